This is an optimization exercise on Yosys and OpenROAD, whose aim is small area and a short achievable clock period, not a production implementation.
In this exercise RTL edits were held to simulation tests only and were not proved equivalent to the original.
Runs are listed by start time; runs that overlapped did not see each other's results, and the first one shown may already differ from the original design.
Some runs may be left out. An edit can pass the tests and still lose a function that they never use.
No activity file was given, so power comes from the tool's default toggle rates.

===== flow/run.sh =====
#!/bin/bash
# synth_recipe.tcl (not shown) runs the flow's synth.tcl, then flattens the netlist and writes it again
# the make line also repeats each setting of config.mk as NAME=value (left out here)
make -C /OpenROAD-flow-scripts/flow DESIGN_CONFIG=/design/flow/config.mk WORK_HOME=/design/flow/orfs CLKGATE_MAP_FILE= SYNTH_SCRIPT=/design/flow/synth_recipe.tcl finish

===== flow/config.mk =====
export PLATFORM = sky130hd
export DESIGN_NAME = pipelined_mips
export DESIGN_NICKNAME = pipelined_mips
export VERILOG_FILES = /design/flow/design.v
export SDC_FILE = /design/flow/constraint.sdc
export NUM_CORES = 4
export LEC_CHECK = 0
export CAP_MARGIN = 20
export CORE_MARGIN = 2
export CORE_UTILIZATION = 40
export SLEW_MARGIN = 20

===== flow/constraint.sdc =====
create_clock -name core_clock -period 9.0 [get_ports {clk}]
set_input_delay 1.8000 -clock core_clock [delete_from_list [all_inputs] [get_ports {clk}]]
set_output_delay 1.8000 -clock core_clock [all_outputs]
set_load 0.01 [all_outputs]

===== flow/design.v =====
`timescale 1ns/1ps
module alu (
    input [32 - 1:0] opA,
    input [32 - 1:0] opB,
    input [3:0] alusel,
    output alu_zero,
    output reg [32 - 1:0] alu_res
);
    wire sign_opA;
    wire sign_opB;
    wire [32 - 1:0] mag_opA;
    wire [32 - 1:0] mag_opB;
    assign sign_opA = opA[31];
    assign sign_opB = opB[31];
    assign mag_opA = sign_opA ? (~opA + 1) : opA;
    assign mag_opB = sign_opB ? (~opB + 1) : opB;
    always @ (*) begin
        case (alusel)
            4'b0111: alu_res <= opA & opB;
            4'b1111:  alu_res <= opA | opB;
            4'b0001: alu_res <= opA + opB;
            4'b0011: alu_res <= opA - opB;
            4'b1110: begin
                case ({sign_opA, sign_opB})
                    2'b01: alu_res <= 32'd0;
                    2'b10: alu_res <= 32'd1;
                    2'b00: alu_res <= mag_opA < mag_opB ? 32'd1 : 32'd0;
                    2'b11: alu_res <= mag_opA > mag_opB ? 32'd1 : 32'd0;
                endcase
            end
            4'b1100: alu_res <= opB << opA;      
            4'b1000: alu_res <= opB >> opA;      
            default:     alu_res <= 0;
        endcase
    end
    assign alu_zero = alu_res ? 1'b0 : 1'b1;
endmodule
`timescale 1ns/1ps
module rf(
    input clk,
    input nrst,
    input [5 - 1:0] rd_addrA,
    input [5 - 1:0] rd_addrB,
    input [5 - 1:0] wr_addr,
    input wr_en,
    input [32 - 1:0] wr_data,
    output [32 - 1:0] rd_dataA,
    output [32 - 1:0] rd_dataB
);
    reg [32 - 1:0] regf [0:32 - 1];
    wire [32 - 1:0] reg0 ;
    wire [32 - 1:0] reg1 ;
    wire [32 - 1:0] reg2 ;
    wire [32 - 1:0] reg3 ;
    wire [32 - 1:0] reg4 ;
    wire [32 - 1:0] reg5 ;
    wire [32 - 1:0] reg6 ;
    wire [32 - 1:0] reg7 ;
    wire [32 - 1:0] reg8 ;
    wire [32 - 1:0] reg9 ;
    wire [32 - 1:0] reg10 ;
    wire [32 - 1:0] reg11 ;
    wire [32 - 1:0] reg12 ;
    wire [32 - 1:0] reg13 ;
    wire [32 - 1:0] reg14 ;
    wire [32 - 1:0] reg15 ;
    wire [32 - 1:0] reg16 ;
    wire [32 - 1:0] reg17 ;
    wire [32 - 1:0] reg18 ;
    wire [32 - 1:0] reg19 ;
    wire [32 - 1:0] reg20 ;
    wire [32 - 1:0] reg21 ;
    wire [32 - 1:0] reg22 ;
    wire [32 - 1:0] reg23 ;
    wire [32 - 1:0] reg24 ;
    wire [32 - 1:0] reg25 ;
    wire [32 - 1:0] reg26 ;
    wire [32 - 1:0] reg27 ;
    wire [32 - 1:0] reg28 ;
    wire [32 - 1:0] reg29 ;
    wire [32 - 1:0] reg30 ;
    wire [32 - 1:0] reg31 ;
    assign reg0 = regf[0];
    assign reg1 = regf[1];
    assign reg2 = regf[2];
    assign reg3 = regf[3];
    assign reg4 = regf[4];
    assign reg5 = regf[5];
    assign reg6 = regf[6];
    assign reg7 = regf[7];
    assign reg8 = regf[8];
    assign reg9 = regf[9];
    assign reg10 = regf[10];
    assign reg11 = regf[11];
    assign reg12 = regf[12];
    assign reg13 = regf[13];
    assign reg14 = regf[14];
    assign reg15 = regf[15];
    assign reg16 = regf[16];
    assign reg17 = regf[17];
    assign reg18 = regf[18];
    assign reg19 = regf[19];
    assign reg20 = regf[20];
    assign reg21 = regf[21];
    assign reg22 = regf[22];
    assign reg23 = regf[23];
    assign reg24 = regf[24];
    assign reg25 = regf[25];
    assign reg26 = regf[26];
    assign reg27 = regf[27];
    assign reg28 = regf[28];
    assign reg29 = regf[29];
    assign reg30 = regf[30];
    assign reg31 = regf[31];
    always @ (posedge clk or negedge nrst) begin
        if (!nrst) begin
            regf[0] <= 32'd0;
            regf[1] <= 32'd0;
            regf[2] <= 32'd0;
            regf[3] <= 32'd0;
            regf[4] <= 32'd0;
            regf[5] <= 32'd0;
            regf[6] <= 32'd0;
            regf[7] <= 32'd0;
            regf[8] <= 32'd0;
            regf[9] <= 32'd0;
            regf[10] <= 32'd0;
            regf[11] <= 32'd0;
            regf[12] <= 32'd0;
            regf[13] <= 32'd0;
            regf[14] <= 32'd0;
            regf[15] <= 32'd0;
            regf[16] <= 32'd0;
            regf[17] <= 32'd0;
            regf[18] <= 32'd0;
            regf[19] <= 32'd0;
            regf[20] <= 32'd0;
            regf[21] <= 32'd0;
            regf[22] <= 32'd0;
            regf[23] <= 32'd0;
            regf[24] <= 32'd0;
            regf[25] <= 32'd0;
            regf[26] <= 32'd0;
            regf[27] <= 32'd0;
            regf[28] <= 32'd0;
            regf[29] <= 32'd0;
            regf[30] <= 32'd0;
            regf[31] <= 32'd0;
        end
        else begin
            if (wr_en && wr_addr)
               regf[wr_addr] <= wr_data;
        end
    end
    assign rd_dataA = regf[rd_addrA];
    assign rd_dataB = regf[rd_addrB];
endmodule
`timescale 1ns/1ps
module controller (
    input clk,
    input nrst,
    input [32 - 1:0] IF_ID_inst,      
    input alu_zero,                      
    input ID_EXE_control_beq,
    input ID_EXE_control_bne,
    output reg reg_write,
    output reg reg_dst,
    output reg data_wr,
    output reg alu_src,
    output reg mem_to_reg,
    output reg pc_src,
    output reg jump,
    output reg jal,
    output reg jr,
    output reg sll,
    output reg srl,
    output reg bne,
    output reg beq,
    output reg [3:0] alusel
);
    wire [5:0] IF_ID_inst_opcode;
    wire [4:0] IF_ID_inst_rs;
    wire [4:0] IF_ID_inst_rt;
    wire [4:0] IF_ID_inst_rd;
    wire [4:0] IF_ID_inst_shamt;
    wire [5:0] IF_ID_inst_funct;
    wire [15:0] IF_ID_inst_imm;
    assign IF_ID_inst_opcode = IF_ID_inst[31:26];
    assign IF_ID_inst_rs = IF_ID_inst[25:21];
    assign IF_ID_inst_rt = IF_ID_inst[20:16];
    assign IF_ID_inst_rd = IF_ID_inst[15:11];
    assign IF_ID_inst_shamt = IF_ID_inst[10:6];
    assign IF_ID_inst_funct = IF_ID_inst[5:0];
    assign IF_ID_inst_imm = IF_ID_inst[15:0];
    always @ (*) begin
        case (IF_ID_inst_opcode)
            6'h23,
            6'h2B,
            6'h08:
                alusel <= 4'b0001;
            6'h04,
            6'h05:
                alusel <= 4'b0011;  
            6'h00:
                case (IF_ID_inst_funct)
                    6'h20: alusel <= 4'b0001;
                    6'h22: alusel <= 4'b0011;
                    6'h24: alusel <= 4'b0111;
                    6'h25:  alusel <= 4'b1111;
                    6'h2A: alusel <= 4'b1110;
                    6'h00: alusel <= 4'b1100;
                    6'h02: alusel <= 4'b1000;
                    default: alusel <= 4'h0;
                endcase
            6'h0A: alusel <= 4'b1110;
            6'h0C: alusel <= 4'b0111;
            6'h0D:  alusel <= 4'b1111;
            default:           alusel <= 4'h0;
        endcase
    end
    always @ (*) begin
        case (IF_ID_inst_opcode)
            6'h23,
            6'h2B,
            6'h08,
            6'h0C,
            6'h0A,
            6'h0D:
                alu_src <= 1'b1;
            default:
                alu_src <= 1'b0;
        endcase
    end
    always @ (*) begin
        case (IF_ID_inst_opcode)
            6'h00:  reg_dst <= 1'b1;
            default:             reg_dst <= 1'b0;
        endcase
    end
    always @ (*) begin
        case (IF_ID_inst_opcode)
            6'h00,
            6'h08,
            6'h0C,
            6'h0A,
            6'h0D,
            6'h23,
            6'h03:
                reg_write <= 1'b1;
            default:
                reg_write <= 1'b0;
        endcase
    end
    always @ (*) begin
        case (IF_ID_inst_opcode)
            6'h23: {data_wr, mem_to_reg} <= 2'b01;
            6'h2B: {data_wr, mem_to_reg} <= 2'b10;
            default:         {data_wr, mem_to_reg} <= 2'b00;
        endcase
    end
    always @ (*) begin
        case (IF_ID_inst_opcode)
            6'h04: {beq, bne} <= 2'b10;
            6'h05: {beq, bne} <= 2'b01;
            default: {beq, bne} <= 2'b00;
        endcase
    end
    always @ (*) begin
        case ({ID_EXE_control_beq, ID_EXE_control_bne})
            2'b10: pc_src <= alu_zero ? 1'b1 : 1'b0;
            2'b01: pc_src <= !alu_zero ? 1'b1 : 1'b0;
            default: pc_src <= 0;
        endcase
    end
    always @ (*) begin
        case (IF_ID_inst_opcode)
            6'h02,
            6'h03:
                jump <= 1'b1;
            default:
                jump <= 1'b0;
        endcase
    end
    always @ (*) begin
        case (IF_ID_inst_opcode)
            6'h03: 
                {jal, jr} <= 2'b10;
            6'h00:
                case (IF_ID_inst_funct)
                    6'h08:   {jal, jr} <= 2'b01;
                    default:                {jal, jr} <= 2'b00;
                endcase
            default:
                {jal, jr} <= 2'b00;
        endcase
    end
    always @ (*) begin
        case (IF_ID_inst_opcode)
            6'h00:
                case (IF_ID_inst_funct)
                    6'h00: {sll, srl} <= 2'b10;
                    6'h02: {sll, srl} <= 2'b01;
                    default:               {sll, srl} <= 2'b00;
                endcase
            default: {sll, srl} <= 2'b0;
        endcase
    end
endmodule
`timescale 1ns/1ps
module IF_ID_pipeline_reg(
    input clk,
    input nrst,
    input [32 - 1:0] pc_IF,
    input [32 - 1:0] inst_addr_plus_4,
    input [32 - 1:0] inst,
    input pc_src,
    input jump,
    input jal,
    input jr,
    output reg [32 - 1:0] pc_ID,
    output reg [32 - 1:0] IF_ID_inst_addr_plus_4,
    output reg [32 - 1:0] IF_ID_inst,
    output reg IF_ID_control_flush
);
    wire flush;
    assign flush = pc_src || jump || jal || jr;
    always @ (posedge clk, negedge nrst) begin
        if (!nrst) begin
            IF_ID_inst <= 0;
        end
        else begin
            IF_ID_inst <= inst;
        end
    end
    always @ (posedge clk, negedge nrst) begin
        if (!nrst) begin
            pc_ID <= 0;
            IF_ID_inst_addr_plus_4 <= 0;
            IF_ID_control_flush <= 0;
        end
        else begin
            pc_ID <= pc_IF;
            IF_ID_inst_addr_plus_4 <= inst_addr_plus_4;
            IF_ID_control_flush <= flush;
        end
    end
endmodule
`timescale 1ns/1ps
module ID_EXE_pipeline_reg(
    input clk,
    input nrst,
    input [32 - 1:0] pc_ID,
    input [32 - 1:0] rd_dataB,
    input [32 - 1:0] alu_opA,
    input [32 - 1:0] alu_opB,
    input [4:0] wr_addr,
    input [3:0] alusel,
    input mem_to_reg,
    input reg_write,
    input data_wr,
    input [32 - 1:0] IF_ID_inst_addr_plus_4,
    input [32 - 1:0] branch_target_address,
    input flush,
    input beq,
    input bne,
    input jal,
    output reg [32 - 1:0] pc_EXE,
    output reg [32 - 1:0] ID_EXE_data_rd_dataB,
    output reg [32 - 1:0] ID_EXE_data_alu_opA,
    output reg [32 - 1:0] ID_EXE_data_alu_opB,
    output reg [4:0] ID_EXE_data_wr_addr,
    output reg [3:0] ID_EXE_control_alusel, 
    output reg ID_EXE_control_mem_to_reg,
    output reg ID_EXE_control_reg_write,
    output reg ID_EXE_control_data_wr,
    output reg [32 - 1:0] ID_EXE_data_inst_addr_plus_4,
    output reg [32 - 1:0] ID_EXE_data_branch_target_address,
    output reg ID_EXE_control_beq,
    output reg ID_EXE_control_bne,
    output reg ID_EXE_control_jal
);
    always @ (posedge clk, negedge nrst) begin
        if (!nrst) begin
            pc_EXE <= 0;
            ID_EXE_data_rd_dataB <= 0;
            ID_EXE_data_alu_opA <= 0;
            ID_EXE_data_alu_opB <= 0;
            ID_EXE_data_wr_addr <= 0;
            ID_EXE_control_alusel <= 0;
            ID_EXE_control_mem_to_reg <= 0;
            ID_EXE_control_reg_write <= 0;
            ID_EXE_control_data_wr <= 0;
            ID_EXE_data_inst_addr_plus_4 <= 0;
            ID_EXE_data_branch_target_address <= 0;
            ID_EXE_control_beq <= 0;
            ID_EXE_control_bne <= 0;
            ID_EXE_control_jal <= 0;
        end
        else begin
            pc_EXE <= pc_ID;
            ID_EXE_data_rd_dataB <= rd_dataB;
            ID_EXE_data_alu_opA <= alu_opA;
            ID_EXE_data_alu_opB <= alu_opB;
            ID_EXE_data_wr_addr <= wr_addr;
            ID_EXE_data_branch_target_address <= branch_target_address;
            ID_EXE_data_inst_addr_plus_4 <= IF_ID_inst_addr_plus_4;
            ID_EXE_control_beq <= beq;
            ID_EXE_control_bne <= bne;
            ID_EXE_control_jal <= jal;
            if (flush) begin
                ID_EXE_control_alusel <= 0;
                ID_EXE_control_mem_to_reg <= 0;
                ID_EXE_control_reg_write <= 0;
                ID_EXE_control_data_wr <= 0;
            end
            else begin
                ID_EXE_control_alusel <= alusel;
                ID_EXE_control_mem_to_reg <= mem_to_reg;
                ID_EXE_control_reg_write <= reg_write;
                ID_EXE_control_data_wr <= data_wr;
            end
        end
    end
endmodule
`timescale 1ns/1ps
module EXE_MEM_pipeline_reg(
    input clk,
    input nrst,
    input [32 - 1:0] pc_EXE,
    input [32 - 1:0] alu_res,
    input [32 - 1:0] ID_EXE_data_rd_dataB,
    input [4:0] ID_EXE_data_wr_addr,
    input ID_EXE_control_mem_to_reg,
    input ID_EXE_control_reg_write,
    input ID_EXE_control_data_wr,
    input ID_EXE_control_jal,
    input [32 - 1:0] ID_EXE_data_inst_addr_plus_4,
    output reg [32 - 1:0] pc_MEM,
    output reg [32 - 1:0] EXE_MEM_data_alu_res,
    output reg [32 - 1:0] EXE_MEM_data_rd_dataB,
    output reg [4:0] EXE_MEM_data_wr_addr,
    output reg EXE_MEM_control_mem_to_reg,
    output reg EXE_MEM_control_reg_write,
    output reg EXE_MEM_control_data_wr,
    output reg EXE_MEM_control_jal,
    output reg [32 - 1:0] EXE_MEM_data_inst_addr_plus_4
);
    always @ (posedge clk, negedge nrst) begin
        if (!nrst) begin
            pc_MEM <= 0;
            EXE_MEM_data_alu_res <= 0;
            EXE_MEM_data_rd_dataB <= 0;
            EXE_MEM_data_wr_addr <= 0;
            EXE_MEM_control_mem_to_reg <= 0;
            EXE_MEM_control_reg_write <= 0;
            EXE_MEM_control_data_wr <= 0;
            EXE_MEM_control_jal <= 0;
            EXE_MEM_data_inst_addr_plus_4 <= 0;
        end
        else begin
            pc_MEM <= pc_EXE;
            EXE_MEM_data_alu_res <= alu_res;
            EXE_MEM_data_rd_dataB <= ID_EXE_data_rd_dataB;
            EXE_MEM_data_wr_addr <= ID_EXE_data_wr_addr;
            EXE_MEM_control_mem_to_reg <= ID_EXE_control_mem_to_reg;
            EXE_MEM_control_reg_write <= ID_EXE_control_reg_write;
            EXE_MEM_control_data_wr <= ID_EXE_control_data_wr;
            EXE_MEM_control_jal <= ID_EXE_control_jal;
            EXE_MEM_data_inst_addr_plus_4 <= ID_EXE_data_inst_addr_plus_4;
        end
    end
endmodule
`timescale 1ns/1ps
module MEM_WB_pipeline_reg(
    input clk,
    input nrst,
    input [32 - 1:0] pc_MEM,
    input [32 - 1:0] mem_data_in,
    input [32 - 1:0] EXE_MEM_data_alu_res,
    input [4:0] EXE_MEM_data_wr_addr,
    input EXE_MEM_control_mem_to_reg,
    input EXE_MEM_control_reg_write,
    input EXE_MEM_control_jal,
    input [32 - 1:0] EXE_MEM_data_inst_addr_plus_4,
    output reg [32 - 1:0] pc_WB,
    output reg [32 - 1:0] MEM_WB_data_mem_data_in,
    output reg [32 - 1:0] MEM_WB_data_alu_res,
    output reg [4:0] MEM_WB_data_wr_addr,
    output reg MEM_WB_control_mem_to_reg,
    output reg MEM_WB_control_reg_write,
    output reg MEM_WB_control_jal,
    output reg [32 - 1:0] MEM_WB_data_inst_addr_plus_4
);
    always @ (posedge clk, negedge nrst) begin
        if (!nrst) begin
            MEM_WB_data_mem_data_in <= 0;
        end
        else begin
            MEM_WB_data_mem_data_in <= mem_data_in;
        end
    end
    always @ (posedge clk, negedge nrst) begin
        if (!nrst) begin
            pc_WB <= 0;
            MEM_WB_data_alu_res <= 0;
            MEM_WB_data_wr_addr <= 0;
            MEM_WB_control_mem_to_reg <= 0;
            MEM_WB_control_reg_write <= 0;
            MEM_WB_control_jal <= 0;
            MEM_WB_data_inst_addr_plus_4 <= 0;
        end
        else begin
            pc_WB <= pc_MEM;
            MEM_WB_data_alu_res <= EXE_MEM_data_alu_res;
            MEM_WB_data_wr_addr <= EXE_MEM_data_wr_addr;
            MEM_WB_control_mem_to_reg <= EXE_MEM_control_mem_to_reg;
            MEM_WB_control_reg_write <= EXE_MEM_control_reg_write;
            MEM_WB_control_jal <= EXE_MEM_control_jal;
            MEM_WB_data_inst_addr_plus_4 <= EXE_MEM_data_inst_addr_plus_4;
        end
    end
endmodule
`timescale 1ns/1ps
module datapath (
    input clk,
    input nrst,
    input reg_write,
    input reg_dst,
    input data_wr,
    input alu_src,
    input mem_to_reg,
    input pc_src,
    input jump,
    input jal,
    input jr,
    input sll,
    input srl,
    input bne,
    input beq,
    input [3:0] alusel,
    input [32 - 1:0] inst,                  
    input [32 - 1:0] mem_data_in,           
    output alu_zero,                                 
    output reg [32 - 1:0] inst_addr,    
    output [32 - 1:0] data_addr,        
    output [32 - 1:0] mem_data_out,         
    output [32 - 1:0] IF_ID_inst,
    output ID_EXE_control_bne,
    output ID_EXE_control_beq,
    output EXE_MEM_control_data_wr,
    output [32 - 1:0] pc_IF,
    output [32 - 1:0] pc_ID,
    output [32 - 1:0] pc_EXE,
    output [32 - 1:0] pc_MEM,
    output [32 - 1:0] pc_WB
);
    wire [4:0] inst_rs;
    wire [4:0] inst_rt;
    wire [4:0] inst_rd;
    wire [4:0] inst_shamt;
    wire [15:0] inst_imm;
    wire [32 - 1:0] inst_imm_sign_extended;
    wire [15:0] inst_jump_target_addr;
    wire [4:0] rd_addrA;
    wire [4:0] rd_addrB;
    reg [4:0] wr_addr;
    reg [32 - 1:0] wr_data;
    wire [32 - 1:0] rd_dataA;
    wire [32 - 1:0] rd_dataB;
    wire [32 - 1:0] IF_ID_inst_addr_plus_4;
    wire IF_ID_control_flush;
    wire [32 - 1:0] ID_EXE_data_rd_dataB;
    wire [32 - 1:0] ID_EXE_data_alu_opA;
    wire [32 - 1:0] ID_EXE_data_alu_opB;
    wire [4:0] ID_EXE_data_wr_addr;
    wire [3:0] ID_EXE_control_alusel; 
    wire ID_EXE_control_mem_to_reg;
    wire ID_EXE_control_reg_write;
    wire ID_EXE_control_data_wr;
    wire [32 - 1:0] ID_EXE_data_inst_addr_plus_4;
    wire [32 - 1:0] ID_EXE_data_branch_target_address;
    wire ID_EXE_control_jal;
    wire [32 - 1:0] EXE_MEM_data_alu_res;
    wire [32 - 1:0] EXE_MEM_data_rd_dataB;
    wire [4:0] EXE_MEM_data_wr_addr;
    wire EXE_MEM_control_mem_to_reg;
    wire EXE_MEM_control_reg_write;
    wire EXE_MEM_control_jal;
    wire [32 - 1:0] EXE_MEM_data_inst_addr_plus_4;
    wire [32 - 1:0] MEM_WB_data_mem_data_in;
    wire [32 - 1:0] MEM_WB_data_alu_res;
    wire [4:0] MEM_WB_data_wr_addr;
    wire MEM_WB_control_mem_to_reg;
    wire MEM_WB_control_reg_write;
    wire MEM_WB_control_jal;
    wire [32 - 1:0] MEM_WB_data_inst_addr_plus_4;
    reg [32 - 1:0] next_inst_addr;
    wire [32 - 1:0] inst_addr_plus_4;
    always @ (posedge clk or negedge nrst) begin
        if (!nrst) 
            inst_addr <= 0;
        else 
            inst_addr <= next_inst_addr;
    end
    assign pc_IF = inst_addr;
    assign inst_addr_plus_4 = inst_addr + 4;
    always @ (*) begin
        case ({pc_src, jump, jr})
            3'b100: next_inst_addr <= ID_EXE_data_branch_target_address + ID_EXE_data_inst_addr_plus_4;     
            3'b010: next_inst_addr <= {IF_ID_inst_addr_plus_4[31:28], inst_jump_target_addr, 2'b00};
            3'b001: next_inst_addr <= rd_dataA;
            default: next_inst_addr <= inst_addr_plus_4;
        endcase
    end
    IF_ID_pipeline_reg P1 (.clk(clk),
        .nrst(nrst),
        .pc_IF(pc_IF),
        .inst_addr_plus_4(inst_addr_plus_4),
        .inst(inst),
        .pc_src(pc_src),
        .jump(jump),
        .jal(jal),
        .jr(jr),
        .IF_ID_inst_addr_plus_4(IF_ID_inst_addr_plus_4),
        .IF_ID_inst(IF_ID_inst),
        .pc_ID(pc_ID),
        .IF_ID_control_flush(IF_ID_control_flush)
    );
    wire [32 - 1:0] branch_target_address;
    assign inst_rs = IF_ID_inst[25:21];
    assign inst_rt = IF_ID_inst[20:16];
    assign inst_rd = IF_ID_inst[15:11];
    assign inst_shamt = IF_ID_inst[10:6];
    assign inst_imm = IF_ID_inst[15:0];
    assign inst_imm_sign_extended = {{16{IF_ID_inst[15]}}, IF_ID_inst[15:0]};
    assign inst_jump_target_addr = IF_ID_inst[25:0];
    wire [32 - 1:0] opA;
    wire [32 - 1:0] opB;
    wire [32 - 1:0] alu_res;
    assign rd_addrA = inst_rs;
    assign rd_addrB = inst_rt;
    always @ (*) begin
        case (jal)
            1'b1: wr_addr <= 32'd31;                         
            1'b0: wr_addr <= reg_dst ? inst_rd : inst_rt;    
        endcase
    end
    always @ (*) begin
        case (MEM_WB_control_jal)
            1'b1: wr_data <= MEM_WB_data_inst_addr_plus_4;
            1'b0: wr_data <= MEM_WB_control_mem_to_reg ? MEM_WB_data_mem_data_in : MEM_WB_data_alu_res;
        endcase
    end
    rf U1 (.clk(clk),
        .nrst(nrst),
        .rd_addrA(rd_addrA),
        .rd_addrB(rd_addrB),
        .wr_addr(MEM_WB_data_wr_addr),
        .wr_en(MEM_WB_control_reg_write),
        .wr_data(wr_data),
        .rd_dataA(rd_dataA),
        .rd_dataB(rd_dataB)
    );
    assign opA = (sll || srl) ? { {27{1'b0}}, inst_shamt } : rd_dataA;
    assign opB = alu_src ? inst_imm_sign_extended : rd_dataB;
    assign branch_target_address = inst_imm_sign_extended << 2;
    wire flush;
    assign flush = pc_src || IF_ID_control_flush;
    ID_EXE_pipeline_reg P2 (.clk(clk),
        .nrst(nrst),
        .pc_ID(pc_ID),
        .rd_dataB(rd_dataB),
        .alu_opA(opA),
        .alu_opB(opB),
        .wr_addr(wr_addr),
        .alusel(alusel),
        .mem_to_reg(mem_to_reg),
        .reg_write(reg_write),
        .data_wr(data_wr),
        .IF_ID_inst_addr_plus_4(IF_ID_inst_addr_plus_4),
        .branch_target_address(branch_target_address),
        .flush(flush),
        .beq(beq),
        .bne(bne),
        .jal(jal),
        .pc_EXE(pc_EXE),
        .ID_EXE_data_rd_dataB(ID_EXE_data_rd_dataB),
        .ID_EXE_data_alu_opA(ID_EXE_data_alu_opA),
        .ID_EXE_data_alu_opB(ID_EXE_data_alu_opB),
        .ID_EXE_data_wr_addr(ID_EXE_data_wr_addr),
        .ID_EXE_control_alusel(ID_EXE_control_alusel),
        .ID_EXE_control_mem_to_reg(ID_EXE_control_mem_to_reg),
        .ID_EXE_control_reg_write(ID_EXE_control_reg_write),
        .ID_EXE_control_data_wr(ID_EXE_control_data_wr),
        .ID_EXE_data_inst_addr_plus_4(ID_EXE_data_inst_addr_plus_4),
        .ID_EXE_data_branch_target_address(ID_EXE_data_branch_target_address),
        .ID_EXE_control_beq(ID_EXE_control_beq),
        .ID_EXE_control_bne(ID_EXE_control_bne),
        .ID_EXE_control_jal(ID_EXE_control_jal)
    );
    alu U2 (.opA(ID_EXE_data_alu_opA), 
        .opB(ID_EXE_data_alu_opB),
        .alusel(ID_EXE_control_alusel),
        .alu_res(alu_res),
        .alu_zero(alu_zero)
    );
    EXE_MEM_pipeline_reg P3 (.clk(clk),
        .nrst(nrst),
        .pc_EXE(pc_EXE),
        .alu_res(alu_res),
        .ID_EXE_data_rd_dataB(ID_EXE_data_rd_dataB),
        .ID_EXE_data_wr_addr(ID_EXE_data_wr_addr),
        .ID_EXE_control_mem_to_reg(ID_EXE_control_mem_to_reg),
        .ID_EXE_control_reg_write(ID_EXE_control_reg_write),
        .ID_EXE_control_data_wr(ID_EXE_control_data_wr),
        .ID_EXE_control_jal(ID_EXE_control_jal),
        .ID_EXE_data_inst_addr_plus_4(ID_EXE_data_inst_addr_plus_4),
        .pc_MEM(pc_MEM),
        .EXE_MEM_data_alu_res(EXE_MEM_data_alu_res),
        .EXE_MEM_data_rd_dataB(EXE_MEM_data_rd_dataB),
        .EXE_MEM_data_wr_addr(EXE_MEM_data_wr_addr),
        .EXE_MEM_control_mem_to_reg(EXE_MEM_control_mem_to_reg),
        .EXE_MEM_control_reg_write(EXE_MEM_control_reg_write),
        .EXE_MEM_control_data_wr(EXE_MEM_control_data_wr),
        .EXE_MEM_control_jal(EXE_MEM_control_jal),
        .EXE_MEM_data_inst_addr_plus_4(EXE_MEM_data_inst_addr_plus_4)
    );
    assign data_addr = EXE_MEM_data_alu_res;
    assign mem_data_out = EXE_MEM_data_rd_dataB;
    MEM_WB_pipeline_reg P4 (.clk(clk),
        .nrst(nrst),
        .pc_MEM(pc_MEM),
        .mem_data_in(mem_data_in),
        .EXE_MEM_data_alu_res(EXE_MEM_data_alu_res),
        .EXE_MEM_data_wr_addr(EXE_MEM_data_wr_addr),
        .EXE_MEM_control_mem_to_reg(EXE_MEM_control_mem_to_reg),
        .EXE_MEM_control_reg_write(EXE_MEM_control_reg_write),
        .EXE_MEM_control_jal(EXE_MEM_control_jal),
        .EXE_MEM_data_inst_addr_plus_4(EXE_MEM_data_inst_addr_plus_4),
        .pc_WB(pc_WB),
        .MEM_WB_data_mem_data_in(MEM_WB_data_mem_data_in),
        .MEM_WB_data_alu_res(MEM_WB_data_alu_res),
        .MEM_WB_data_wr_addr(MEM_WB_data_wr_addr),
        .MEM_WB_control_mem_to_reg(MEM_WB_control_mem_to_reg),
        .MEM_WB_control_reg_write(MEM_WB_control_reg_write),
        .MEM_WB_control_jal(MEM_WB_control_jal),
        .MEM_WB_data_inst_addr_plus_4(MEM_WB_data_inst_addr_plus_4)
    );
endmodule
`timescale 1ns/1ps
module pipelined_mips(
    input clk,
    input nrst,
    input [32 - 1:0] inst,              
    input [32 - 1:0] data_in,           
    output [32 - 1:0] data_out,         
    output data_wr,                            
    output [32 - 1:0] inst_addr,    
    output [32 - 1:0] data_addr,     
    output [32 - 1:0] pc_IF,
    output [32 - 1:0] pc_ID,
    output [32 - 1:0] pc_EXE,    
    output [32 - 1:0] pc_MEM,
    output [32 - 1:0] pc_WB
);
    wire reg_write;
    wire reg_dst;
    wire alu_src;
    wire mem_to_reg;
    wire pc_src;
    wire jump;
    wire jal;
    wire jr;
    wire sll;
    wire srl;
    wire [3:0] alusel;
    wire alu_zero;
    wire ID_data_wr;
    wire ID_EXE_control_bne;
    wire ID_EXE_control_beq;
    wire bne;
    wire beq;
    wire [32 - 1:0] IF_ID_inst;
    datapath U1 (.clk(clk),
        .nrst(nrst),
        .reg_write(reg_write),
        .reg_dst(reg_dst),
        .data_wr(ID_data_wr),
        .alu_src(alu_src),
        .mem_to_reg(mem_to_reg),
        .pc_src(pc_src),
        .jump(jump),
        .jal(jal),
        .jr(jr),
        .sll(sll),
        .srl(srl),
        .bne(bne),
        .beq(beq),
        .alusel(alusel),
        .inst(inst),
        .mem_data_in(data_in),
        .alu_zero(alu_zero),
        .inst_addr(inst_addr),
        .data_addr(data_addr),
        .mem_data_out(data_out),
        .IF_ID_inst(IF_ID_inst),
        .ID_EXE_control_bne(ID_EXE_control_bne),
        .ID_EXE_control_beq(ID_EXE_control_beq),
        .EXE_MEM_control_data_wr(data_wr),
        .pc_IF(pc_IF),
        .pc_ID(pc_ID),
        .pc_EXE(pc_EXE),
        .pc_MEM(pc_MEM),
        .pc_WB(pc_WB)
    );
    controller U2 (.clk(clk),
        .nrst(nrst),
        .IF_ID_inst(IF_ID_inst),
        .alu_zero(alu_zero),
        .ID_EXE_control_beq(ID_EXE_control_beq),
        .ID_EXE_control_bne(ID_EXE_control_bne),
        .reg_write(reg_write),
        .reg_dst(reg_dst),
        .data_wr(ID_data_wr),
        .alu_src(alu_src),
        .mem_to_reg(mem_to_reg),
        .pc_src(pc_src),
        .jump(jump),
        .jal(jal),
        .jr(jr),
        .sll(sll),
        .srl(srl),
        .bne(bne),
        .beq(beq),
        .alusel(alusel)
    );
endmodule

==> results of run 1 <==
synth_stat cells, types with 23 or more instances:
master,number
dfrtp_1,1609
clkbuf_1,624
a31oi_1,29
maj3_1,27
a221oi_1,331
buf_4,46
nand4_1,146
a22oi_1,362
and3_1,32
xor2_1,85
a22o_1,327
mux2i_1,114
a21oi_1,207
nor2_1,233
o31ai_1,23
o21ai_0,1075
nor2b_1,23
buf_2,27
inv_1,41
ha_1,97
buf_1,40
xnor2_1,73
or3_1,46
o32a_1,64
nand2_1,1229
nand3_1,138
mux2_2,47
a211oi_1,25
and2_1,45
a21o_1,40
nor3_1,45
mux4_2,58
final cells by class:
cell class / count / share of cell area
multi-input cells: 5181 / 0.381
flip-flops and latches: 1609 / 0.456
well taps: 2511 / 0.0355
diodes: 25 / 0.000708
clock inverters: 70 / 0.0111
inverters: 45 / 0.00191
clock buffers: 244 / 0.0557
repair buffers: 548 / 0.0579
critical path, cell delays in order, from the launching register on:
cell	delay, ps
dfrtp_1	400
or3_1	370
or3_1	340
or3_1	340
or3_4	370
or3_1	370
or3_4	360
or3_4	360
or3_1	380
or3_4	390
o31ai_2	210
xor2_1	190
ha_1	290
a21oi_2	190
nor2b_1	70
or2_2	310
or3_1	400
a211o_1	290
or4_1	550
or4_1	470
or4_1	460
or4_1	430
buf_6	190
mux2_4	370
buf_12	150
mux2i_1	110
a211o_1	270
cells by family (layout without fill, tap and decap cells):
| kind of cell | after synthesis | in the layout |
|---|---|---|
| xor+xnor | 158 | 158 |
| flops | 1609 | 1609 |
| mux | 223 | 224 |
| fa+ha+maj | 126 | 126 |
| other cells | 0 | 25 |
| buf+inv | 786 | 907 |
| simple gates | 2031 | 2031 |
| compound gates | 2642 | 2642 |
per-stage QoR:
step                      total power, mW  setup WS [ps]  instance area, µm²
final                                18.9            221               88400
after global routing                 19.4           17.0               88300
after CTS                            18.8           31.1               88100
after detailed placement             11.4           50.2               82200
after global placement               11.4            129               82200
after floorplan                      9.69            493               76100
timing repair:
item | 4_1_cts | 5_1_grt
setup buffers | 0 | 1
resized for setup | 0 | 24
endpoints found under the hold margin | 0 | 0
endpoints found under the setup margin | 0 | 39
hold buffers | 0 | 0
worst max path at each step:
stage                                                 from                     endpoint  slack (ps)  cells past startpoint
floorplan           U1.P2.ID_EXE_data_alu_opB[1]$_DFF_PN0_  U1.inst_addr[0]$_DFFE_PN0P_         490                     32
global placement    U1.P2.ID_EXE_data_alu_opB[1]$_DFF_PN0_  U1.inst_addr[1]$_DFFE_PN0P_         130                     26
detailed placement  U1.P2.ID_EXE_data_alu_opB[1]$_DFF_PN0_  U1.inst_addr[1]$_DFFE_PN0P_          50                     26
CTS                 U1.P2.ID_EXE_data_alu_opB[1]$_DFF_PN0_  U1.inst_addr[1]$_DFFE_PN0P_          30                     26
global route        U1.P2.ID_EXE_data_alu_opB[1]$_DFF_PN0_   U1.inst_addr[19]$_DFF_PN0_          20                     26
finish              U1.P2.ID_EXE_data_alu_opB[1]$_DFF_PN0_  U1.inst_addr[1]$_DFFE_PN0P_         220                     26
layer usage:
metal | routed length [µm] | GRT usage | up-vias
met5 | 381 | 0.00918 | -
met4 | 27200 | 0.227 | 24
met3 | 53600 | 0.138 | 1621
met2 | 151000 | 0.520 | 5942
met1 | 140000 | 0.501 | 34399
li1 | - | - | 27850
report_power, final:
part           total (mW)  switching, mW  internal (mW)
combinational        2.91           1.65           1.27
sequential           8.45          0.598           7.86
clock                7.49           3.19           4.30
==> results.sh, run 1 <==
export IMPL_outcome="no timing/DRC/antenna violations"
export IMPL_timing_critical_path_from_type="register"
export IMPL_grt_usage=0.377
export IMPL_largest_register="U1.U1.regf"
export IMPL_worst_setup_path_end_kind="register"
export IMPL_hp_start="U1.P1.IF_ID_inst_addr_plus_4[2]$_DFF_PN0_"
export IMPL_post_route_drc_count=0
export IMPL_timing_hold_worst_class="register to register"
export IMPL_tightestPinTransition_ps=1310
export IMPL_fill_cells=17494
export IMPL_slew_violations=0
export IMPL_critical_path_required_ps=9730
export IMPL_total_congestion_overflow=0
export IMPL_regArea_mm2=0.0403
export IMPL_area_of_the_multi_input_gates_mm2=0.0337
export IMPL_synth_simple_gate_area_share=0.117
export IMPL_number_of_global_route_vias_before_repair=65939
export IMPL_mappedNetlistArea_mm2=0.0761
export IMPL_post_synth_edffs=0
export IMPL_design_core_area_mm2=0.190
export IMPL_placedCellCount=9891
export IMPL_ant_nets=0
export IMPL_initial_core_utilization=0.401
export IMPL_initial_antenna_violation_count=37
export IMPL_synth_top_area_frac=0.529
export IMPL_r2r_slack_ps=220
export IMPL_syn_inst=7575
export IMPL_clkSinkCount=1609
export IMPL_vias=69836
export IMPL_synth_xor_xnor_area_share=0.0182
export IMPL_period_utilisation_layout=0.975
export IMPL_setup_viol_count_final=0
export IMPL_power_density_cell_area_mw_per_mm2=213
export IMPL_most_used_cells_in_the_layout_excluding_fill_and_tap_cells="1603 x dfrtp_1, 1216 x nand2_1, 1072 x o21ai_0"
export IMPL_port_buffers=322
export IMPL_mostFrequentLayoutCell="dfrtp_1"
export IMPL_die_area_mm2=0.194
export IMPL_yosys_mux_area_fraction=0.0398
export IMPL_power_ir_vdd_worst_uv=176
export IMPL_crit_path_class="register to register"
export IMPL_synth_avg_cell_area_um2=10.0
export IMPL_adder_cell_area_share_of_the_yosys_netlist=0.0200
export IMPL_synthArstFlopShare=1.00
export IMPL_ctsLongestPathBuffers=3
export IMPL_power_leakage_nw=37.5
export IMPL_htree_levels=4
export IMPL_worst_hold_slack_ps=343
export IMPL_wire_per_inst_um=36.4
export IMPL_syn_to_final_growth_pct=16.2
export IMPL_ctsRootBufferMaster="clkbuf_16"
export IMPL_critical_path_reg2reg_endpoint="U1.inst_addr[1]$_DFFE_PN0P_"
export IMPL_final_core_utilization=0.466
export IMPL_die_height_um=440
export IMPL_largest_register_ff_count=1024
export IMPL_cts_buffer_count=172
export IMPL_tritoncts="done"
export IMPL_route_detailed_vias_per_inst=6.82
export IMPL_synth_area_leader_cell="dfrtp_1"
export IMPL_place_hpwl_um=218000
export IMPL_rsz0062_at_grt="no"
export IMPL_finalClockSkew_ps=47.1
export IMPL_design_final_nets=7722
export IMPL_hold_violations=0
export IMPL_holdPathStages=0
export IMPL_synthDistinctLibCells=87
export IMPL_post_route_cells_drive_above_1_share=0.104
export IMPL_grt_start_max_net_pins=163
export IMPL_synth_top_cells_by_area="dfrtp_1 53%, o21ai_0 7.1%, nand2_1 6.1%, a221oi_1 3.8%, a22o_1 3.8%"
export IMPL_synth_net_count=7740
export IMPL_routed_wirelength_um=372000
export IMPL_synthesized_area_fraction_occupied_by_ao_oa_aoi_and_oai_cells=0.234
export IMPL_maxClockFrequency_mhz=114
export IMPL_drt_pre_antenna_iters=7
export IMPL_r2r_startpoint="U1.P2.ID_EXE_data_alu_opB[1]$_DFF_PN0_"
export IMPL_ys_dominant_reg_cell="dfrtp_1"
export IMPL_clk_insertion_delay_late_ps=860
export IMPL_place_congestion=1.01
export IMPL_grt_pass1_wl_um=517000
export IMPL_timing_hold_worst_endpoint="U1.P2.ID_EXE_data_inst_addr_plus_4[2]$_DFF_PN0_"
export IMPL_drt_first_iter_violations=11590
export IMPL_maxCapViolations=0
export IMPL_io_pins=323
export IMPL_path_clk_slew_ps=60
export IMPL_crit_path_dat_ps=9510
export IMPL_die_w_um=440
export IMPL_timing_slew_headroom=0.127
export IMPL_seq_area_frac_synth=0.529
export IMPL_finish_cell_count_without_fillers=10233
export IMPL_dominant_combinational_cell_family_by_area_after_synthesis="compound AO/OA/AOI/OAI gates"
export IMPL_worst_reg_to_reg_cells=26
export IMPL_timing_critical_path_fanout_max=8
export IMPL_yosysWarnings=9
export IMPL_finalCriticalPeriod_ps=8780
export IMPL_fin_setup_tns_ps=0
export IMPL_ys_ff_latch=1609
export IMPL_rows=160
==> inputs of run 2 (changes only) <==
==> flow/design.v (replaced) <==
`timescale 1ns/1ps
module pipelined_mips(
    input clk,
    input nrst,
    input [31:0] inst,
    input [31:0] data_in,
    output [31:0] data_out,
    output data_wr,
    output [31:0] inst_addr,
    output [31:0] data_addr,
    output [31:0] pc_IF,
    output [31:0] pc_ID,
    output [31:0] pc_EXE,
    output [31:0] pc_MEM,
    output [31:0] pc_WB
);
    integer i;
    reg [31:0] pc_f;
    reg [31:0] ir_d, pc_d;
    reg        sq_d;             
    reg [31:0] pc_e, b_e;
    reg [31:0] a_e;              
    reg [15:0] imm_e;            
    reg [4:0]  wa_e;             
    reg        srcimm_e;
    reg        ar_e, m_e, and_e, or_e, slt_e, sll_e, srl_e;
    reg        lw_e, sw_e, rw_e, jal_e;
    reg        tka_e, tkeq_e, tkne_e;
    reg [31:0] pc_m, alu_m, b_m;
    reg [4:0]  wa_m;             
    reg        sw_m, rw_m, lw_m, jal_m;
    reg [31:0] pc_w;
    reg [31:0] wd_w;             
    reg [4:0]  wa_w;             
    reg        we_w;
    reg [31:0] rf [1:31];
    reg [31:1] vld;
    always @(posedge clk) begin
        for (i = 1; i < 32; i = i + 1)
            if (we_w && wa_w == i)
                rf[i] <= wd_w;
    end
    always @(posedge clk or negedge nrst) begin
        if (!nrst)
            vld <= 31'd0;
        else
            for (i = 1; i < 32; i = i + 1)
                if (we_w && wa_w == i)
                    vld[i] <= 1'b1;
    end
    wire [4:0] rs = ir_d[25:21];
    wire [4:0] rt = ir_d[20:16];
    wire [4:0] rd = ir_d[15:11];
    reg [31:0] rdA, rdB;
    always @(*) begin
        rdA = 32'd0;
        rdB = 32'd0;
        for (i = 1; i < 32; i = i + 1) begin
            rdA = rdA | ({32{vld[i] && rs == i}} & rf[i]);
            rdB = rdB | ({32{vld[i] && rt == i}} & rf[i]);
        end
    end
    wire [5:0] opc = ir_d[31:26];
    wire [5:0] fn  = ir_d[5:0];
    wire rtype  = opc == 6'h00;
    wire f_add  = rtype && fn == 6'h20;
    wire f_sub  = rtype && fn == 6'h22;
    wire f_and  = rtype && fn == 6'h24;
    wire f_or   = rtype && fn == 6'h25;
    wire f_slt  = rtype && fn == 6'h2A;
    wire f_sll  = rtype && fn == 6'h00;
    wire f_srl  = rtype && fn == 6'h02;
    wire f_jr   = rtype && fn == 6'h08;
    wire o_lw   = opc == 6'h23;
    wire o_sw   = opc == 6'h2B;
    wire o_addi = opc == 6'h08;
    wire o_andi = opc == 6'h0C;
    wire o_ori  = opc == 6'h0D;
    wire o_slti = opc == 6'h0A;
    wire o_beq  = opc == 6'h04;
    wire o_bne  = opc == 6'h05;
    wire o_j    = opc == 6'h02;
    wire o_jal  = opc == 6'h03;
    wire d_add  = o_lw | o_sw | o_addi | f_add;
    wire d_sub  = o_beq | o_bne | f_sub;
    wire d_and  = o_andi | f_and;
    wire d_or   = o_ori | f_or;
    wire d_slt  = o_slti | f_slt;
    wire d_src  = o_lw | o_sw | o_addi | o_andi | o_ori | o_slti;
    wire d_rw   = rtype | o_addi | o_andi | o_slti | o_ori | o_lw | o_jal;
    wire jump   = o_j | o_jal;
    wire [4:0] wa_d = o_jal ? 5'd31 : (rtype ? rd : rt);
    wire [31:0] opB = srcimm_e ? {{16{imm_e[15]}}, imm_e} : b_e;
    wire [31:0] sum = a_e + (opB ^ {32{m_e}}) + {31'd0, m_e};
    wire lt = (a_e[31] ^ opB[31]) ? a_e[31] : sum[31];
    wire [4:0] sh = imm_e[10:6];
    reg  [31:0] shin;
    always @(*)
        for (i = 0; i < 32; i = i + 1)
            shin[i] = sll_e ? opB[31 - i] : opB[i];
    wire [31:0] shr = shin >> sh;
    reg  [31:0] shl;
    always @(*)
        for (i = 0; i < 32; i = i + 1)
            shl[i] = shr[31 - i];
    wire [31:0] alu_res = ({32{ar_e}}  & sum)
                        | ({32{and_e}} & (a_e & opB))
                        | ({32{or_e}}  & (a_e | opB))
                        | {31'd0, slt_e & lt}
                        | ({32{sll_e}} & shl)
                        | ({32{srl_e}} & shr);
    wire eq = a_e == b_e;
    wire pc_src = tka_e | (tkeq_e & eq) | (tkne_e & ~eq);
    wire [31:0] btarget = {pc_e[31:2] + {{14{imm_e[15]}}, imm_e} + 30'd1, pc_e[1:0]};
    wire [31:0] pc4_f = {pc_f[31:2] + 30'd1, pc_f[1:0]};
    wire [3:0]  pc4_d_hi = pc_d[31:28] + {3'd0, &pc_d[27:2]};
    wire [31:0] jtarget = {10'd0, pc4_d_hi, ir_d[15:0], 2'b00};
    reg [31:0] npc;
    always @(*) begin
        case ({pc_src, jump, f_jr})
            3'b100:  npc = btarget;
            3'b010:  npc = jtarget;
            3'b001:  npc = rdA;
            default: npc = pc4_f;
        endcase
    end
    wire flush = pc_src | sq_d;
    wire [31:0] pc4_m = {pc_m[31:2] + 30'd1, pc_m[1:0]};
    wire [31:0] wd_m = jal_m ? pc4_m : (lw_m ? data_in : alu_m);
    always @(posedge clk or negedge nrst) begin
        if (!nrst) begin
            pc_f <= 32'd0;
            ir_d <= 32'd0; pc_d <= 32'd0; sq_d <= 1'b0;
            pc_e <= 32'd0; b_e <= 32'd0; srcimm_e <= 1'b0;
            ar_e <= 1'b0; m_e <= 1'b0; and_e <= 1'b0; or_e <= 1'b0;
            slt_e <= 1'b0; sll_e <= 1'b0; srl_e <= 1'b0;
            lw_e <= 1'b0; sw_e <= 1'b0; rw_e <= 1'b0; jal_e <= 1'b0;
            tka_e <= 1'b0; tkeq_e <= 1'b0; tkne_e <= 1'b0;
            pc_m <= 32'd0; alu_m <= 32'd0; b_m <= 32'd0;
            sw_m <= 1'b0; rw_m <= 1'b0; lw_m <= 1'b0; jal_m <= 1'b0;
            pc_w <= 32'd0; we_w <= 1'b0;
        end else begin
            pc_f <= npc;
            ir_d <= inst;
            pc_d <= pc_f;
            sq_d <= pc_src | jump | f_jr;
            pc_e <= pc_d;
            b_e <= rdB;
            srcimm_e <= d_src;
            ar_e  <= ~flush & (d_add | d_sub);
            m_e   <= ~flush & (d_sub | d_slt);
            and_e <= ~flush & d_and;
            or_e  <= ~flush & d_or;
            slt_e <= ~flush & d_slt;
            sll_e <= ~flush & f_sll;
            srl_e <= ~flush & f_srl;
            lw_e  <= ~flush & o_lw;
            sw_e  <= ~flush & o_sw;
            rw_e  <= ~flush & d_rw & (wa_d != 5'd0);
            jal_e <= o_jal;
            tka_e  <= o_beq & flush;
            tkeq_e <= o_beq & ~flush;
            tkne_e <= o_bne & ~flush;
            pc_m <= pc_e;
            alu_m <= alu_res;
            b_m <= b_e;
            sw_m <= sw_e; rw_m <= rw_e; lw_m <= lw_e; jal_m <= jal_e;
            pc_w <= pc_m;
            we_w <= rw_m;
        end
    end
    always @(posedge clk) begin
        a_e <= rdA;
        imm_e <= ir_d[15:0];
        wa_e <= wa_d;
        wa_m <= wa_e;
        wa_w <= wa_m;
        wd_w <= wd_m;
    end
    assign inst_addr = pc_f;
    assign pc_IF = pc_f;
    assign pc_ID = pc_d;
    assign pc_EXE = pc_e;
    assign pc_MEM = pc_m;
    assign pc_WB = pc_w;
    assign data_addr = alu_m;
    assign data_out = b_m;
    assign data_wr = sw_m;
endmodule
==> results.sh, run 2 <==
export IMPL_mappedNetlistArea_mm2=0.0623
export IMPL_timing_final_ws_setup_ps=4400
export IMPL_die_height_um=399
export IMPL_most_used_cells_in_the_layout_excluding_fill_and_tap_cells="992 x edfxtp_1, 594 x a22oi_1, 335 x dfrtp_1"
export IMPL_synth_top_area_frac=0.478
export IMPL_power_density_cell_area_mw_per_mm2=236
export IMPL_setup_viol_count_final=0
export IMPL_grt_usage=0.363
export IMPL_drt_pre_antenna_iters=11
export IMPL_timing_slew_headroom=0.0803
export IMPL_fin_setup_tns_ps=0
export IMPL_rsz0062_at_grt="no"
export IMPL_syn_inst=4592
export IMPL_yosysWarnings=2
export IMPL_placedCellCount=6699
export IMPL_drt_first_iter_violations=11280
export IMPL_route_detailed_vias_per_inst=7.30
export IMPL_ctsLongestPathBuffers=3
export IMPL_die_area_mm2=0.159
export IMPL_ys_ff_latch=1427
export IMPL_post_route_drc_count=0
export IMPL_number_of_global_route_vias_before_repair=47896
export IMPL_timing_hold_worst_class="register to register"
export IMPL_ys_dominant_reg_cell="edfxtp_1"
export IMPL_rows=144
export IMPL_dpl_worst_slack_ps=4500
export IMPL_largest_register="rf"
export IMPL_finish_instance_area_mm2=0.0730
export IMPL_critical_path_required_ps=9740
export IMPL_vias=51123
export IMPL_power_ir_vdd_worst_uv=163
export IMPL_routed_wirelength_um=297000
export IMPL_synth_top_cells_by_area="edfxtp_1 48%, dfrtp_1 14%, a22oi_1 7.2%, dfxtp_1 3.1%, a221oi_1 2.3%"
export IMPL_worst_setup_path_end_kind="register"
export IMPL_synthMostInstantiatedCell="edfxtp_1"
export IMPL_hold_buffers=0
export IMPL_outcome="no timing/DRC/antenna violations"
export IMPL_crit_path_class="register to register"
export IMPL_path_clk_slew_ps=70
export IMPL_clk_insertion_delay_late_ps=830
export IMPL_syn_to_final_growth_pct=17.2
export IMPL_maxClockFrequency_mhz=217
export IMPL_postCtsResizedCells=0
export IMPL_synth_net_count=4725
export IMPL_place_hpwl_um=173000
export IMPL_ctsRootBufferMaster="clkbuf_16"
export IMPL_worst_hold_slack_ps=328
export IMPL_crit_path_dat_ps=5340
export IMPL_power_leakage_nw=26.7
export IMPL_grt_pass1_wl_um=397000
export IMPL_post_cts_buffers=0
export IMPL_grt_start_max_net_pins=115
export IMPL_largest_register_ff_count=992
export IMPL_ant_nets=0
export IMPL_synth_avg_cell_area_um2=13.6
export IMPL_post_synth_edffs=992
export IMPL_clkSinkCount=1427
export IMPL_yosys_top_cells_count="992 x edfxtp_1, 594 x a22oi_1, 340 x dfrtp_1, 263 x nand3_1, 249 x clkbuf_1"
export IMPL_seq_area_frac_synth=0.645
export IMPL_timing_critical_path_fanout_max=56
export IMPL_maxCapViolations=0
export IMPL_finalClockSkew_ps=30.4
export IMPL_timing_critical_path_from_type="register"
export IMPL_slew_violations=0
export IMPL_finalCriticalPeriod_ps=4600
export IMPL_design_core_area_mm2=0.154
export IMPL_post_route_cells_drive_above_1_share=0.116
export IMPL_initial_antenna_violation_count=20
export IMPL_synthDistinctLibCells=76
export IMPL_dpl_instance_area_mm2=0.0677
export IMPL_htree_levels=4
export IMPL_synth_area_leader_cell="edfxtp_1"
export IMPL_cts_buffer_count=150
export IMPL_total_congestion_overflow=0
export IMPL_place_congestion=0.968
export IMPL_mostFrequentLayoutCell="edfxtp_1"
export IMPL_tightestPinTransition_ps=1370
export IMPL_finish_cell_count_without_fillers=7007
export IMPL_hold_violations=0
export IMPL_wire_per_inst_um=42.4
export IMPL_port_buffers=322
export IMPL_period_utilisation_layout=0.511
export IMPL_tritoncts="done"
export IMPL_die_w_um=399
export IMPL_io_pins=323
export IMPL_initial_core_utilization=0.403
export IMPL_design_final_nets=4940
export IMPL_synthArstFlopShare=0.238
==> run 2: cell count changes after synthesis, moves of 107 or more <==
cell	delta
dfrtp_1	-1269
nand2_1	-1066
edfxtp_1	+992
o21ai_0	-968
clkbuf_1	-375
a22oi_1	+232
a22o_1	-171
a221oi_1	-169
nand3_1	+125
a21oi_1	-119
nor2_1	-107
==> run 2: area by class of cell <==
type	instances	area (µm²)
Sequential cell	1427	40200
Tap cell	2044	2560
Fill cell	13487	81400
Clock inverter	98	1130
Timing Repair Buffer	420	3980
Antenna cell	26	65.1
Multi-Input combinational cell	2766	20800
Clock buffer	184	4100
Inverter	42	158
==> run 2: metrics by stage <==
step	power, mW	util
after global routing	17.6	0.473
after floorplan	9.16	-
final	17.2	0.473
after detailed placement	10.7	0.439
after global placement	10.7	0.439
after CTS	17.2	0.473
==> run 2: report_power, final <==
group          leakage (nW)  switching, mW  total [mW]  internal, mW
clock                  2.54           2.83        6.63          3.80
sequential             14.4          0.633        8.05          7.42
combinational          9.69           1.33        2.55          1.22
total                  26.7           4.79        17.2          12.4
==> run 2: worst paths after layout <==
kind,startpoint,depth (start not counted),slack (ps),end
max in group asynchronous,nrst,2,6430,vld[16]$_DFFE_PN0P_
min in group asynchronous,nrst,1,1030,pc_m[18]$_DFF_PN0_
max reg2reg,srcimm_e$_DFF_PN0_,14,4400,alu_m[24]$_DFF_PN0_
min,wa_m[4]$_DFF_P_,0,330,wa_w[4]$_DFF_P_
min reg2reg,wa_m[4]$_DFF_P_,0,330,wa_w[4]$_DFF_P_
max,srcimm_e$_DFF_PN0_,14,4400,alu_m[24]$_DFF_PN0_
==> run 2: worst max-delay path, cell delays in order (launching register included) <==
cell and delay, ps:
dfrtp_2 340, buf_4 640, mux2i_1 460, mux2_2 420, inv_1 80, fa_1 220
nor2b_1 70, o31a_1 310, nor4_1 220, o21ai_1 270, o31a_1 440, o21a_1 290
or4b_1 480, a21o_1 170, nand4_1 70
==> run 2: cell families after synthesis <==
| logic type | Yosys count | synth area share |
|---|---|---|
| AOI/OAI and AO/OA | 1373 | 0.169 |
| xor gates and xnor gates | 169 | 0.0238 |
| adders and majority gates | 67 | 0.0137 |
| buffers and inverters | 399 | 0.0272 |
| DFF | 1427 | 0.645 |
| muxes | 187 | 0.0384 |
| and+or+nand+nor | 970 | 0.0828 |
==> run 2: per-layer routing <==
layer | wire (µm) | part of all wire | vias up | GRT usage
met5 | 158 | 0.00053 | - | 0
met4 | 26100 | 0.088 | 10 | 0.260
met3 | 45900 | 0.15 | 1491 | 0.146
met2 | 126000 | 0.42 | 5515 | 0.533
met1 | 99300 | 0.33 | 25035 | 0.433
li1 | - | - | 19072 | -
==> inputs of run 3 (changes only) <==
--- a/flow/design.v
+++ b/flow/design.v
@@ -93,3 +93,23 @@
     wire [31:0] opB = srcimm_e ? {{16{imm_e[15]}}, imm_e} : b_e;
-    wire [31:0] sum = a_e + (opB ^ {32{m_e}}) + {31'd0, m_e};
+    wire [31:0] bx = opB ^ {32{m_e}};
+    reg  [31:0] pg [0:5];
+    reg  [31:0] pp [0:5];
+    reg  [31:0] sum;
+    integer l, j;
+    always @(*) begin
+        pg[0] = a_e & bx;
+        pp[0] = a_e ^ bx;
+        pg[0][0] = pg[0][0] | (pp[0][0] & m_e);
+        for (l = 0; l < 5; l = l + 1) begin
+            pg[l+1] = pg[l];
+            pp[l+1] = pp[l];
+            for (i = 0; i < 32; i = i + 1)
+                if ((i >> l) & 1) begin
+                    j = ((i >> (l + 1)) << (l + 1)) + (1 << l) - 1;
+                    pg[l+1][i] = pg[l][i] | (pp[l][i] & pg[l][j]);
+                    pp[l+1][i] = pp[l][i] & pp[l][j];
+                end
+        end
+        sum = pp[0] ^ {pg[5][30:0], m_e};
+    end
     wire lt = (a_e[31] ^ opB[31]) ? a_e[31] : sum[31];
--- a/flow/config.mk
+++ b/flow/config.mk
@@ -10,2 +10,3 @@
 export CORE_UTILIZATION = 40
+export SETUP_SLACK_MARGIN = 5
 export SLEW_MARGIN = 20
==> results.sh, run 3 <==
export IMPL_timing_critical_path_fanout_max=17
export IMPL_initial_core_utilization=0.402
export IMPL_syn_inst=4526
export IMPL_most_used_cells_in_the_layout_excluding_fill_and_tap_cells="992 x edfxtp_1, 624 x a22oi_1, 334 x dfrtp_1"
export IMPL_crit_path_dat_ps=4830
export IMPL_synth_area_leader_cell="edfxtp_1"
export IMPL_wire_per_inst_um=42.0
export IMPL_number_of_global_route_vias_before_repair=46777
export IMPL_cts_buffer_count=145
export IMPL_place_congestion=1.00
export IMPL_routed_wirelength_um=291000
export IMPL_hold_buffers=0
export IMPL_route_detailed_vias_per_inst=7.21
export IMPL_hold_violations=0
export IMPL_synth_top_cells_by_area="edfxtp_1 48%, dfrtp_1 14%, a22oi_1 7.6%, dfxtp_1 3.1%, a22o_1 2.2%"
export IMPL_mappedNetlistArea_mm2=0.0618
export IMPL_yosys_top_cells_count="992 x edfxtp_1, 624 x a22oi_1, 340 x dfrtp_1, 259 x nand3_1, 244 x clkbuf_1"
export IMPL_htree_levels=4
export IMPL_setup_viol_count_final=0
export IMPL_clkSinkCount=1427
export IMPL_fin_setup_tns_ps=0
export IMPL_yosysWarnings=4
export IMPL_grt_usage=0.358
export IMPL_vias=50003
export IMPL_slew_violations=0
export IMPL_die_w_um=397
export IMPL_total_congestion_overflow=0
export IMPL_synthMostInstantiatedCell="edfxtp_1"
export IMPL_worst_setup_path_end_kind="register"
export IMPL_path_clk_slew_ps=60
export IMPL_port_buffers=322
export IMPL_ys_dominant_reg_cell="edfxtp_1"
export IMPL_ctsLongestPathBuffers=3
export IMPL_synth_top_area_frac=0.482
export IMPL_initial_antenna_violation_count=34
export IMPL_synthArstFlopShare=0.238
export IMPL_synth_avg_cell_area_um2=13.7
export IMPL_finish_instance_area_mm2=0.0726
export IMPL_design_final_nets=4876
export IMPL_grt_pass1_wl_um=389000
export IMPL_timing_hold_worst_class="register to register"
export IMPL_fill_cells=13284
export IMPL_post_route_cells_drive_above_1_share=0.123
export IMPL_synthDistinctLibCells=83
export IMPL_busiest_layer="met2"
export IMPL_dpl_instance_area_mm2=0.0672
export IMPL_grt_start_max_net_pins=122
export IMPL_rows=144
export IMPL_tritoncts="done"
export IMPL_die_height_um=397
export IMPL_seq_area_frac_synth=0.650
export IMPL_clk_insertion_delay_late_ps=800
export IMPL_period_utilisation_layout=0.458
export IMPL_outcome="no timing/DRC/antenna violations"
export IMPL_synth_net_count=4662
export IMPL_gr_usage_met1=0.420
export IMPL_post_route_drc_count=0
export IMPL_design_core_area_mm2=0.154
export IMPL_syn_to_final_growth_pct=17.5
export IMPL_drt_pre_antenna_iters=13
export IMPL_ant_nets=0
export IMPL_power_ir_vdd_worst_uv=157
export IMPL_crit_path_class="register to register"
export IMPL_timing_critical_path_from_type="register"
export IMPL_power_density_cell_area_mw_per_mm2=237
export IMPL_place_hpwl_um=164000
export IMPL_ys_ff_latch=1427
export IMPL_finalCriticalPeriod_ps=4120
export IMPL_mostFrequentLayoutCell="edfxtp_1"
export IMPL_post_synth_edffs=992
export IMPL_largest_register_ff_count=992
export IMPL_drt_first_iter_violations=11817
export IMPL_power_leakage_nw=26.4
export IMPL_tightestPinTransition_ps=1230
export IMPL_rsz0062_at_grt="no"
export IMPL_largest_register="rf"
export IMPL_maxClockFrequency_mhz=242
export IMPL_globalRouteMet2Util=0.537
export IMPL_finalClockSkew_ps=29.0
export IMPL_ctsRootBufferMaster="clkbuf_16"
export IMPL_die_area_mm2=0.158
export IMPL_io_pins=323
export IMPL_timing_slew_headroom=0.183
export IMPL_critical_path_required_ps=9700
export IMPL_maxCapViolations=0
export IMPL_grt_met3_usage=0.145
-- run 3: area by class of cell --
cell class | count | area (µm²) | area share
Antenna cell | 34 | 85.1 | 0.00117
Tap cell | 2044 | 2560 | 0.0352
Sequential cell | 1427 | 40200 | 0.554
Multi-Input combinational cell | 2687 | 20300 | 0.279
Clock inverter | 67 | 1010 | 0.0138
Timing Repair Buffer | 434 | 4130 | 0.0569
Clock buffer | 201 | 4210 | 0.0580
Inverter | 45 | 169 | 0.00233
-- run 3: final timing paths --
kind / from / end / slack, ps / depth (start not counted)
max in group asynchronous: nrst / ir_d[25]$_DFF_PN0_ / 6720 / 2
min in group asynchronous: nrst / pc_w[27]$_DFF_PN0_ / 1030 / 1
worst max register to register: ir_d[24]$_DFF_PN0_ / pc_f[20]$_DFF_PN0_ / 4880 / 11
worst max-delay path: ir_d[24]$_DFF_PN0_ / pc_f[20]$_DFF_PN0_ / 4880 / 11
worst min-delay path: wa_e[4]$_DFF_P_ / wa_m[4]$_DFF_P_ / 320 / 0
worst min register to register: wa_e[4]$_DFF_P_ / wa_m[4]$_DFF_P_ / 320 / 0
-- run 3: kinds of logic (layout without fill, tap and decap cells) --
logic type	count (synthesis)	after routing	synth area share
AO/OA/AOI/OAI	1353	1353	0.168
multiplexers	173	173	0.0347
buffers and inverters	412	747	0.0293
flip-flops	1427	1427	0.650
AND/OR/NAND/NOR	923	923	0.0790
XOR/XNOR	168	168	0.0238
adder cells (fa/ha/maj)	70	70	0.0149
other	0	34	0
-- run 3: layer usage --
metal / vias to the layer above / wire length (µm) / share of wire
li1: 18729 / - / -
met1: 24410 / 94500 / 0.32
met2: 5412 / 126000 / 0.43
met3: 1430 / 46400 / 0.16
met4: 22 / 24300 / 0.083
met5: - / 172 / 0.00059
-- run 3: per-stage QoR --
step	utilization	setup WS [ps]	hold slack (ps)	power, mW	instances
2_1_floorplan	-	5080	310	9.13	4526
3_3_place_gp	0.437	3780	311	10.6	6632
3_5_place_dp	0.437	3830	314	10.7	6632
4_1_cts	0.472	5010	327	17.2	6904
5_1_grt	0.472	5000	331	17.7	6920
6_report	0.473	4880	323	17.2	6939
-- run 3: critical path: stages, from the launching register on --
cell	delay, ps
dfrtp_1	620
nor3b_1	450
and3_2	530
buf_4	440
buf_4	580
a22o_1	240
a221oi_1	50
nand3_1	120
or4_1	330
a22oi_1	180
mux2_2	300
a32oi_1	150
-- run 3: repair_timing --
item | CTS | global route
setup endpoints to repair | 30 | 18
resized for setup | 8 | 15
cloned | 1 | 0
pin swaps | 2 | 1
buffers inserted | 3 | 1
-- run 3: where the power goes --
part / leakage, nW / switching [mW] / internal, mW / total, mW
clock network: 2.53 / 2.71 / 3.91 / 6.62
logic: 9.39 / 1.28 / 1.21 / 2.49
registers: 14.4 / 0.701 / 7.41 / 8.11
total: 26.4 / 4.69 / 12.5 / 17.2
==> inputs of run 4 (changes only) <==
--- a/flow/design.v
+++ b/flow/design.v
@@ -22,5 +22,5 @@
     reg [31:0] a_e;              
+    reg [31:0] bx_e;             
     reg [15:0] imm_e;            
     reg [4:0]  wa_e;             
-    reg        srcimm_e;
     reg        ar_e, m_e, and_e, or_e, slt_e, sll_e, srl_e;
@@ -92,4 +92,8 @@
     wire [4:0] wa_d = o_jal ? 5'd31 : (rtype ? rd : rt);
-    wire [31:0] opB = srcimm_e ? {{16{imm_e[15]}}, imm_e} : b_e;
-    wire [31:0] bx = opB ^ {32{m_e}};
+    wire [31:0] opB_d = d_src ? {{16{ir_d[15]}}, ir_d[15:0]} : rdB;
+    reg  [31:0] bx_d;
+    always @(*)
+        for (i = 0; i < 32; i = i + 1)
+            bx_d[i] = f_sll ? rdB[31 - i] : (opB_d[i] ^ (d_sub | d_slt));
+    wire [31:0] bx = bx_e;
     reg  [31:0] pg [0:5];
@@ -114,9 +118,5 @@
     end
-    wire lt = (a_e[31] ^ opB[31]) ? a_e[31] : sum[31];
+    wire lt = (a_e[31] ~^ bx[31]) ? a_e[31] : sum[31];
     wire [4:0] sh = imm_e[10:6];
-    reg  [31:0] shin;
-    always @(*)
-        for (i = 0; i < 32; i = i + 1)
-            shin[i] = sll_e ? opB[31 - i] : opB[i];
-    wire [31:0] shr = shin >> sh;
+    wire [31:0] shr = bx >> sh;
     reg  [31:0] shl;
@@ -126,4 +126,4 @@
     wire [31:0] alu_res = ({32{ar_e}}  & sum)
-                        | ({32{and_e}} & (a_e & opB))
-                        | ({32{or_e}}  & (a_e | opB))
+                        | ({32{and_e}} & (a_e & bx))
+                        | ({32{or_e}}  & (a_e | bx))
                         | {31'd0, slt_e & lt}
@@ -153,3 +153,3 @@
             ir_d <= 32'd0; pc_d <= 32'd0; sq_d <= 1'b0;
-            pc_e <= 32'd0; b_e <= 32'd0; srcimm_e <= 1'b0;
+            pc_e <= 32'd0; b_e <= 32'd0;
             ar_e <= 1'b0; m_e <= 1'b0; and_e <= 1'b0; or_e <= 1'b0;
@@ -168,3 +168,2 @@
             b_e <= rdB;
-            srcimm_e <= d_src;
             ar_e  <= ~flush & (d_add | d_sub);
@@ -193,2 +192,3 @@
         a_e <= rdA;
+        bx_e <= bx_d;
         imm_e <= ir_d[15:0];
==> flow/flow/run.sh (new file) <==
#!/bin/bash
# Layout with the standard flow (standard.sh), changing only how it optimises:
#  - no full/half-adder cell extraction in synthesis (ADDER_MAP_FILE empty), so the
#    parallel-prefix adder in the RTL is mapped by ABC as plain gates;
#  - port buffers are buf_4 instead of the default delay-buffer pick.
# The clock period, SDC and everything else are the standard flow's. Make's output goes to
# flow_standard.log here; each ORFS step logs under orfs/logs/.
set -euo pipefail
bash standard.sh ADDER_MAP_FILE= SETUP_SLACK_MARGIN=5.8 \
    "BUFFER_PORTS_ARGS=-buffer_cell sky130_fd_sc_hd__buf_4" finish > flow_standard.log 2>&1
==> flow/standard.sh (new file) <==
#!/bin/bash
# synth_recipe.tcl (not shown) runs the flow's synth.tcl, then flattens the netlist and writes it again
# the make line also repeats each setting of config.mk as NAME=value (left out here)
make -C /OpenROAD-flow-scripts/flow DESIGN_CONFIG=/design/flow/config.mk WORK_HOME=/design/flow/orfs CLKGATE_MAP_FILE= SYNTH_SCRIPT=/design/flow/synth_recipe.tcl "${@:-finish}"
--- a/flow/config.mk
+++ b/flow/config.mk
@@ -10,3 +10,4 @@
 export CORE_UTILIZATION = 40
-export SETUP_SLACK_MARGIN = 5
+export CTS_CLUSTER_DIAMETER = 70
+export CTS_CLUSTER_SIZE = 30
 export SLEW_MARGIN = 20
removed: flow/run.sh
==> results.sh, run 4 <==
export IMPL_dpl_worst_slack_ps=4710
export IMPL_maxCapViolations=0
export IMPL_routed_wirelength_um=302000
export IMPL_worst_reg_to_reg_cells=11
export IMPL_power_leakage_nw=26.6
export IMPL_drt_pre_antenna_iters=14
export IMPL_hold_violations=0
export IMPL_critical_path_required_ps=9660
export IMPL_htree_levels=3
export IMPL_synth_avg_cell_area_um2=13.4
export IMPL_crit_path_class="register to register"
export IMPL_fill_cells=13296
export IMPL_grt_usage=0.358
export IMPL_ant_nets=0
export IMPL_seq_area_frac_synth=0.657
export IMPL_synthMostInstantiatedCell="edfxtp_1"
export IMPL_port_buffers=322
export IMPL_die_w_um=398
export IMPL_timing_critical_path_from_type="register"
export IMPL_clkSinkCount=1458
export IMPL_ys_dominant_reg_cell="edfxtp_1"
export IMPL_synthArstFlopShare=0.233
export IMPL_post_route_cells_drive_above_1_share=0.264
export IMPL_worst_setup_path_end_kind="register"
export IMPL_drt_first_iter_violations=12310
export IMPL_ctsLongestPathBuffers=3
export IMPL_rsz0062_at_grt="yes"
export IMPL_initial_antenna_violation_count=18
export IMPL_r2r_startpoint="ir_d[25]$_DFF_PN0_"
export IMPL_post_route_drc_count=0
export IMPL_die_height_um=398
export IMPL_total_congestion_overflow=0
export IMPL_timing_critical_path_fanout_max=16
export IMPL_outcome="no timing/DRC/antenna violations"
export IMPL_die_area_mm2=0.158
export IMPL_place_hpwl_um=169000
export IMPL_most_used_cells_in_the_layout_excluding_fill_and_tap_cells="992 x edfxtp_1, 617 x a22oi_1, 518 x buf_4"
export IMPL_mappedNetlistArea_mm2=0.0621
export IMPL_number_of_global_route_vias_before_repair=47143
export IMPL_power_density_cell_area_mw_per_mm2=214
export IMPL_cp_slowest_stage_delay_ps=870
export IMPL_tightestPinTransition_ps=1440
export IMPL_post_synth_edffs=992
export IMPL_wire_per_inst_um=42.7
export IMPL_area_of_the_multi_input_gates_mm2=0.0209
export IMPL_largest_register="rf"
export IMPL_setup_viol_count_final=0
export IMPL_rows=144
export IMPL_timing_slew_headroom=0.0371
export IMPL_synth_top_area_frac=0.480
export IMPL_mostFrequentLayoutCell="edfxtp_1"
export IMPL_finish_instance_area_mm2=0.0736
export IMPL_vias=51912
export IMPL_final_core_utilization=0.478
export IMPL_timing_final_ws_setup_ps=5410
export IMPL_crit_buf_inv=1
export IMPL_crit_path_dat_ps=4250
export IMPL_dominant_combinational_cell_family_by_area_after_synthesis="compound AO/OA/AOI/OAI gates"
export IMPL_grt_pass1_wl_um=392000
export IMPL_yosys_top_cells_count="992 x edfxtp_1, 622 x a22oi_1, 339 x dfrtp_1, 303 x clkbuf_1, 259 x nand3_1"
export IMPL_holdPathStages=0
export IMPL_critPathSlowestCell="nor3_2"
export IMPL_synth_simple_gate_area_share=0.0792
export IMPL_path_clk_slew_ps=110
export IMPL_hold_buffers=0
export IMPL_synth_area_leader_cell="edfxtp_1"
export IMPL_yosys_mux_area_fraction=0.0241
export IMPL_critical_path_top_delay_family="simple AND/OR/NAND/NOR gates"
export IMPL_tritoncts="done"
export IMPL_synthesized_area_fraction_occupied_by_ao_oa_aoi_and_oai_cells=0.173
export IMPL_largest_register_ff_count=992
export IMPL_design_core_area_mm2=0.154
export IMPL_power_ir_vdd_worst_uv=176
export IMPL_finalClockSkew_ps=57.6
export IMPL_cts_buffer_count=87
export IMPL_regArea_mm2=0.0410
export IMPL_ctsRootBufferMaster="clkbuf_16"
export IMPL_syn_to_final_growth_pct=18.6
export IMPL_ys_ff_latch=1458
export IMPL_critical_path_cell_chain="buf_4 > nor3_2 > and3_4 > a22o_1 > a221oi_1 > nand3_1 > or4_4 > a22oi_2 > o21ai_0 > nor2_1 > a21oi_1"
export IMPL_synth_top_cells_by_area="edfxtp_1 48%, dfrtp_1 14%, a22oi_1 7.5%, dfxtp_1 4.1%, a221oi_1 2.4%"
export IMPL_io_pins=323
export IMPL_synthDistinctLibCells=95
export IMPL_initial_core_utilization=0.403
export IMPL_adder_cell_area_share_of_the_yosys_netlist=0.00373
export IMPL_synth_net_count=4684
export IMPL_timing_hold_worst_class="register to register"
export IMPL_slew_violations=0
export IMPL_r2r_slack_ps=5410
export IMPL_hp_start="wa_m[0]$_DFF_P_"
export IMPL_grt_start_max_net_pins=190
export IMPL_dpl_instance_area_mm2=0.0666
export IMPL_syn_inst=4618
export IMPL_clk_insertion_delay_late_ps=790
export IMPL_synth_xor_xnor_area_share=0.0316
export IMPL_place_congestion=0.995
export IMPL_design_final_nets=5010
export IMPL_finalCriticalPeriod_ps=3590
export IMPL_timing_hold_worst_endpoint="wa_w[0]$_DFF_P_"
export IMPL_period_utilisation_layout=0.399
export IMPL_critical_path_reg2reg_endpoint="pc_f[17]$_DFF_PN0_"
export IMPL_fin_setup_tns_ps=0
export IMPL_yosysWarnings=4
export IMPL_route_detailed_vias_per_inst=7.32
export IMPL_maxClockFrequency_mhz=279
## run 4: where the power goes
| group | switching (mW) | internal (mW) | total, mW |
|---|---|---|---|
| Sequential | 0.590 | 7.57 | 8.16 |
| Combinational | 1.47 | 1.24 | 2.71 |
| Clock | 2.78 | 2.13 | 4.92 |
| Total | 4.84 | 10.9 | 15.8 |
## run 4: per-stage QoR
step,hold WS [ps],power [mW],instances
finish,336,15.8,7089
global route,342,16.2,7065
CTS,339,15.5,6946
detailed placement,314,10.3,6688
global placement,312,10.3,6687
floorplan,310,9.13,4618
## run 4: cell families (layout without fill, tap and decap cells)
| group | after synthesis | count (layout) |
|---|---|---|
| other | 0 | 28 |
| AOI/OAI and AO/OA | 1425 | 1425 |
| DFF | 1458 | 1458 |
| xor gates and xnor gates | 222 | 222 |
| buffers and inverters | 441 | 826 |
| adders and majority gates | 22 | 22 |
| and+or+nand+nor | 932 | 946 |
| muxes | 118 | 118 |
## run 4: routing by layer
layer / track usage / wire (µm) / part of all wire / up-vias
li1: - / - / - / 19135
met1: 0.423 / 96800 / 0.32 / 24873
met2: 0.520 / 123000 / 0.41 / 5937
met3: 0.159 / 49800 / 0.16 / 1955
met4: 0.251 / 32400 / 0.11 / 12
met5: 0.000605 / 170 / 0.00056 / -
## run 4: worst reg2reg max path: stages (launching register included)
cell      delay (ps)
dfrtp_2          490
buf_4            160
nor3_2           870
and3_4           780
a22o_1           260
a221oi_1          50
nand3_1          120
or4_4            300
a22oi_2          150
o21ai_0          100
nor2_1            50
a21oi_1          120
## run 4: cell type report
cell class,count,area share
diodes,28,0.000952
clock buffers,91,0.0301
clock inverters,71,0.0163
inverters,28,0.00143
multi-input cells,2733,0.284
flip-flops and latches,1458,0.557
well taps,2044,0.0347
repair buffers,636,0.0750
## run 4: worst max path at each step
stage	from	end	slack [ps]	depth (start not counted)
after floorplan	pc_e[3]$_DFF_PN0_	pc_f[28]$_DFF_PN0_	5970	11
after global placement	a_e[9]$_DFF_P_	pc_f[29]$_DFF_PN0_	4750	9
after detailed placement	ir_d[26]$_DFF_PN0_	pc_f[29]$_DFF_PN0_	4710	10
after CTS	ir_d[26]$_DFF_PN0_	pc_f[8]$_DFF_PN0_	5730	10
after global routing	ir_d[25]$_DFF_PN0_	pc_f[17]$_DFF_PN0_	5490	11
final	ir_d[25]$_DFF_PN0_	pc_f[17]$_DFF_PN0_	5410	11
## run 4: repair_timing
action                                  4_1_cts  5_1_grt
pin swaps                                    24       92
endpoints found under the setup margin      232      116
gates cloned                                  2       13
gates resized for setup                     341      230
setup buffers                                94      101
==> inputs of run 5 (changes only) <==
--- a/flow/flow/run.sh
+++ b/flow/flow/run.sh
@@ -4,3 +4,3 @@
 #    parallel-prefix adder in the RTL is mapped by ABC as plain gates;
-#  - port buffers are buf_4 instead of the default delay-buffer pick.
+#  - port buffers are buf_2 instead of the default delay-buffer pick.
 # The clock period, SDC and everything else are the standard flow's. Make's output goes to
@@ -9,2 +9,2 @@
 bash standard.sh ADDER_MAP_FILE= SETUP_SLACK_MARGIN=5.8 \
-    "BUFFER_PORTS_ARGS=-buffer_cell sky130_fd_sc_hd__buf_4" finish > flow_standard.log 2>&1
+    "BUFFER_PORTS_ARGS=-buffer_cell sky130_fd_sc_hd__buf_2" finish > flow_standard.log 2>&1
==> results.sh, run 5 <==
export IMPL_die_area_mm2=0.158
export IMPL_synthArstFlopShare=0.233
export IMPL_timing_final_ws_setup_ps=5640
export IMPL_place_hpwl_um=167000
export IMPL_die_w_um=398
export IMPL_worst_hold_slack_ps=334
export IMPL_largest_register_ff_count=992
export IMPL_cts_buffer_count=87
export IMPL_power_ir_vdd_worst_uv=157
export IMPL_regArea_mm2=0.0410
export IMPL_ys_dominant_reg_cell="edfxtp_1"
export IMPL_cp_slowest_stage_delay_ps=620
export IMPL_syn_inst=4618
export IMPL_place_congestion=0.953
export IMPL_fin_setup_tns_ps=0
export IMPL_post_synth_edffs=992
export IMPL_seq_area_frac_synth=0.657
export IMPL_route_detailed_vias_per_inst=7.43
export IMPL_tritoncts="done"
export IMPL_path_clk_slew_ps=110
export IMPL_largest_register="rf"
export IMPL_ant_nets=0
export IMPL_drt_pre_antenna_iters=15
export IMPL_yosys_mux_area_fraction=0.0241
export IMPL_synth_top_cells_by_area="edfxtp_1 48%, dfrtp_1 14%, a22oi_1 7.5%, dfxtp_1 4.1%, a221oi_1 2.4%"
export IMPL_grt_usage=0.372
export IMPL_wire_per_inst_um=43.9
export IMPL_power_leakage_nw=26.2
export IMPL_mostFrequentLayoutCell="edfxtp_1"
export IMPL_initial_antenna_violation_count=42
export IMPL_vias=52442
export IMPL_area_of_the_multi_input_gates_mm2=0.0211
export IMPL_timing_hold_worst_class="register to register"
export IMPL_synth_top_area_frac=0.480
export IMPL_htree_levels=3
export IMPL_post_route_drc_count=0
export IMPL_dpl_worst_slack_ps=4690
export IMPL_hold_violations=0
export IMPL_initial_core_utilization=0.403
export IMPL_yosys_top_cells_count="992 x edfxtp_1, 622 x a22oi_1, 339 x dfrtp_1, 303 x clkbuf_1, 259 x nand3_1"
export IMPL_synth_net_count=4684
export IMPL_port_buffers=322
export IMPL_finalClockSkew_ps=64.5
export IMPL_clk_insertion_delay_late_ps=770
export IMPL_most_used_cells_in_the_layout_excluding_fill_and_tap_cells="992 x edfxtp_1, 617 x a22oi_1, 293 x buf_2"
export IMPL_die_height_um=398
export IMPL_adder_cell_area_share_of_the_yosys_netlist=0.00373
export IMPL_yosysWarnings=4
export IMPL_io_pins=323
export IMPL_synthMostInstantiatedCell="edfxtp_1"
export IMPL_slew_violations=0
export IMPL_number_of_global_route_vias_before_repair=47620
export IMPL_grt_pass1_wl_um=404000
export IMPL_rows=144
export IMPL_crit_path_class="register to register"
export IMPL_synth_xor_xnor_area_share=0.0316
export IMPL_maxClockFrequency_mhz=298
export IMPL_ys_ff_latch=1458
export IMPL_period_utilisation_layout=0.373
export IMPL_mappedNetlistArea_mm2=0.0621
export IMPL_worst_setup_path_end_kind="register"
export IMPL_syn_to_final_growth_pct=16.6
export IMPL_power_density_cell_area_mw_per_mm2=215
export IMPL_timing_slew_headroom=0.155
export IMPL_grt_start_max_net_pins=79
export IMPL_design_core_area_mm2=0.154
export IMPL_critical_path_required_ps=9670
export IMPL_post_route_cells_drive_above_1_share=0.255
export IMPL_crit_path_dat_ps=4030
export IMPL_rsz0062_at_grt="yes"
export IMPL_synth_simple_gate_area_share=0.0792
export IMPL_setup_viol_count_final=0
export IMPL_outcome="no timing/DRC/antenna violations"
export IMPL_ctsLongestPathBuffers=3
export IMPL_drt_first_iter_violations=12974
export IMPL_synthDistinctLibCells=95
export IMPL_synth_area_leader_cell="edfxtp_1"
export IMPL_critPathSlowestCell="buf_4"
export IMPL_synth_avg_cell_area_um2=13.4
export IMPL_clkSinkCount=1458
export IMPL_timing_critical_path_fanout_max=24
export IMPL_fill_cells=13295
export IMPL_routed_wirelength_um=310000
export IMPL_dominant_combinational_cell_family_by_area_after_synthesis="compound AO/OA/AOI/OAI gates"
export IMPL_timing_critical_path_from_type="register"
export IMPL_critical_path_cell_chain="nor2_2 > and3_4 > buf_4 > a22oi_1 > nand3_1 > or4_4 > o21ai_1 > xor2_1 > o21ai_0"
export IMPL_tightestPinTransition_ps=1250
export IMPL_finalCriticalPeriod_ps=3360
export IMPL_synthesized_area_fraction_occupied_by_ao_oa_aoi_and_oai_cells=0.173
export IMPL_maxCapViolations=0
export IMPL_ctsRootBufferMaster="clkbuf_16"
export IMPL_total_congestion_overflow=0
export IMPL_design_final_nets=4966
## run 5: cell count changes in the layout (fill, tap and decap cells not counted), sizes merged
| cell | before | now |
|---|---|---|
| a311o | 3 | 4 |
| diode | 28 | 41 |
| and3 | 83 | 91 |
| clkinvlp | 3 | 6 |
| clkbuf | 95 | 97 |
| inv | 65 | 61 |
| clkinv | 28 | 26 |
| nor2b | 28 | 27 |
| buf | 632 | 581 |
## run 5: worst paths after layout
kind / from / endpoint / slack [ps] / depth (start not counted)
setup reg to reg: ir_d[17]$_DFF_PN0_ / bx_e[30]$_DFF_P_ / 5640 / 9
hold / removal: wa_e[0]$_DFF_P_ / wa_m[0]$_DFF_P_ / 330 / 0
hold reg to reg: wa_e[0]$_DFF_P_ / wa_m[0]$_DFF_P_ / 330 / 0
min in group asynchronous: nrst / lw_m$_DFF_PN0_ / 1010 / 1
max in group asynchronous: nrst / pc_e[30]$_DFF_PN0_ / 6520 / 2
setup / recovery: ir_d[17]$_DFF_PN0_ / bx_e[30]$_DFF_P_ / 5640 / 9
## run 5: kinds of logic (layout without fill, tap and decap cells)
kind of cell,count (synthesis),count (layout)
AOI/OAI and AO/OA,1425,1426
xor gates and xnor gates,222,222
adders and majority gates,22,22
buffers and inverters,441,774
DFF,1458,1458
muxes,118,118
other,0,41
and+or+nand+nor,932,953
## run 5: repair_timing
action | 4_1_cts | 5_1_grt
setup endpoints to repair | 204 | 108
cloned | 15 | 9
pin swaps | 34 | 69
hold buffers | 0 | 0
resized for setup | 316 | 204
buffers inserted | 87 | 67
## run 5: cell type report
cell class / count / share of cell area
Clock inverter: 68 / 0.0148
Inverter: 28 / 0.00145
Clock buffer: 94 / 0.0316
Multi-Input combinational cell: 2741 / 0.291
Antenna cell: 41 / 0.00142
Timing Repair Buffer: 584 / 0.0583
Sequential cell: 1458 / 0.566
Tap cell: 2044 / 0.0353
## run 5: routing by layer
metal  part of all wire  vias up  GRT usage
li1                   -    19103          -
met1               0.31    25178      0.423
met2               0.41     6027      0.533
met3               0.17     2102      0.189
met4               0.11       32      0.278
met5             0.0022        -    0.00757
## run 5: critical path: cells and delay by family (launching register included)
| kind | cells | cell delay (ps) |
|---|---|---|
| flip-flops | 1 | 460 |
| buffers and inverters | 1 | 620 |
| AO/OA/AOI/OAI | 3 | 500 |
| XOR/XNOR | 1 | 150 |
| AND/OR/NAND/NOR | 4 | 1500 |
## run 5: power breakdown
part	internal [mW]	switching, mW
registers	7.57	0.627
logic	1.05	1.45
clock network	2.16	2.74
## run 5: metrics by stage
step | std cells | util | power [mW] | cell area [µm²]
floorplan | 4618 | - | 9.13 | 62100
global placement | 6677 | 0.427 | 10.1 | 65700
detailed placement | 6677 | 0.427 | 10.1 | 65700
CTS | 6941 | 0.460 | 15.3 | 70900
global route | 7031 | 0.470 | 15.9 | 72300
finish | 7058 | 0.470 | 15.6 | 72400
==> inputs of run 6 (changes only) <==
--- a/flow/design.v
+++ b/flow/design.v
@@ -20,2 +20,3 @@
     reg        sq_d;             
+    reg [31:1] selA_d, selB_d;   
     reg [31:0] pc_e, b_e;
@@ -50,5 +51,11 @@
     end
-    wire [4:0] rs = ir_d[25:21];
     wire [4:0] rt = ir_d[20:16];
     wire [4:0] rd = ir_d[15:11];
+    reg [31:1] vld_next, selA_f, selB_f;
+    always @(*)
+        for (i = 1; i < 32; i = i + 1) begin
+            vld_next[i] = vld[i] | (we_w && wa_w == i);
+            selA_f[i] = vld_next[i] && inst[25:21] == i;
+            selB_f[i] = vld_next[i] && inst[20:16] == i;
+        end
     reg [31:0] rdA, rdB;
@@ -58,4 +65,4 @@
         for (i = 1; i < 32; i = i + 1) begin
-            rdA = rdA | ({32{vld[i] && rs == i}} & rf[i]);
-            rdB = rdB | ({32{vld[i] && rt == i}} & rf[i]);
+            rdA = rdA | ({32{selA_d[i]}} & rf[i]);
+            rdB = rdB | ({32{selB_d[i]}} & rf[i]);
         end
@@ -153,2 +160,3 @@
             ir_d <= 32'd0; pc_d <= 32'd0; sq_d <= 1'b0;
+            selA_d <= 31'd0; selB_d <= 31'd0;
             pc_e <= 32'd0; b_e <= 32'd0;
@@ -164,2 +172,4 @@
             ir_d <= inst;
+            selA_d <= selA_f;
+            selB_d <= selB_f;
             pc_d <= pc_f;
==> results.sh, run 6 <==
export IMPL_outcome="no timing/DRC/antenna violations"
export IMPL_largest_register_ff_count=992
export IMPL_wire_per_inst_um=41.9
export IMPL_mappedNetlistArea_mm2=0.0630
export IMPL_io_pins=323
export IMPL_ctsLongestPathBuffers=3
export IMPL_yosys_top_cells_count="992 x edfxtp_1, 682 x a22oi_1, 396 x dfrtp_1, 267 x clkbuf_1"
export IMPL_synth_area_leader_cell="edfxtp_1"
export IMPL_place_hpwl_um=172000
export IMPL_power_leakage_nw=26.5
export IMPL_die_w_um=401
export IMPL_drt_pre_antenna_iters=10
export IMPL_critical_path_required_ps=9620
export IMPL_route_detailed_vias_per_inst=7.16
export IMPL_slew_violations=0
export IMPL_power_density_cell_area_mw_per_mm2=220
export IMPL_synth_net_count=4751
export IMPL_mostFrequentLayoutCell="edfxtp_1"
export IMPL_syn_to_final_growth_pct=15.4
export IMPL_power_ir_vdd_worst_uv=189
export IMPL_design_final_nets=5085
export IMPL_synthDistinctLibCells=84
export IMPL_path_clk_slew_ps=110
export IMPL_syn_inst=4685
export IMPL_timing_critical_path_from_type="register"
export IMPL_initial_core_utilization=0.403
export IMPL_worst_setup_path_end_kind="register"
export IMPL_post_synth_edffs=992
export IMPL_critical_path_cell_chain="buf_4 > a22o_1 > a221oi_1 > nand3_1 > or4_1 > a22oi_1 > o21ai_0"
export IMPL_maxCapViolations=0
export IMPL_cts_buffer_count=90
export IMPL_crit_path_dat_ps=4010
export IMPL_synth_avg_cell_area_um2=13.4
export IMPL_ys_ff_latch=1515
export IMPL_grt_pass1_wl_um=401000
export IMPL_synthMostInstantiatedCell="edfxtp_1"
export IMPL_total_congestion_overflow=0
export IMPL_finish_instance_area_mm2=0.0727
export IMPL_port_buffers=322
export IMPL_ant_nets=0
export IMPL_finalCriticalPeriod_ps=3390
export IMPL_yosysWarnings=4
export IMPL_rsz0062_at_grt="yes"
export IMPL_design_core_area_mm2=0.156
export IMPL_timing_slew_headroom=0.191
export IMPL_drt_first_iter_violations=11365
export IMPL_place_congestion=0.994
export IMPL_die_area_mm2=0.161
export IMPL_rows=145
export IMPL_synthArstFlopShare=0.261
export IMPL_maxClockFrequency_mhz=295
export IMPL_fin_setup_tns_ps=0
export IMPL_clk_insertion_delay_late_ps=780
export IMPL_vias=51487
export IMPL_ctsRootBufferMaster="clkbuf_16"
export IMPL_cp_slowest_stage_delay_ps=970
export IMPL_ys_dominant_reg_cell="edfxtp_1"
export IMPL_tritoncts="done"
export IMPL_post_route_drc_count=0
export IMPL_post_route_cells_drive_above_1_share=0.221
export IMPL_hold_buffers=0
export IMPL_final_core_utilization=0.465
export IMPL_die_height_um=401
export IMPL_number_of_global_route_vias_before_repair=47590
export IMPL_largest_register="rf"
export IMPL_period_utilisation_layout=0.376
export IMPL_seq_area_frac_synth=0.671
export IMPL_routed_wirelength_um=301000
export IMPL_clkSinkCount=1515
export IMPL_hold_violations=0
export IMPL_most_used_cells_in_the_layout_excluding_fill_and_tap_cells="992 x edfxtp_1, 682 x a22oi_1, 274 x buf_2"
export IMPL_synth_top_area_frac=0.473
export IMPL_critPathSlowestCell="or4_1"
export IMPL_crit_buf_inv=1
export IMPL_grt_start_max_net_pins=142
export IMPL_timing_hold_worst_class="register to register"
export IMPL_setup_viol_count_final=0
export IMPL_crit_path_class="register to register"
export IMPL_timing_critical_path_fanout_max=25
export IMPL_htree_levels=3
export IMPL_tightestPinTransition_ps=1210
export IMPL_dpl_instance_area_mm2=0.0670
export IMPL_grt_usage=0.361
export IMPL_synth_top_cells_by_area="edfxtp_1 47%, dfrtp_1 16%, a22oi_1 8.1%, dfxtp_1 4.0%, a221oi_1 2.0%"
export IMPL_initial_antenna_violation_count=27
export IMPL_finalClockSkew_ps=49.5
export IMPL_critical_path_top_delay_family="simple AND/OR/NAND/NOR gates"
-- run 6: final timing paths --
| check | startpoint | end | slack [ps] | cells past startpoint |
|---|---|---|---|---|
| hold reg to reg | wa_m[0]$_DFF_P_ | wa_w[0]$_DFF_P_ | 330 | 0 |
| max in group asynchronous | nrst | selA_d[11]$_DFF_PN0_ | 6500 | 2 |
| min in group asynchronous | nrst | alu_m[1]$_DFF_PN0_ | 1090 | 1 |
| setup / recovery | selA_d[19]$_DFF_PN0_ | pc_f[26]$_DFF_PN0_ | 5610 | 7 |
| setup reg to reg | selA_d[19]$_DFF_PN0_ | pc_f[26]$_DFF_PN0_ | 5610 | 7 |
| hold / removal | wa_m[0]$_DFF_P_ | wa_w[0]$_DFF_P_ | 330 | 0 |
-- run 6: per-layer routing --
| metal | part of all wire | vias to the layer above | track usage | wire (µm) |
|---|---|---|---|---|
| li1 | - | 19348 | - | - |
| met1 | 0.33 | 25235 | 0.435 | 99600 |
| met2 | 0.42 | 5404 | 0.526 | 127000 |
| met3 | 0.17 | 1484 | 0.161 | 50000 |
| met4 | 0.083 | 16 | 0.225 | 24900 |
| met5 | 0.0011 | - | 0.00981 | 342 |
-- run 6: logic make-up after synthesis --
group                    after synthesis  share of synthesized area
buffers and inverters                416                     0.0269
multiplexers                         106                     0.0192
flip-flops                          1515                      0.671
AO/OA/AOI/OAI                       1425                      0.170
adder cells (fa/ha/maj)               25                    0.00407
AND/OR/NAND/NOR                      978                     0.0788
XOR/XNOR                             220                     0.0307
-- run 6: area by class of cell --
| class | instances | area [µm²] |
|---|---|---|
| fill | 13753 | 83700 |
| sequential | 1515 | 42500 |
| multi-input combinational | 2755 | 19800 |
| timing repair buffer | 593 | 4020 |
| tap | 2058 | 2570 |
| clock buffer | 96 | 2330 |
| clock inverter | 74 | 1060 |
| inverter | 62 | 240 |
| antenna | 40 | 100 |
| timing repair inverter | 2 | 10.0 |
-- run 6: timing repair --
item	CTS	global route
resized for setup	221	84
endpoints found under the setup margin	203	115
setup buffers	116	34
pin swaps	26	30
cloned	2	1
-- run 6: per-stage QoR --
step	setup WS [ps]	hold slack [ps]	std cells	total power, mW
final	5610	334	7195	16.0
after global routing	5650	324	7170	16.3
after CTS	5720	326	7120	15.7
after detailed placement	4300	312	6832	10.5
after global placement	4210	312	6832	10.5
after floorplan	5920	310	4685	9.40
-- run 6: power breakdown --
part	leakage, nW	internal [mW]	switching (mW)
clock	1.62	2.14	2.84
combinational	9.63	1.09	1.54
sequential	15.2	7.83	0.533
==> inputs of run 7 (changes only) <==
--- a/flow/config.mk
+++ b/flow/config.mk
@@ -9,5 +9,5 @@
 export CORE_MARGIN = 2
-export CORE_UTILIZATION = 40
-export CTS_CLUSTER_DIAMETER = 70
-export CTS_CLUSTER_SIZE = 30
+export CORE_UTILIZATION = 50
+export CTS_CLUSTER_DIAMETER = 60
+export CTS_CLUSTER_SIZE = 25
 export SLEW_MARGIN = 20
==> results.sh, run 7 <==
export IMPL_outcome="no timing/DRC/antenna violations"
export IMPL_post_route_cells_drive_above_1_share=0.225
export IMPL_post_route_drc_count=0
export IMPL_grt_start_max_net_pins=150
export IMPL_crit_start="selA_d[28]$_DFF_PN0_"
export IMPL_setup_viol_count_final=0
export IMPL_critical_path_cell_chain="buf_4 > a22o_1 > a221oi_1 > nand3_1 > or4_1 > a221oi_1 > o21ai_0"
export IMPL_die_height_um=359
export IMPL_initial_core_utilization=0.503
export IMPL_hold_violations=0
export IMPL_largest_register_ff_count=992
export IMPL_placedCellCount=6431
export IMPL_grt_pass1_wl_um=400000
export IMPL_path_clk_slew_ps=90
export IMPL_timing_critical_path_fanout_max=28
export IMPL_vias=51715
export IMPL_maxCapViolations=0
export IMPL_ant_nets=0
export IMPL_synth_avg_cell_area_um2=13.4
export IMPL_synthMostInstantiatedCell="edfxtp_1"
export IMPL_mostFrequentLayoutCell="edfxtp_1"
export IMPL_largest_register="rf"
export IMPL_die_area_mm2=0.129
export IMPL_total_congestion_overflow=0
export IMPL_io_pins=323
export IMPL_port_buffers=322
export IMPL_power_leakage_nw=26.8
export IMPL_clkSinkCount=1515
export IMPL_synth_area_leader_cell="edfxtp_1"
export IMPL_worst_setup_path_end_kind="register"
export IMPL_finalClockSkew_ps=59.6
export IMPL_route_detailed_vias_per_inst=7.59
export IMPL_timing_slew_headroom=0.104
export IMPL_critical_path_reg2reg_endpoint="pc_f[16]$_DFF_PN0_"
export IMPL_ys_dominant_reg_cell="edfxtp_1"
export IMPL_drt_pre_antenna_iters=11
export IMPL_number_of_global_route_vias_before_repair=48115
export IMPL_rsz0062_at_grt="yes"
export IMPL_r2r_slack_ps=5660
export IMPL_hp_start="wa_e[0]$_DFF_P_"
export IMPL_critPathSlowestCell="or4_1"
export IMPL_synth_top_cells_by_area="edfxtp_1 47%, dfrtp_1 16%, a22oi_1 8.1%, dfxtp_1 4.0%, a221oi_1 2.0%"
export IMPL_htree_levels=3
export IMPL_synthDistinctLibCells=84
export IMPL_ctsRootBufferMaster="clkbuf_16"
export IMPL_rows=130
export IMPL_syn_inst=4685
export IMPL_area_of_the_multi_input_gates_mm2=0.0197
export IMPL_mappedNetlistArea_mm2=0.0630
export IMPL_most_common_cell_type_on_the_critical_path="a221oi_1"
export IMPL_clk_insertion_delay_late_ps=790
export IMPL_critical_path_required_ps=9620
export IMPL_timing_critical_path_from_type="register"
export IMPL_maxClockFrequency_mhz=300
export IMPL_drt_first_iter_violations=11533
export IMPL_power_ir_vdd_worst_uv=173
export IMPL_routed_wirelength_um=299000
export IMPL_crit_buf_inv=1
export IMPL_fin_setup_tns_ps=0
export IMPL_worst_reg_to_reg_cells=7
export IMPL_synth_net_count=4751
export IMPL_finish_instance_area_mm2=0.0727
export IMPL_holdPathStages=0
export IMPL_finalCriticalPeriod_ps=3340
export IMPL_dpl_worst_slack_ps=4540
export IMPL_regArea_mm2=0.0425
export IMPL_design_core_area_mm2=0.125
export IMPL_crit_path_dat_ps=3960
export IMPL_initial_antenna_violation_count=23
export IMPL_r2r_startpoint="selA_d[28]$_DFF_PN0_"
export IMPL_cts_buffer_count=113
export IMPL_seq_area_frac_synth=0.671
export IMPL_power_density_cell_area_mw_per_mm2=227
export IMPL_synthArstFlopShare=0.261
export IMPL_timing_hold_worst_endpoint="wa_m[0]$_DFF_P_"
export IMPL_most_used_cells_in_the_layout_excluding_fill_and_tap_cells="992 x edfxtp_1, 682 x a22oi_1, 279 x buf_2"
export IMPL_ctsLongestPathBuffers=3
export IMPL_worst_hold_slack_ps=336
export IMPL_place_hpwl_um=172000
export IMPL_syn_to_final_growth_pct=15.4
export IMPL_place_congestion=0.978
export IMPL_critical_path_top_delay_family="compound AO/OA/AOI/OAI gates"
export IMPL_crit_path_class="register to register"
export IMPL_wire_per_inst_um=43.9
export IMPL_ys_ff_latch=1515
export IMPL_timing_final_ws_setup_ps=5660
export IMPL_finish_cell_count_without_fillers=6814
export IMPL_grt_usage=0.451
export IMPL_die_w_um=359
export IMPL_yosysWarnings=4
export IMPL_yosys_top_cells_count="992 x edfxtp_1, 682 x a22oi_1, 396 x dfrtp_1, 267 x clkbuf_1"
export IMPL_cp_slowest_stage_delay_ps=770
export IMPL_synth_top_area_frac=0.473
export IMPL_period_utilisation_layout=0.371
export IMPL_design_final_nets=5109
export IMPL_timing_hold_worst_class="register to register"
export IMPL_tritoncts="done"
export IMPL_dpl_instance_area_mm2=0.0666
export IMPL_post_synth_edffs=992
export IMPL_tightestPinTransition_ps=1330
export IMPL_slew_violations=0
export IMPL_fill_cells=9956
[run 7: cell count changes in the layout (fill, tap and decap cells not counted), moves of 6 or more]
cell | previous run | this run
diode_2 | 40 | 21
clkinv_4 | 3 | 10
inv_6 | 7 | 13
clkbuf_16 | 92 | 116
dfxtp_2 | 15 | 21
inv_8 | 11 | 20
inv_12 | 15 | 5
[run 7: cells by family (layout without fill, tap and decap cells)]
| logic type | after synthesis | count (layout) | synth area share |
|---|---|---|---|
| multiplexers | 106 | 106 | 0.0192 |
| adder cells (fa/ha/maj) | 25 | 25 | 0.00407 |
| XOR/XNOR | 220 | 220 | 0.0307 |
| AND/OR/NAND/NOR | 978 | 979 | 0.0788 |
| flip-flops | 1515 | 1515 | 0.671 |
| AO/OA/AOI/OAI | 1425 | 1425 | 0.170 |
| other | 0 | 21 | 0 |
| buffers and inverters | 416 | 873 | 0.0269 |
[run 7: final cells by class]
type,count,area share
repair inverters,1,0.0000689
multi-input cells,2755,0.271
inverters,62,0.00331
clock buffers,122,0.0403
flip-flops and latches,1515,0.585
diodes,21,0.000723
clock inverters,93,0.0152
repair buffers,595,0.0558
well taps,1650,0.0284
[run 7: timing repair]
action / 4_1_cts / 5_1_grt
setup endpoints to repair: 210 / 111
hold buffers: 0 / 0
pin swaps: 20 / 34
gates resized for setup: 208 / 83
gates cloned: 1 / 1
buffers inserted: 127 / 18
[run 7: per-layer routing]
metal  track usage  wire (µm)
met1         0.542      96600
met2         0.664     127000
met3         0.177      47800
met4         0.326      27400
met5             0        497
[run 7: power by group]
part           internal, mW  switching [mW]  leakage [nW]
sequential             7.83           0.490          15.2
combinational          1.08            1.58          9.67
clock                  2.62            2.91          1.96
[run 7: metrics by stage]
step	util	power [mW]
2_1_floorplan	-	9.40
3_3_place_gp	0.531	10.5
3_5_place_dp	0.531	10.5
4_1_cts	0.576	16.3
5_1_grt	0.580	16.9
6_report	0.580	16.5
[run 7: worst register-to-register path: cells and delay by family, from the launching register on]
| kind | cells | cell delay (ps) |
|---|---|---|
| and+or+nand+nor | 2 | 900 |
| buffers and inverters | 1 | 380 |
| DFF | 1 | 560 |
| AOI/OAI and AO/OA | 4 | 1340 |
[run 7: how the worst max path moves through the flow]
| stage | to | slack (ps) | cells past startpoint |
|---|---|---|---|
| finish | pc_f[16]$_DFF_PN0_ | 5660 | 7 |
| global route | pc_IF[2] | 5690 | 2 |
| CTS | inst_addr[1] | 5730 | 1 |
| detailed placement | pc_f[10]$_DFF_PN0_ | 4540 | 11 |
| global placement | pc_f[10]$_DFF_PN0_ | 4370 | 11 |
| floorplan | pc_f[15]$_DFF_PN0_ | 5920 | 11 |
==> inputs of run 8 (changes only) <==
--- a/flow/design.v
+++ b/flow/design.v
@@ -103,3 +103,3 @@
         for (i = 0; i < 32; i = i + 1)
-            bx_d[i] = f_sll ? rdB[31 - i] : (opB_d[i] ^ (d_sub | d_slt));
+            bx_d[i] = f_sll ? rdB[31 - i] : opB_d[i];
     wire [31:0] bx = bx_e;
@@ -112,3 +112,2 @@
         pp[0] = a_e ^ bx;
-        pg[0][0] = pg[0][0] | (pp[0][0] & m_e);
         for (l = 0; l < 5; l = l + 1) begin
@@ -123,5 +122,5 @@
         end
-        sum = pp[0] ^ {pg[5][30:0], m_e};
-    end
-    wire lt = (a_e[31] ~^ bx[31]) ? a_e[31] : sum[31];
+        sum = pp[0] ^ {pg[5][30:0], 1'b0};
+    end
+    wire lt = (a_e[31] ~^ bx[31]) ? ~a_e[31] : ~sum[31];
     wire [4:0] sh = imm_e[10:6];
@@ -132,3 +131,3 @@
             shl[i] = shr[31 - i];
-    wire [31:0] alu_res = ({32{ar_e}}  & sum)
+    wire [31:0] alu_res = ({32{ar_e}}  & (sum ^ {32{m_e}}))
                         | ({32{and_e}} & (a_e & bx))
@@ -138,3 +137,3 @@
                         | ({32{srl_e}} & shr);
-    wire eq = a_e == b_e;
+    wire eq = &(a_e ^ b_e);
     wire pc_src = tka_e | (tkeq_e & eq) | (tkne_e & ~eq);
@@ -201,3 +200,3 @@
     always @(posedge clk) begin
-        a_e <= rdA;
+        a_e <= rdA ^ {32{d_sub | d_slt}};
         bx_e <= bx_d;
==> results.sh, run 8 <==
export IMPL_grt_start_max_net_pins=128
export IMPL_yosysWarnings=4
export IMPL_synthDistinctLibCells=78
export IMPL_power_ir_vdd_worst_uv=156
export IMPL_cp_slowest_stage_delay_ps=840
export IMPL_wire_per_inst_um=43.2
export IMPL_place_hpwl_um=169000
export IMPL_initial_antenna_violation_count=14
export IMPL_critPathSlowestCell="or4_1"
export IMPL_total_congestion_overflow=0
export IMPL_route_detailed_vias_per_inst=7.59
export IMPL_adder_cell_area_share_of_the_yosys_netlist=0.00308
export IMPL_design_core_area_mm2=0.126
export IMPL_synth_top_cells_by_area="edfxtp_1 47%, dfrtp_1 16%, a22oi_1 8.0%, dfxtp_1 4.0%, xnor2_1 2.1%"
export IMPL_most_used_cells_in_the_layout_excluding_fill_and_tap_cells="992 x edfxtp_1, 678 x a22oi_1, 282 x buf_2"
export IMPL_synthArstFlopShare=0.261
export IMPL_outcome="no timing/DRC/antenna violations"
export IMPL_ys_ff_latch=1515
export IMPL_ant_nets=0
export IMPL_power_density_cell_area_mw_per_mm2=224
export IMPL_path_clk_slew_ps=80
export IMPL_seq_area_frac_synth=0.667
export IMPL_maxCapViolations=0
export IMPL_synth_area_leader_cell="edfxtp_1"
export IMPL_setup_viol_count_final=0
export IMPL_worst_setup_path_end_kind="register"
export IMPL_io_pins=323
export IMPL_ctsRootBufferMaster="clkbuf_16"
export IMPL_hold_buffers=0
export IMPL_yosys_mux_area_fraction=0.0209
export IMPL_timing_hold_worst_class="register to register"
export IMPL_place_congestion=0.968
export IMPL_critical_path_cell_chain="buf_4 > a22o_1 > a221oi_1 > nand3_1 > or4_1 > xnor2_1"
export IMPL_port_buffers=322
export IMPL_syn_inst=4708
export IMPL_ys_dominant_reg_cell="edfxtp_1"
export IMPL_rsz0062_at_grt="yes"
export IMPL_die_w_um=360
export IMPL_synth_xor_xnor_area_share=0.0347
export IMPL_tightestPinTransition_ps=1210
export IMPL_clk_insertion_delay_late_ps=800
export IMPL_dominant_combinational_cell_family_by_area_after_synthesis="compound AO/OA/AOI/OAI gates"
export IMPL_timing_critical_path_fanout_max=17
export IMPL_placedCellCount=6447
export IMPL_power_leakage_nw=27.1
export IMPL_rows=130
export IMPL_holdPathStages=0
export IMPL_r2r_startpoint="selA_d[23]$_DFF_PN0_"
export IMPL_synth_net_count=4774
export IMPL_finish_cell_count_without_fillers=6802
export IMPL_fill_cells=9917
export IMPL_mostFrequentLayoutCell="edfxtp_1"
export IMPL_mappedNetlistArea_mm2=0.0634
export IMPL_grt_pass1_wl_um=395000
export IMPL_synthesized_area_fraction_occupied_by_ao_oa_aoi_and_oai_cells=0.170
export IMPL_clkSinkCount=1515
export IMPL_initial_core_utilization=0.504
export IMPL_critical_path_required_ps=9640
export IMPL_synth_avg_cell_area_um2=13.5
export IMPL_vias=51655
export IMPL_hold_violations=0
export IMPL_syn_to_final_growth_pct=15.3
export IMPL_post_route_cells_drive_above_1_share=0.219
export IMPL_post_route_drc_count=0
export IMPL_crit_path_dat_ps=3950
export IMPL_drt_first_iter_violations=11059
export IMPL_drt_pre_antenna_iters=12
export IMPL_number_of_global_route_vias_before_repair=48079
export IMPL_final_core_utilization=0.581
export IMPL_finalClockSkew_ps=45.2
export IMPL_synth_simple_gate_area_share=0.0779
export IMPL_period_utilisation_layout=0.368
export IMPL_ctsLongestPathBuffers=3
export IMPL_largest_register_ff_count=992
export IMPL_tritoncts="done"
export IMPL_fin_setup_tns_ps=0
export IMPL_finalCriticalPeriod_ps=3320
export IMPL_largest_register="rf"
export IMPL_timing_critical_path_from_type="register"
export IMPL_timing_hold_worst_endpoint="wa_w[1]$_DFF_P_"
export IMPL_regArea_mm2=0.0425
export IMPL_htree_levels=3
export IMPL_crit_buf_inv=1
export IMPL_routed_wirelength_um=294000
export IMPL_crit_path_class="register to register"
export IMPL_critical_path_top_delay_family="simple AND/OR/NAND/NOR gates"
export IMPL_design_final_nets=5103
export IMPL_grt_usage=0.443
export IMPL_hp_start="wa_m[1]$_DFF_P_"
export IMPL_yosys_top_cells_count="992 x edfxtp_1, 679 x a22oi_1, 396 x dfrtp_1, 283 x clkbuf_1, 233 x nand3_1"
export IMPL_timing_final_ws_setup_ps=5680
export IMPL_slew_violations=0
export IMPL_die_area_mm2=0.130
export IMPL_critical_path_reg2reg_endpoint="a_e[26]$_DFF_P_"
export IMPL_area_of_the_multi_input_gates_mm2=0.0200
export IMPL_timing_slew_headroom=0.185
export IMPL_post_synth_edffs=992
export IMPL_worst_reg_to_reg_cells=6
export IMPL_dpl_worst_slack_ps=5130
export IMPL_cts_buffer_count=111
export IMPL_synth_top_area_frac=0.470
export IMPL_maxClockFrequency_mhz=302
export IMPL_die_height_um=360
export IMPL_r2r_slack_ps=5680
export IMPL_synthMostInstantiatedCell="edfxtp_1"
==> run 8: cells by family after synthesis <==
logic type / Yosys count
DFF: 1515
AOI/OAI and AO/OA: 1435
and+or+nand+nor: 970
buffers and inverters: 416
xor gates and xnor gates: 251
muxes: 102
adders and majority gates: 19
==> run 8: worst max-delay path by stage <==
stage / end / depth (start not counted) / from
floorplan: pc_f[28]$_DFF_PN0_ / 12 / pc_e[3]$_DFF_PN0_
global placement: pc_f[31]$_DFF_PN0_ / 10 / a_e[13]$_DFF_P_
detailed placement: pc_f[31]$_DFF_PN0_ / 10 / a_e[5]$_DFF_P_
CTS: pc_f[24]$_DFF_PN0_ / 11 / pc_e[2]$_DFF_PN0_
global route: pc_f[24]$_DFF_PN0_ / 11 / selA_d[1]$_DFF_PN0_
finish: a_e[26]$_DFF_P_ / 6 / selA_d[23]$_DFF_PN0_
==> run 8: through the flow <==
step | instance area, µm² | hold slack (ps) | total power, mW
final | 73000 | 342 | 16.3
after global routing | 73000 | 347 | 16.7
after CTS | 72600 | 342 | 16.2
after detailed placement | 66900 | 315 | 10.2
after global placement | 66900 | 317 | 10.2
after floorplan | 63400 | 310 | 9.24
==> run 8: timing repair <==
action                                  in CTS  in global routing
cloned                                       1                  0
buffers inserted                           111                 13
resized for setup                          173                 81
endpoints found under the hold margin        0                  0
pin swaps                                   19                 19
endpoints found under the setup margin     186                 93
==> run 8: routing by layer <==
layer | vias up | share of wire | track usage
li1 | 19440 | - | -
met1 | 25181 | 0.32 | 0.532
met2 | 5476 | 0.42 | 0.642
met3 | 1550 | 0.16 | 0.177
met4 | 8 | 0.093 | 0.325
met5 | - | 0.00025 | 0.0196
==> run 8: final cells by class <==
cell class                      count  share of cell area
Sequential cell                  1515               0.582
Multi-Input combinational cell   2778               0.274
Timing Repair Buffer              579              0.0532
Clock buffer                      124              0.0409
Tap cell                         1650              0.0283
Clock inverter                     88              0.0179
Inverter                           52             0.00272
Antenna cell                       16            0.000548
==> run 8: worst reg2reg max path, stage by stage (launching register included) <==
cell and delay (ps):
dfrtp_2 700, buf_4 490, a22o_1 300, a221oi_1 240, nand3_1 110, or4_1 840
xnor2_1 500
==> run 8: power by group <==
group / internal, mW / switching (mW)
registers: 7.79 / 0.458
clock network: 2.78 / 3.00
logic: 0.955 / 1.35
==> inputs of run 9 (changes only) <==
--- a/flow/design.v
+++ b/flow/design.v
@@ -103,3 +103,3 @@
         for (i = 0; i < 32; i = i + 1)
-            bx_d[i] = f_sll ? rdB[31 - i] : opB_d[i];
+            bx_d[i] = f_sll ? rdB[31 - i] : (opB_d[i] ^ (d_sub | d_slt));
     wire [31:0] bx = bx_e;
@@ -112,2 +112,3 @@
         pp[0] = a_e ^ bx;
+        pg[0][0] = pg[0][0] | (pp[0][0] & m_e);
         for (l = 0; l < 5; l = l + 1) begin
@@ -122,5 +123,5 @@
         end
-        sum = pp[0] ^ {pg[5][30:0], 1'b0};
-    end
-    wire lt = (a_e[31] ~^ bx[31]) ? ~a_e[31] : ~sum[31];
+        sum = pp[0] ^ {pg[5][30:0], m_e};
+    end
+    wire lt = (a_e[31] ~^ bx[31]) ? a_e[31] : sum[31];
     wire [4:0] sh = imm_e[10:6];
@@ -131,3 +132,3 @@
             shl[i] = shr[31 - i];
-    wire [31:0] alu_res = ({32{ar_e}}  & (sum ^ {32{m_e}}))
+    wire [31:0] alu_res = ({32{ar_e}}  & sum)
                         | ({32{and_e}} & (a_e & bx))
@@ -137,3 +138,3 @@
                         | ({32{srl_e}} & shr);
-    wire eq = &(a_e ^ b_e);
+    wire eq = a_e == b_e;
     wire pc_src = tka_e | (tkeq_e & eq) | (tkne_e & ~eq);
@@ -200,3 +201,3 @@
     always @(posedge clk) begin
-        a_e <= rdA ^ {32{d_sub | d_slt}};
+        a_e <= rdA;
         bx_e <= bx_d;
--- a/flow/flow/run.sh
+++ b/flow/flow/run.sh
@@ -8,3 +8,3 @@
 set -euo pipefail
-bash standard.sh ADDER_MAP_FILE= SETUP_SLACK_MARGIN=5.8 \
+bash standard.sh ADDER_MAP_FILE= SETUP_SLACK_MARGIN=6.0 \
     "BUFFER_PORTS_ARGS=-buffer_cell sky130_fd_sc_hd__buf_2" finish > flow_standard.log 2>&1
==> results.sh, run 9 <==
export IMPL_placedCellCount=6426
export IMPL_initial_antenna_violation_count=24
export IMPL_timing_hold_worst_class="register to register"
export IMPL_setup_viol_count_final=0
export IMPL_largest_register="rf"
export IMPL_yosys_top_cells_count="992 x edfxtp_1, 682 x a22oi_1, 396 x dfrtp_1, 267 x clkbuf_1"
export IMPL_ctsRootBufferMaster="clkbuf_16"
export IMPL_design_final_nets=5223
export IMPL_cts_buffer_count=110
export IMPL_critical_path_required_ps=7200
export IMPL_maxCapViolations=0
export IMPL_io_pins=323
export IMPL_hold_violations=0
export IMPL_die_area_mm2=0.129
export IMPL_grt_usage=0.451
export IMPL_htree_levels=3
export IMPL_drt_first_iter_violations=11198
export IMPL_critical_path_reg2reg_endpoint="pc_f[4]$_DFF_PN0_"
export IMPL_rsz0062_at_grt="yes"
export IMPL_route_detailed_vias_per_inst=7.56
export IMPL_initial_core_utilization=0.503
export IMPL_crit_path_dat_ps=1450
export IMPL_ant_nets=0
export IMPL_total_congestion_overflow=0
export IMPL_ctsLongestPathBuffers=3
export IMPL_outcome="no timing/DRC/antenna violations"
export IMPL_finish_cell_count_without_fillers=6927
export IMPL_synth_avg_cell_area_um2=13.4
export IMPL_timing_critical_path_fanout_max=6
export IMPL_crit_path_class="register to output pin"
export IMPL_period_utilisation_layout=0.362
export IMPL_fin_setup_tns_ps=0
export IMPL_power_leakage_nw=27.6
export IMPL_clkSinkCount=1515
export IMPL_ys_ff_latch=1515
export IMPL_r2r_startpoint="selA_d[23]$_DFF_PN0_"
export IMPL_maxClockFrequency_mhz=307
export IMPL_finalClockSkew_ps=44.9
export IMPL_path_clk_slew_ps=90
export IMPL_synth_net_count=4751
export IMPL_design_core_area_mm2=0.125
export IMPL_worst_hold_slack_ps=336
export IMPL_syn_inst=4685
export IMPL_synthArstFlopShare=0.261
export IMPL_synthDistinctLibCells=84
export IMPL_clk_insertion_delay_late_ps=800
export IMPL_worst_setup_path_end_kind="output pin"
export IMPL_grt_pass1_wl_um=400000
export IMPL_r2r_slack_ps=5880
export IMPL_rows=130
export IMPL_grt_start_max_net_pins=137
export IMPL_timing_hold_worst_endpoint="wa_m[4]$_DFF_P_"
export IMPL_place_hpwl_um=165000
export IMPL_wire_per_inst_um=43.4
export IMPL_power_ir_vdd_worst_uv=161
export IMPL_critPathSlowestCell="dfrtp_2"
export IMPL_tritoncts="done"
export IMPL_tightestPinTransition_ps=1270
export IMPL_hp_start="wa_e[4]$_DFF_P_"
export IMPL_timing_slew_headroom=0.151
export IMPL_synth_top_area_frac=0.473
export IMPL_post_route_drc_count=0
export IMPL_routed_wirelength_um=301000
export IMPL_drt_pre_antenna_iters=12
export IMPL_post_synth_edffs=992
export IMPL_critical_path_cell_chain="buf_6"
export IMPL_power_density_cell_area_mw_per_mm2=228
export IMPL_post_route_cells_drive_above_1_share=0.256
export IMPL_seq_area_frac_synth=0.671
export IMPL_timing_critical_path_from_type="register"
export IMPL_critical_path_top_delay_family="flip-flops"
export IMPL_crit_buf_inv=1
export IMPL_vias=52337
export IMPL_syn_to_final_growth_pct=18.9
export IMPL_number_of_global_route_vias_before_repair=48820
export IMPL_cp_slowest_stage_delay_ps=510
export IMPL_hold_buffers=0
export IMPL_ys_dominant_reg_cell="edfxtp_1"
export IMPL_holdPathStages=0
export IMPL_yosysWarnings=4
export IMPL_mappedNetlistArea_mm2=0.0630
export IMPL_die_w_um=359
export IMPL_synth_top_cells_by_area="edfxtp_1 47%, dfrtp_1 16%, a22oi_1 8.1%, dfxtp_1 4.0%, a221oi_1 2.0%"
export IMPL_port_buffers=322
export IMPL_largest_register_ff_count=992
export IMPL_synthMostInstantiatedCell="edfxtp_1"
export IMPL_worst_reg_to_reg_cells=7
export IMPL_synth_area_leader_cell="edfxtp_1"
export IMPL_most_used_cells_in_the_layout_excluding_fill_and_tap_cells="992 x edfxtp_1, 682 x a22oi_1, 350 x buf_4"
export IMPL_slew_violations=0
export IMPL_place_congestion=1.00
export IMPL_mostFrequentLayoutCell="edfxtp_1"
export IMPL_die_height_um=359
export IMPL_finalCriticalPeriod_ps=3250
-- run 9: cell types whose count changed in the layout (fill, tap and decap cells not counted), sizes merged, moves of 10 or more --
cell	change
buf	+131
nand2	+32
xnor2	-25
a21oi	-17
mux4	-13
mux2i	+12
nor3	+11
a221o	-10
inv	+10
-- run 9: area by class of cell --
| cell class | instances | area (µm²) |
|---|---|---|
| Timing Repair Buffer | 709 | 5760 |
| Timing Repair inverter | 2 | 10.0 |
| Fill cell | 9709 | 50400 |
| Clock buffer | 117 | 2840 |
| Multi-Input combinational cell | 2757 | 20100 |
| Sequential cell | 1515 | 42600 |
| Inverter | 62 | 240 |
| Antenna cell | 23 | 57.6 |
| Tap cell | 1650 | 2060 |
| Clock inverter | 92 | 1260 |
-- run 9: cells by family after synthesis --
family | count (synthesis) | share of synthesized area
DFF | 1515 | 0.671
AOI/OAI and AO/OA | 1425 | 0.170
and+or+nand+nor | 978 | 0.0788
buffers and inverters | 416 | 0.0269
xor gates and xnor gates | 220 | 0.0307
muxes | 106 | 0.0192
adders and majority gates | 25 | 0.00407
-- run 9: worst max path at each step --
stage / from / cells past startpoint / to / slack (ps)
after floorplan: pc_e[3]$_DFF_PN0_ / 11 / pc_f[15]$_DFF_PN0_ / 6010
after global placement: a_e[13]$_DFF_P_ / 11 / pc_f[10]$_DFF_PN0_ / 4480
final: pc_f[2]$_DFF_PN0_ / 1 / inst_addr[2] / 5750
after CTS: pc_f[2]$_DFF_PN0_ / 1 / inst_addr[2] / 5730
after global routing: pc_f[2]$_DFF_PN0_ / 1 / inst_addr[2] / 5740
after detailed placement: a_e[13]$_DFF_P_ / 11 / pc_f[10]$_DFF_PN0_ / 4580
-- run 9: repair_timing --
item                                    4_1_cts  5_1_grt
resized for setup                           401      145
pin swaps                                    48       41
gates cloned                                  3        2
setup buffers                               195       69
endpoints found under the setup margin      436      436
-- run 9: power by group --
part / internal (mW) / switching, mW
clock network: 2.59 / 3.00
logic: 1.43 / 1.68
registers: 7.83 / 0.543
-- run 9: metal layers --
| layer | GRT usage | share of wire | wire, µm |
|---|---|---|---|
| met5 | 0.00925 | 0.00053 | 158 |
| met4 | 0.336 | 0.095 | 28600 |
| met3 | 0.181 | 0.16 | 49600 |
| met2 | 0.660 | 0.42 | 127000 |
| met1 | 0.536 | 0.32 | 95600 |
-- run 9: per-stage QoR --
step / utilization / power [mW] / instance area, µm² / worst slack [ps]
after CTS: 0.588 / 16.7 / 73700 / 5730
after floorplan: - / 9.40 / 63000 / 6010
after detailed placement: 0.531 / 10.5 / 66500 / 4580
after global placement: 0.531 / 10.5 / 66500 / 4480
final: 0.598 / 17.1 / 74900 / 5750
after global routing: 0.597 / 17.5 / 74800 / 5740
==> inputs of run 10 (changes only) <==
--- a/flow/design.v
+++ b/flow/design.v
@@ -103,3 +103,3 @@
         for (i = 0; i < 32; i = i + 1)
-            bx_d[i] = f_sll ? rdB[31 - i] : (opB_d[i] ^ (d_sub | d_slt));
+            bx_d[i] = f_sll ? rdB[31 - i] : opB_d[i];
     wire [31:0] bx = bx_e;
@@ -112,3 +112,2 @@
         pp[0] = a_e ^ bx;
-        pg[0][0] = pg[0][0] | (pp[0][0] & m_e);
         for (l = 0; l < 5; l = l + 1) begin
@@ -123,5 +122,5 @@
         end
-        sum = pp[0] ^ {pg[5][30:0], m_e};
-    end
-    wire lt = (a_e[31] ~^ bx[31]) ? a_e[31] : sum[31];
+        sum = pp[0] ^ {pg[5][30:0], 1'b0};
+    end
+    wire lt = (a_e[31] ~^ bx[31]) ? ~a_e[31] : ~sum[31];
     wire [4:0] sh = imm_e[10:6];
@@ -132,3 +131,3 @@
             shl[i] = shr[31 - i];
-    wire [31:0] alu_res = ({32{ar_e}}  & sum)
+    wire [31:0] alu_res = ({32{ar_e}}  & (sum ^ {32{m_e}}))
                         | ({32{and_e}} & (a_e & bx))
@@ -138,3 +137,3 @@
                         | ({32{srl_e}} & shr);
-    wire eq = a_e == b_e;
+    wire eq = &(a_e ^ b_e);
     wire pc_src = tka_e | (tkeq_e & eq) | (tkne_e & ~eq);
@@ -201,3 +200,3 @@
     always @(posedge clk) begin
-        a_e <= rdA;
+        a_e <= rdA ^ {32{d_sub | d_slt}};
         bx_e <= bx_d;
==> results.sh, run 10 <==
export IMPL_total_congestion_overflow=0
export IMPL_power_leakage_nw=27.8
export IMPL_rows=130
export IMPL_grt_start_max_net_pins=134
export IMPL_fin_setup_tns_ps=0
export IMPL_tritoncts="done"
export IMPL_hp_start="wa_e[1]$_DFF_P_"
export IMPL_mostFrequentLayoutCell="edfxtp_1"
export IMPL_die_area_mm2=0.130
export IMPL_r2r_startpoint="selA_d[13]$_DFF_PN0_"
export IMPL_die_height_um=360
export IMPL_place_congestion=0.992
export IMPL_power_density_cell_area_mw_per_mm2=226
export IMPL_drt_pre_antenna_iters=10
export IMPL_path_clk_slew_ps=90
export IMPL_initial_antenna_violation_count=14
export IMPL_r2r_slack_ps=5710
export IMPL_cts_buffer_count=121
export IMPL_io_pins=323
export IMPL_timing_critical_path_fanout_max=5
export IMPL_place_hpwl_um=167000
export IMPL_synthMostInstantiatedCell="edfxtp_1"
export IMPL_route_detailed_vias_per_inst=7.53
export IMPL_fill_cells=9673
export IMPL_initial_core_utilization=0.504
export IMPL_worst_reg_to_reg_cells=11
export IMPL_synth_area_leader_cell="edfxtp_1"
export IMPL_finish_instance_area_mm2=0.0750
export IMPL_holdPathStages=0
export IMPL_setup_viol_count_final=0
export IMPL_post_route_cells_drive_above_1_share=0.248
export IMPL_dpl_instance_area_mm2=0.0670
export IMPL_crit_path_class="register to output pin"
export IMPL_syn_to_final_growth_pct=18.4
export IMPL_period_utilisation_layout=0.366
export IMPL_rsz0062_at_grt="yes"
export IMPL_maxClockFrequency_mhz=303
export IMPL_worst_setup_path_end_kind="output pin"
export IMPL_critical_path_reg2reg_endpoint="pc_f[24]$_DFF_PN0_"
export IMPL_design_final_nets=5199
export IMPL_drt_first_iter_violations=11039
export IMPL_slew_violations=0
export IMPL_mappedNetlistArea_mm2=0.0634
export IMPL_tightestPinTransition_ps=1160
export IMPL_ys_ff_latch=1515
export IMPL_grt_usage=0.451
export IMPL_syn_inst=4708
export IMPL_maxCapViolations=0
export IMPL_outcome="no timing/DRC/antenna violations"
export IMPL_synth_top_area_frac=0.470
export IMPL_largest_register="rf"
export IMPL_finalClockSkew_ps=39.3
export IMPL_routed_wirelength_um=300000
export IMPL_vias=51986
export IMPL_ant_nets=0
export IMPL_wire_per_inst_um=43.5
export IMPL_port_buffers=322
export IMPL_hold_violations=0
export IMPL_synthDistinctLibCells=78
export IMPL_seq_area_frac_synth=0.667
export IMPL_most_used_cells_in_the_layout_excluding_fill_and_tap_cells="992 x edfxtp_1, 679 x a22oi_1, 318 x buf_4"
export IMPL_synth_net_count=4774
export IMPL_ctsLongestPathBuffers=3
export IMPL_die_w_um=360
export IMPL_synth_avg_cell_area_um2=13.5
export IMPL_yosys_top_cells_count="992 x edfxtp_1, 679 x a22oi_1, 396 x dfrtp_1, 283 x clkbuf_1, 233 x nand3_1"
export IMPL_crit_path_dat_ps=1500
export IMPL_timing_slew_headroom=0.229
export IMPL_number_of_global_route_vias_before_repair=48535
export IMPL_timing_critical_path_from_type="register"
export IMPL_post_synth_edffs=992
export IMPL_ys_dominant_reg_cell="edfxtp_1"
export IMPL_ctsRootBufferMaster="clkbuf_16"
export IMPL_synthArstFlopShare=0.261
export IMPL_post_route_drc_count=0
export IMPL_synth_top_cells_by_area="edfxtp_1 47%, dfrtp_1 16%, a22oi_1 8.0%, dfxtp_1 4.0%, xnor2_1 2.1%"
export IMPL_clkSinkCount=1515
export IMPL_largest_register_ff_count=992
export IMPL_htree_levels=3
export IMPL_final_core_utilization=0.597
export IMPL_grt_pass1_wl_um=402000
export IMPL_clk_insertion_delay_late_ps=790
export IMPL_timing_hold_worst_endpoint="wa_m[1]$_DFF_P_"
export IMPL_timing_hold_worst_class="register to register"
export IMPL_critical_path_required_ps=7200
export IMPL_finalCriticalPeriod_ps=3300
export IMPL_design_core_area_mm2=0.126
export IMPL_power_ir_vdd_worst_uv=167
export IMPL_yosysWarnings=4
export IMPL_hold_buffers=0
[run 10: cells by family (layout without fill, tap and decap cells)]
kind of cell | Yosys count | in the layout | share of synthesized area
xor+xnor | 251 | 251 | 0.0347
fa+ha+maj | 19 | 20 | 0.00308
flops | 1515 | 1515 | 0.667
simple gates | 970 | 971 | 0.0779
buf+inv | 416 | 947 | 0.0268
mux | 102 | 102 | 0.0209
other cells | 0 | 9 | 0
compound gates | 1435 | 1435 | 0.170
[run 10: critical path, cell delays in order, from the launching register on]
cell	delay, ps
dfrtp_2	460
buf_4	150
buf_6	110
[run 10: how the worst max path moves through the flow]
stage,endpoint,from
after floorplan,pc_f[28]$_DFF_PN0_,pc_e[6]$_DFF_PN0_
after global placement,pc_f[31]$_DFF_PN0_,a_e[12]$_DFF_P_
after detailed placement,pc_f[28]$_DFF_PN0_,a_e[12]$_DFF_P_
after CTS,pc_IF[19],pc_f[19]$_DFF_PN0_
after global routing,pc_f[24]$_DFF_PN0_,pc_e[2]$_DFF_PN0_
final,pc_EXE[2],pc_e[2]$_DFF_PN0_
[run 10: final cells by class]
type / count / area [µm²] / area share
flip-flops and latches: 1515 / 42600 / 0.567
diodes: 9 / 22.5 / 0.000300
clock buffers: 134 / 3180 / 0.0424
clock inverters: 97 / 1340 / 0.0179
inverters: 52 / 199 / 0.00265
well taps: 1650 / 2060 / 0.0275
repair buffers: 664 / 5320 / 0.0709
multi-input cells: 2779 / 20300 / 0.271
[run 10: per-stage QoR]
step	hold WS [ps]	total power, mW	setup WS [ps]	std cells
finish	331	16.9	5700	6900
global route	335	17.3	5640	6891
CTS	333	16.6	5710	6836
detailed placement	314	10.2	4900	6451
global placement	317	10.2	4870	6450
floorplan	310	9.24	5920	4708
[run 10: where the power goes]
| part | internal, mW | total [mW] | switching (mW) |
|---|---|---|---|
| clock | 2.98 | 6.01 | 3.03 |
| combinational | 1.22 | 2.63 | 1.41 |
| sequential | 7.79 | 8.29 | 0.498 |
[run 10: per-layer routing]
layer  GRT usage  part of all wire  vias up
met5           0           0.00025        -
met4       0.343              0.10       12
met3       0.175              0.16     1662
met2       0.664              0.42     5310
met1       0.534              0.32    25377
li1            -                 -    19625
[run 10: what timing repair did]
action                                  CTS  global route
pin swaps                                28            24
cloned                                    2             0
endpoints found under the setup margin  335           334
setup buffers                           152            55
gates resized for setup                 380           109

## separate check: timing with driven ports
How much do the figures lean on ideal ports? The routed layouts below were timed once more, with nothing changed but the port constraints. Step 1 (the two cells are an assumption about what drives the block):
set clk [get_ports {clk}]
set_driving_cell -lib_cell sky130_fd_sc_hd__clkbuf_16 $clk
set_driving_cell -lib_cell sky130_fd_sc_hd__buf_2 [delete_from_list [all_inputs] $clk]
Step 2 also shifts input and output timing later by t, the mid clock arrival at the registers, as if the neighbouring blocks saw the same clock. Three values: no drivers, after step 1, after step 2; two values: the first two.
run | t, ns | setup WS [ns] | worst register clock-pin slew, ns
run 1 | 0.932 | 0.221 / 0.221 / 0.221 | 0.07 / 0.07
run 2 | 0.897 | 4.398 / 4.398 / 4.398 | 0.07 / 0.07
run 3 | 0.867 | 4.876 / 4.876 / 4.876 | 0.07 / 0.07
run 4 | 0.839 | 5.412 / 5.412 / 5.412 | 0.11 / 0.11
run 5 | 0.819 | 5.640 / 5.628 / 5.640 | 0.12 / 0.12
run 6 | 0.824 | 5.613 / 5.613 / 5.613 | 0.12 / 0.12
run 7 | 0.849 | 5.662 / 5.622 / 5.614 | 0.10 / 0.10
run 8 | 0.862 | 5.684 / 5.666 / 5.553 | 0.10 / 0.10
run 9 | 0.861 | 5.746 / 5.661 / 5.553 | 0.10 / 0.10
run 10 | 0.857 | 5.703 / 5.619 / 5.477 | 0.10 / 0.10
After both steps setup and hold are still met in every run listed. For run 10, which loses most, drivers alone change the setup slack by -0.084 ns; drivers and shift together by -0.226 ns. The worst setup slack also covers recovery checks on asynchronous resets.
